Context: an optimization exercise on an open-source flow, tuned for small area. The choices shown serve that exercise and are no tape-out recipe.
Only simulation tests tie the RTL to the original design; equivalence was not proved.
Runs are listed by start time; runs that overlapped did not see each other's results, and the first one shown may already differ from the original design.
The series may have gaps, and a smaller design here may also do less where the tests do not look.
Power is estimated from default activity; no workload was simulated.

`run.sh`:
```
#!/bin/bash
# synth_recipe.tcl (not shown) runs the flow's synth.tcl, then flattens the netlist and writes it again
# the make line also repeats each setting of config.mk as NAME=value (left out here)
make -C /OpenROAD-flow-scripts/flow DESIGN_CONFIG=/design/flow/config.mk WORK_HOME=/design/flow/orfs CLKGATE_MAP_FILE= SYNTH_SCRIPT=/design/flow/synth_recipe.tcl finish
```
`config.mk`:
```
export PLATFORM = sky130hd
export DESIGN_NAME = riscv_core
export DESIGN_NICKNAME = riscv_core
export VERILOG_FILES = /design/flow/design.v
export SDC_FILE = /design/flow/constraint.sdc
export NUM_CORES = 8
export LEC_CHECK = 0
export CAP_MARGIN = 20
export CORE_MARGIN = 2
export CORE_UTILIZATION = 32
export SLEW_MARGIN = 20
```
`constraint.sdc`:
```
create_clock -name core_clock -period 14.0 [get_ports {clock}]
set_input_delay 2.8000 -clock core_clock [delete_from_list [all_inputs] [get_ports {clock}]]
set_output_delay 2.8000 -clock core_clock [all_outputs]
set_load 0.01 [all_outputs]
```
`design.v`:
```
module signExtend(	input [24:0] instr,
					output [31:0] imm_i,
					output [31:0] imm_s,
					output [31:0] imm_b,
					output [31:0] imm_u,
					output [31:0] imm_j,
					output [31:0] imm_z
					);
assign imm_i = { {20{{instr[24]}}}, instr[24:13]};
assign imm_s = { {20{instr[24]}}, instr[24:18], instr[4:0]};
assign imm_b = { {20{instr[24]}}, instr[0], instr[23:18], instr[4:1], 1'b0};
assign imm_u = { instr[24:5], {12{1'b0}}};
assign imm_j = { {12{instr[24]}}, instr[12:5], instr[13], instr[23:18], instr[17:14], 1'b0};
assign imm_z = { {27{1'b0}}, instr[19:15] };  
endmodule
module SignExtendSelector(	output reg [31:0] out,
							input [31:0] imm_i,
							input [31:0] imm_s,
							input [31:0] imm_b,
							input [31:0] imm_u,
							input [31:0] imm_j,
							input [31:0] imm_z,
							input [6:0] opcode);
always @(*)
begin
	case (opcode)
		7'b0010011:	out = imm_i;
		7'b0000011:	out = imm_i;
		7'b1100111:	out = imm_i;
		7'b1110011:  out = imm_z;
		7'b0100011:		out = imm_s;
		7'b1100011:		out = imm_b;
		7'b1101111:		out = imm_j;
		7'b0010111,
		7'b0110111:	out = imm_u;
		default:		out = 32'b0;
	endcase
end
endmodule
module RegFile (input clock, reset,
				input [4:0] raA, raB, wa,
				input wen,
				input [31:0] wd,
				output [31:0] rdA, rdB);
integer i;
reg [31:0] data[31:0];
always @(posedge clock or negedge reset)
begin
	if (reset == 1'b0) begin
		for (i = 0; i < 32; i = i+1)
			data[i] <= 0;
            data[2] <= 256;
    end
	else begin
		if (wen == 1'b1 && wa != 5'b0)
			data[wa] <=  wd;
	end
end
assign rdA = (wen == 1'b1 && wa == raA && wa != 5'b0) ? wd : data[raA];
assign rdB = (wen == 1'b1 && wa == raB && wa != 5'b0) ? wd : data[raB];
endmodule
module CSRFile (input clock, 
                input reset,
                input [11:0] csrAddr,
                input [11:0] csrWAddr,
                input ren,
                input wen,
                input [31:0] wd,
                output reg [31:0] rd,
                input write_pc,
                input [31:0] PC,
                input [31:0] IDEX_PC,
                input timer_interrupt,
                input software_interrupt,
                input external_interrupt,
                input syscall,
                output reg int_taken,
                output reg trap_in_ID,
                output reg flushPipeline,
                output reg [31:0] trap_vector
);
parameter FLUSH_COUNT = 4'd13;
integer i;
reg [31:0] mstatus;  
reg [31:0] mstatush;  
reg [31:0] misa;     
reg [31:0] mie;      
reg [31:0] mtvec;    
reg [31:0] mscratch; 
reg [31:0] mepc;     
reg [31:0] mcause;   
reg [31:0] mtval;    
wire [31:0] mip;      
assign mip = {16'b0,4'b0,external_interrupt,3'b0,timer_interrupt,3'b0,software_interrupt,3'b0}; 
reg [2:0] enableInterrupts;
reg [3:0] pipeline_flush_count;
always @(posedge clock or negedge reset)
begin
    if(reset == 1'b0)
    begin
        mstatus <= 32'b0;
        mstatush <= 32'b0;
        misa <= 32'h40000100;
        mie <= 32'b0;
        mtvec <= 32'b0;
        mscratch <= 32'b0;
        mepc <= 32'b0;
        mcause <= 32'b0;
        mtval <= 32'b0;
        int_taken <= 1'b0;
        trap_vector <= 32'b0;
        enableInterrupts <= 3'b111;
        flushPipeline <= 1'b0;
        pipeline_flush_count <= FLUSH_COUNT;
        rd <= 32'b0;
        trap_in_ID <= 1'b0;
    end
    else
    begin
        begin  
            if(wen == 1'b1)
            begin
                case(csrWAddr)
                    12'h300: mstatus <= wd;
                    12'h304: mie <= wd;
                    12'h305: mtvec <= {wd[31:2],2'b0};
                    12'h301: mstatush <= wd;
                    12'h340: mscratch <= wd;
                    12'h341: mepc <= wd;
                    12'h342: mcause <= wd;
                    12'h343: mtval <= wd;
                endcase 
            end
            if(csrAddr==csrWAddr)
            begin
                rd <= wd;
            end
            else begin
                if(write_pc)begin
                    case(csrAddr)
                        12'h300: rd <= mstatus;
                        12'h301: rd <= misa;
                        12'h304: rd <= mie;
                        12'h305: rd <= mtvec;
                        12'h301: rd <= mstatush;
                        12'h340: rd <= mscratch;
                        12'h341: rd <= mepc;
                        12'h342: rd <= mcause;
                        12'h343: rd <= mtval;
                        12'h344: rd <= mip;
                        default: rd <= 32'b0;
                    endcase 
                end
            end
        end
        begin  
            if(enableInterrupts <= 3'b110)
            begin
                enableInterrupts <= enableInterrupts + 1;
                if(enableInterrupts == 3'b110)
                begin
                    mstatus[3] <= mstatus[7];
                end
            end
            if(flushPipeline == 1'b1)
            begin
                if(write_pc == 1'b1)
                    pipeline_flush_count <= pipeline_flush_count + 1;
                if(pipeline_flush_count == FLUSH_COUNT)
                begin
                    flushPipeline <= 1'b0;
                    mepc <= IDEX_PC;
                    int_taken <= 1;
                end
            end
            else if(write_pc == 1'b1)
            begin
                int_taken <= 1'b0;
                trap_in_ID <= 1'b0;
                if(syscall == 1'b1) begin
                    if(csrAddr==0)begin
                        mepc <= IDEX_PC;
                        trap_in_ID <= 1'b1;
                        trap_vector <= {mtvec[31:2],2'b0};
                        mcause <= {1'b1,31'd11};
                        mstatus[7] <= mstatus[3];
                        mstatus[3] <= 1'b0;
                    end
                    else if(csrAddr==1)begin
                        mepc <= IDEX_PC;
                        trap_in_ID <= 1'b1;
                        trap_vector <= {mtvec[31:2],2'b0};
                        mcause <= {1'b1,31'd3};
                        mstatus[7] <= mstatus[3];
                        mstatus[3] <= 1'b0;
                    end
                    else if(csrAddr=='h302)begin
                        trap_in_ID <= 1'b1;
                        trap_vector <= mepc;
                        enableInterrupts <= 0;
                    end
                end
                else if(mstatus[3] == 1'b1) begin
                    if(external_interrupt & mie[11]==1'b1 & mip[11] == 1'b1) begin
                        trap_vector <= {mtvec[31:2],2'b0};
                        mcause <= {1'b1,31'd11};
                        mstatus[7] <= mstatus[3];
                        mstatus[3] <= 1'b0;
                        flushPipeline <= 1'b1;
                        pipeline_flush_count <= 0;
                    end
                    else if(timer_interrupt & mie[7]==1'b1 & mip[7] == 1'b1) begin
                        trap_vector <= {mtvec[31:2],2'b0};
                        mcause <= {1'b1,31'd7};
                        mstatus[7] <= mstatus[3];
                        mstatus[3] <= 1'b0;
                        flushPipeline <= 1'b1;
                        pipeline_flush_count <= 0;
                    end
                    else if(software_interrupt & mie[3]==1'b1 & mip[3] == 1'b1) begin
                        trap_vector <= {mtvec[31:2],2'b0};
                        mcause <= {1'b1,31'd3};
                        mstatus[7] <= mstatus[3];
                        mstatus[3] <= 1'b0;
                        flushPipeline <= 1'b1;
                        pipeline_flush_count <= 0;
                    end
                end
            end
        end
    end
end
endmodule
module ALUCPU #(parameter N = 32) (output [N-1:0] out,
								output zero,
								output overflow,
								input signed [N-1:0] inA, inB,
								input [3:0] op);
wire 	[N-1:0] 	out_val;
/*verilator lint_off UNUSED*/
wire 	[N:0]		unsigned_sub;
/*verilator lint_on UNUSED*/
assign unsigned_sub = {({1'b0, inA} - {1'b0, inB})};
assign {overflow, out_val} = (op == 4'b0000) ? (inA + inB) : 
	(op == 4'b0001) 	? 	(inA - inB) :  
	(op == 4'b0010) 	? 	{1'b0, (inA ^ inB)} :
	(op == 4'b0011)  	? 	{1'b0, (inA | inB)} :
	(op == 4'b0100) 	? 	{1'b0, (inA & inB)} :
	(op == 4'b1110) 	? 	{1'b0, ((!inA) & inB)} :
	(op == 4'b0101) 	? 	{1'b0, (inA << inB[4:0])} :
	(op == 4'b0110) 	? 	{1'b0, (inA >> inB[4:0])} :
	(op == 4'b0111) 	? 	{1'b0, {inA >>> inB[4:0]}} :
	(op == 4'b1000) 	? 	{1'b0, ( (inA < inB) ? 32'b1 : 32'b0 )} :
	(op == 4'b1001)	? 	{1'b0, ( ($unsigned(inA) < $unsigned(inB)) ? 32'b1 : 32'b0)} :
	(op == 4'b1010)  	? 	{1'b0, unsigned_sub[32:1]} :  
	(op == 4'b1011)   	? 	{1'b0, inB[31:12], 12'b0}:
	(op == 4'b1100) 	? 	(inA + {inB[31:12], 12'b0}) : 33'b0;
assign zero = (out == 0);
assign out 	= {{(N-32){out_val[31]}}, out_val[31:0]};
endmodule
module control_alu(	output reg [3:0] ALUOp,
					output reg csr_immidiate,
					input [2:0] ALUcntrl,
					input [2:0] funct3,
					input [6:0] funct7);
always @(ALUcntrl or funct3 or funct7)
begin
	csr_immidiate = 0;
	case (ALUcntrl)
		3'b000: begin
			case (funct3)
				3'b000:	ALUOp = (funct7 == 7'h00) ? 4'b0000 : 4'b0001;
				3'b100:		ALUOp = 4'b0010;
				3'b110:			ALUOp = 4'b0011;
				3'b111:		ALUOp = 4'b0100;
				3'b001:		ALUOp = 4'b0101;
				3'b101:		ALUOp = (funct7 == 7'h00) ? 4'b0110 : 4'b0111;
				3'b010:		ALUOp = 4'b1000;
				3'b011:		ALUOp = 4'b1001;
				default:			ALUOp = 4'b0000;
			endcase
		end
		3'b001: begin
			ALUOp  = 4'b0000;
		end
		3'b010: begin
			case (funct3)
				3'b000, 3'b001, 3'b100, 3'b101:	ALUOp = 4'b0001;
				3'b110, 3'b111:							ALUOp = 4'b1010;
				default:											ALUOp = 4'b0001;
			endcase
		end
		3'b011: begin
			ALUOp = 4'b1011;
		end
		3'b100: begin
			ALUOp = 4'b1100;
		end
		3'b101: begin
			case (funct3)
				3'b000:	ALUOp = 4'b0000;
				3'b100:	ALUOp = 4'b0010;
				3'b110:	ALUOp = 4'b0011;
				3'b111:	ALUOp = 4'b0100;
				3'b001:	ALUOp = 4'b0101;
				3'b101:	ALUOp = (funct7 == 7'h00) ? 4'b0110 : 4'b0111;
				3'b010:	ALUOp = 4'b1000;
				3'b011:	ALUOp = 4'b1001;
				default:		ALUOp = 4'b0000;
			endcase
		end
		3'b110: begin
			ALUOp = 4'b0000;
		end
		3'b111:begin
			case (funct3)
				3'b001:
				begin
					csr_immidiate = 0;
					ALUOp = 4'b0000;
				end
				3'b010:
				begin
					csr_immidiate = 0;
					ALUOp = 4'b0011;
				end
				3'b011:
				begin
					csr_immidiate = 0;
					ALUOp = 4'b1110;
				end
				3'b101:
				begin
					csr_immidiate = 1;
					ALUOp = 4'b0000;
				end
				3'b110:
				begin
					csr_immidiate = 1;
					ALUOp = 4'b0011;
				end
				3'b111:
				begin
					csr_immidiate = 1;
					ALUOp = 4'b1110;
				end
				default:
				begin
					csr_immidiate = 0;
					ALUOp = 4'b0000;
				end
			endcase
		end
		default: begin
			ALUOp = 4'b0000;
		end
	endcase
end
endmodule
module control_branch(	output reg branch_taken,
						input [2:0] funct3,
						input Branch,
						input zero,
						input sign);
always @(*)
begin
	if (Branch) begin
		case (funct3)
			3'b000:	branch_taken = zero;
			3'b001:	branch_taken = ~zero;
			3'b100,
			3'b110:	branch_taken = sign;
			3'b101,
			3'b111:	branch_taken = ~sign;
			default:		branch_taken = 1'b0;
		endcase
	end
	else begin
		branch_taken = 1'b0;
	end
end
endmodule
module control_bypass_ex(
    output reg [31:0] bypassOutA,      
    output reg [31:0] bypassOutB,      
    input [4:0] idex_rs1,              
    input [4:0] idex_rs2,              
    input [4:0] idex_rd,               
    input [1:0] idex_reg_type,         
	input [1:0] exmem_reg_type,              
	input [1:0] memwb_reg_type,              
    input [31:0] idex_rdA,             
    input [31:0] idex_rdB,             
    input [31:0] wRegData,             
    input [31:0] EXMEM_ALUOut,         
    input [31:0] csr_data,             
    input [31:0] WB_csr_data,             
    input [31:0] idex_csr_addr,             
    input [31:0] exmem_csr_addr,             
    input [31:0] memwb_csr_addr,             
    input csr_immidiate,               
	input exmem_csr_write_allowed,
	input memwb_csr_write_allowed,
    input [4:0] exmem_rd,              
    input [4:0] memwb_rd,              
    input exmem_regwrite,              
    input memwb_regwrite               
);
reg [1:0] bypassA;  
reg [1:0] bypassB;  
always @(*) begin
	if (exmem_regwrite == 1'b1 && exmem_rd != 5'b0 && exmem_rd == idex_rs1) begin
		bypassA = 2'b10;  
	end
	else if (memwb_regwrite == 1'b1 && memwb_rd != 5'b0 && memwb_rd == idex_rs1) begin
		bypassA = 2'b01;  
	end
	else begin
		bypassA = 2'b00;  
	end
end
always @(*) begin
	case(idex_reg_type)
	2'b00:begin
		if (exmem_regwrite == 1'b1 && exmem_rd == idex_rs2) begin
			bypassB = 2'b10;  
		end
		else if (memwb_regwrite == 1'b1 && memwb_rd == idex_rs2) begin
			bypassB = 2'b01;  
		end
		else begin
			bypassB = 2'b00;  
		end
	end
	2'b01:begin
		if (exmem_regwrite == 1'b1 && exmem_rd != 5'b0 && exmem_csr_addr == idex_csr_addr) begin
			bypassB = 2'b10;  
		end
		else if (memwb_regwrite == 1'b1 && memwb_rd != 5'b0 && memwb_csr_addr == idex_csr_addr) begin
			bypassB = 2'b01;  
		end
		else begin
			bypassB = 2'b00;  
		end
	end
	default:begin
		bypassB = 2'b00;  
	end
	endcase
end
always @(*) begin
	if(csr_immidiate == 1'b1) begin
		bypassOutA = idex_rs1;
	end
	else begin
		case (bypassA)
			2'b00: bypassOutA = idex_rdA;			 
			2'b01: bypassOutA = (idex_reg_type == 2'b01) ?WB_csr_data:wRegData; 
			default: bypassOutA = EXMEM_ALUOut;		 
		endcase
	end
end
always @(*) begin
    case (bypassB)
        2'b00: bypassOutB = (idex_reg_type == 2'b01) ? csr_data : idex_rdB; 	 
        2'b01: bypassOutB = (idex_reg_type == 2'b01) ? WB_csr_data : wRegData; 	 
        default: bypassOutB = EXMEM_ALUOut;                                		 
    endcase
end
endmodule
module control_main(output reg RegDst,
					output reg Branch,
					output reg MemRead,
					output reg MemWrite,
					output reg MemToReg,
					output reg ALUSrc,
					output reg RegWrite,
					output reg Jump,
					output reg JumpJALR,
					output reg inA_is_PC,
					output reg [1:0] reg_type,
					output reg [2:0] ALUcntrl,
					input [6:0] opcode);
always @(*)
begin
	reg_type = 0;  
	case (opcode)
		7'b0110011: begin 
			RegDst		= 1'b1;
			MemRead		= 1'b0;
			MemWrite	= 1'b0;
			MemToReg	= 1'b0;
			ALUSrc		= 1'b0;
			RegWrite	= 1'b1;
			Branch		= 1'b0;
			Jump		= 0;
			JumpJALR	= 0;
			inA_is_PC	= 1'b0;
			ALUcntrl	= 3'b000;
		end
		7'b0010011: begin
			RegDst 		= 1'b1;
			MemRead 	= 1'b0;
			MemWrite 	= 1'b0;
			MemToReg 	= 1'b0;
			ALUSrc 		= 1'b1;
			RegWrite 	= 1'b1;
			Branch 		= 1'b0;
			Jump 		= 0;
			JumpJALR 	= 0;
			inA_is_PC 	= 1'b0;
			ALUcntrl 	= 3'b101;
		end
		7'b0000011: begin 
			RegDst		= 1'b1;
			MemRead		= 1'b1;
			MemWrite	= 1'b0;
			MemToReg	= 1'b1;
			ALUSrc		= 1'b1;
			RegWrite	= 1'b1;
			Branch		= 1'b0;
			Jump		= 0;
			JumpJALR	= 0;
			inA_is_PC	= 1'b0;
			ALUcntrl	= 3'b001;
		end
		7'b1110011: 	begin
			reg_type 	= 2'b01;  
			RegDst		= 1'b1;
			MemRead		= 1'b0;
			MemWrite	= 1'b0;
			MemToReg	= 1'b0;
			ALUSrc		= 1'b0;
			RegWrite	= 1'b1;
			Branch		= 1'b0;
			Jump		= 0;
			JumpJALR	= 0;
			inA_is_PC	= 1'b0;
			ALUcntrl	= 3'b111;
		end
		7'b1100111: begin
			RegDst		= 1'b1;
			MemRead		= 1'b0;
			MemWrite	= 1'b0;
			MemToReg	= 1'b0;
			ALUSrc		= 1'b0;
			RegWrite	= 1'b1;
			Branch		= 1'b0;
			Jump		= 0;
			JumpJALR	= 1;
			inA_is_PC	= 1'b1;
			ALUcntrl	= 3'b110;
		end
		7'b0100011: begin 
			RegDst		= 1'b0;
			MemRead		= 1'b0;
			MemWrite	= 1'b1;
			MemToReg	= 1'b0;
			ALUSrc		= 1'b1;
			RegWrite	= 1'b0;
			Branch		= 1'b0;
			Jump		= 0;
			JumpJALR	= 0;
			inA_is_PC	= 1'b0;
			ALUcntrl	= 3'b001;
		end
		7'b1100011: begin 
			RegDst		= 1'b0;
			MemRead		= 1'b0;
			MemWrite	= 1'b0;
			MemToReg	= 1'b0;
			ALUSrc		= 1'b0;
			RegWrite	= 1'b0;
			Branch		= 1'b1;
			Jump		= 0;
			JumpJALR	= 0;
			inA_is_PC	= 1'b0;
			ALUcntrl	= 3'b010;
		end
		7'b1101111: begin
			RegDst		= 1'b1;
			MemRead		= 1'b0;
			MemWrite	= 1'b0;
			MemToReg	= 1'b0;
			ALUSrc		= 1'b0;
			RegWrite	= 1'b1;
			Branch		= 1'b0;
			Jump		= 1;
			JumpJALR	= 0;
			inA_is_PC	= 1'b1;
			ALUcntrl	= 3'b110;
		end
		7'b0110111: begin
			RegDst		= 1'b1;
			MemRead		= 1'b0;
			MemWrite	= 1'b0;
			MemToReg	= 1'b0;
			ALUSrc		= 1'b1;
			RegWrite	= 1'b1;
			Branch		= 1'b0;
			Jump		= 1'b0;
			JumpJALR	= 0;
			inA_is_PC	= 1'b0;
			ALUcntrl	= 3'b011;
		end
		7'b0010111: begin
			RegDst		= 1'b1;
			MemRead		= 1'b0;
			MemWrite	= 1'b0;
			MemToReg	= 1'b0;
			ALUSrc		= 1'b1;
			RegWrite	= 1'b1;
			Branch		= 1'b0;
			Jump		= 1'b0;
			JumpJALR	= 0;
			inA_is_PC	= 1'b1;
			ALUcntrl	= 3'b100;
		end
		default: begin
			RegDst		= 1'b0;
			MemRead		= 1'b0;
			MemWrite	= 1'b0;
			MemToReg	= 1'b0;
			ALUSrc		= 1'b0;
			RegWrite	= 1'b0;
			Branch		= 0;
			Jump		= 0;
			JumpJALR	= 0;
			inA_is_PC	= 1'b0;
			ALUcntrl	= 3'b000;
		end
	endcase
end  
endmodule
module  control_stall_id(	
	output reg bubble_ifid,
	output reg bubble_idex,
	output reg bubble_exmem,
	output reg bubble_memwb,
	output reg write_ifid,
	output reg write_idex,
	output reg write_exmem,
	output reg write_memwb,
	output reg write_pc,
	output reg instr_en,
	output reg trap_waiting,
	input [4:0] ifid_rs,
	input [4:0] ifid_rt,
	input [4:0] idex_rd,
	input memRead,
	input idex_memWrite,
	input idex_memread,
	input memReady,
	input Jump,
	input IDEX_Branch,
	input EXMEM_Branch,
	input syscall,
	input int_trap,
	input trap_in_ID,
	input flushPipeline,
	input PCSrc);
reg memStalled;
reg suppressTrap;
reg [3:0] state;
always @(*)
begin
	state = 4'b0000;
	bubble_ifid		= 1'b0;
	bubble_idex		= 1'b0;
	bubble_exmem	= 1'b0;
	bubble_memwb	= 1'b0;
	write_pc		= 1'b1;
	write_ifid		= 1'b1;
	write_idex		= 1'b1;
	write_exmem		= 1'b1;
	write_memwb		= 1'b1;
	memStalled		= 1'b0;
	suppressTrap	= 1'b0;
	trap_waiting   	= syscall;
	instr_en 		= 1'b1;
	if(memReady == 1'b0) begin  
		state = 4'd1;
		memStalled		= 1'b1;
		if(memStalled == 1'b0) begin
			write_exmem		= 1'b0;
			write_idex		= 1'b0;
			write_ifid		= 1'b1;
			write_pc		= 1'b0;
		end
		else begin
			write_memwb		= 1'b0;
			write_exmem		= 1'b0;
			write_idex		= 1'b0;
			write_ifid		= 1'b0;
			write_pc		= 1'b0;
			trap_waiting	= 1'b0;
		end
	end
	else if((IDEX_Branch|EXMEM_Branch) && (syscall))begin
		state = 4'd2;
		suppressTrap=1;
		bubble_idex	= 1'b1;
		write_ifid	= 1'b0;
		trap_waiting= 1'b0;
	end
	else if(memRead==1'b1 && idex_memWrite == 1'b1)begin
		state = 4'd3;
		bubble_idex	= 1'b1;
		write_ifid	= 1'b0;
		write_pc	= 1'b0;
		instr_en	= 1'b0;
		trap_waiting= 1'b0;
	end
	else if ((idex_memread == 1'b1) && ((idex_rd==ifid_rs) || (idex_rd==ifid_rt))) begin  
		state = 4'd4;
		bubble_idex	= 1'b1;
		write_ifid	= 1'b0;
		write_pc	= 1'b0;
		instr_en 	= 1'b0;
		trap_waiting= 1'b0;
	end
	else if (Jump == 1'b1||trap_in_ID == 1'b1) begin  
		state = 4'd5;
		bubble_ifid	= 1'b1;
	end
	if(int_trap == 1'b1) begin  
		state = 4'd6;
		bubble_ifid		= 1'b1;
		bubble_idex		= 1'b1;
		bubble_exmem	= 1'b1;
		bubble_memwb	= 1'b1;
		write_pc	= 1'b1;
	end
	else if (PCSrc == 1'b1) begin  
		state = 4'd7;
		bubble_ifid		= 1'b1;
		bubble_idex		= 1'b1;
		bubble_exmem	= 1'b1;
		write_pc	= 1'b1;  
		instr_en = 1'b0;
	end
	if(flushPipeline == 1'b1) begin
		state = 4'd8;
		bubble_ifid		= 1'b1;
	end
end
endmodule
module mem_read_selector(	input [2:0] mem_select,
							input [31:0] DMemOut,
							input [1:0] byte_index,
							output reg [31:0] out);
wire [7:0] byte_sel;
wire [15:0] half;
assign byte_sel = (byte_index == 2'b00) ? DMemOut[7:0] :
				(byte_index == 2'b01) ? DMemOut[15:8] :
				(byte_index == 2'b10) ? DMemOut[23:16] : DMemOut[31:24];
assign half = (byte_index[1] == 1'b0) ? DMemOut[15:0] : DMemOut[31:16];
always @(*)
begin
	case (mem_select)
		3'b000:		out = {{24{byte_sel[7]}}, byte_sel};
		3'b001:		out = {{16{half[15]}}, half};
		3'b100:	out = {{24{1'b0}}, byte_sel};
		3'b101:	out = {{16{1'b0}}, half};
		default:		out = DMemOut;
	endcase
end
endmodule
module mem_write_selector(	input [2:0] mem_select,
							input [31:0] ALUin,
							input [1:0] offset,
							output reg [3:0] byte_select_vector,
							output reg [31:0] out);
always @(*)
begin
	case (mem_select)
		3'b000  : byte_select_vector = 4'b0001 << offset; 
		3'b001  : byte_select_vector = (offset[1] == 1'b1) ? 4'b1100 : 4'b0011;
		default: byte_select_vector = 4'b1111;
	endcase
end
always @(*)
begin
	if (mem_select == 3'b000)
		case (offset)
			2'b00: out = ALUin;
			2'b01: out = ALUin << 8;
			2'b10: out = ALUin << 16;
			2'b11: out = ALUin << 24;
		endcase
	else if (mem_select == 3'b001)
		case (offset)
			2'b00:		out = ALUin;
			2'b10:		out = ALUin << 16;
			default:	out = 32'b0;
		endcase
	else
		out = ALUin;
end
endmodule
module cpu(	input clock,
			input reset,
			output overflow,
			output 	[31:0] PC_out,
			input  	[31:0] instr_in,
			output 	[31:0] data_addr,
			output ren,
			output wen,
			output instr_en,
			output 	[31:0] data_out,
			input 	[31:0] data_in,
			output 	[3:0]  byte_select,
			input software_interrupt,
			input timer_interrupt,
			input external_interrupt,
			output write_pc_out,
			input memReady
			);
reg		[31:0]	IFID_instr;
reg 	[31:0]  PC_IF2;
reg		[31:0]	PC, PC_OLD, IFID_PC, IDEX_PC, EXMEM_PC, MEMWB_PC;
wire	[31:0]	PCplus4, JumpAddress;
reg 	[31:0] PC_new;
wire	[31:0]	instr;
reg		[31:0]	IF2_instr;
reg	[31:0]	IDEX_instr;
reg	[31:0]	EXMEM_instr;
reg	[31:0]	MEMWB_instr;
reg     [31:0]  delayed_instr;
wire			inA_is_PC, branch_taken;
wire	[31:0]	BranchInA;
reg		[31:0]	IDEX_signExtend;
wire	[31:0]	signExtend;
wire	[31:0]	rdA, rdB;
reg		[31:0]	IDEX_rdA, IDEX_rdB;
reg		[2:0]	IDEX_funct3;
reg		[6:0]	IDEX_funct7;
reg		[4:0]	IDEX_instr_rs2, IDEX_instr_rs1, IDEX_instr_rd;
reg				IDEX_RegDst, IDEX_ALUSrc, IDEX_inA_is_PC, IDEX_Jump, IDEX_JumpJALR;
reg 	[1:0] 	IDEX_reg_type;
reg		[2:0]	IDEX_ALUcntrl;
reg				IDEX_MemRead, IDEX_MemWrite;
reg				IDEX_MemToReg, IDEX_RegWrite;
reg 	[2:0]	EXMEM_funct3, MEMWB_funct3;
reg 	[4:0]	EXMEM_RegWriteAddr;
reg 	[31:0]	EXMEM_ALUOut;
reg 	[31:0]	EXMEM_BranchALUOut;
reg 	[1:0] 	EXMEM_reg_type;
reg				EXMEM_Zero, EXMEM_JumpJALR;
wire		[3:0]	byte_select_vector;
reg		[31:0]	EXMEM_MemWriteData;
wire	[31:0]	MemWriteData;
reg				EXMEM_MemRead, EXMEM_MemWrite, EXMEM_RegWrite, EXMEM_MemToReg;
reg		[31:0]	MEMWB_DMemOut;
reg		[4:0]	MEMWB_RegWriteAddr;
reg		[31:0]	MEMWB_ALUOut;
reg				MEMWB_MemToReg, MEMWB_RegWrite;
reg 	[1:0] 	MEMWB_reg_type;
reg 	[31:0] 	ALUInA, ALUInB;
wire 	[31:0] 	bypassOutA, bypassOutB;
wire	[31:0]	ALUOut, BranchALUOut, DMemOut, MemOut;
reg     [31:0]  wRegData;
reg     [31:0]  WB_csr_data;
wire			Zero, RegDst, MemRead, MemWrite, MemToReg, ALUSrc, PCSrc, RegWrite, Jump, JumpJALR;
wire 	[1:0] 	reg_type;  
wire			Branch;
reg				IDEX_Branch, EXMEM_Branch;
wire			bubble_ifid, bubble_idex, bubble_exmem;    
wire			bubble_memwb = 1'b0;  
wire			write_ifid, write_idex, write_exmem, write_memwb, write_pc;   
wire	[6:0]	opcode;
wire	[2:0]	funct3, ALUcntrl; 
wire 	[31:0] 	csr_data;
reg 	[31:0] 	EXMEM_csr_data;
reg 	[31:0] 	MEMWB_csr_data;
wire 	[11:0]	csr_addr;
reg 	[11:0]	IDEX_csr_addr;
reg 	[11:0]	EXMEM_csr_addr;
reg 	[11:0]	MEMWB_csr_addr;
reg 			csr_write_allowed;
reg 			IDEX_csr_write_allowed;
reg 			EXMEM_csr_write_allowed;
reg 			MEMWB_csr_write_allowed;
wire       		csr_immidiate;
reg      		IDEX_csr_immidiate;
reg      		EXMEM_csr_immidiate;
reg      		MEMWB_csr_immidiate;
wire	[6:0]	funct7;
wire	[4:0]	instr_rs1, instr_rs2, instr_rd, RegWriteAddr;
wire	[3:0]	ALUOp;
wire	[1:0]	bypassA, bypassB;
wire	[31:0]	imm_i, imm_s, imm_b, imm_u, imm_j, imm_z;
reg keepDelayInstr;
wire flushPipeline;
wire int_taken;
wire [31:0] trap_vector;
wire syscall, trap_waiting;
wire trap_in_ID;
assign PC_out = PC;
assign instr = instr_in;
assign write_pc_out = write_pc;
assign data_addr = (ren==1'b1)?ALUOut:EXMEM_ALUOut;
assign ren = IDEX_MemRead&(~branch_taken);
assign wen = EXMEM_MemWrite;
assign data_out = MemWriteData;
assign DMemOut = data_in;
assign byte_select = byte_select_vector;
always @(posedge clock or negedge reset)
begin 
	if (reset == 1'b0)
	begin
		PC <= 32'h00000000; 
	end
	else if (write_pc == 1'b1)
	begin
		PC <= PC_new;
	end
	else
	begin
	end
end
reg write_pc_delayed;
reg bubble_ifid_delayed;
always @(posedge clock or negedge reset)
begin
	if(reset == 1'b0)begin
		PC_IF2 <= 32'b0;
		write_pc_delayed <= 1'b0;
		bubble_ifid_delayed <= 1'b0;
		delayed_instr <= 32'b0;
		keepDelayInstr <= 1'b0;
	end
	else begin
		write_pc_delayed <= write_pc;
		if(write_ifid == 1'b1)begin
			if(bubble_ifid == 1'b1)begin
				PC_IF2 <= 32'hffffffff;
			end
			else begin
				PC_IF2 <= PC;
			end
			bubble_ifid_delayed <= bubble_ifid;
			delayed_instr <= 0;
			keepDelayInstr <= 0;
		end
		else begin
			if(bubble_ifid == 1'b1||bubble_ifid_delayed == 1'b1)begin
				PC_IF2 <= 32'hffffffff;
			end
			if(keepDelayInstr ==1'b0) begin
				keepDelayInstr <= 1;
				delayed_instr <= (PCSrc)?32'hffffffff: instr;
			end
		end
	end
end
always@(*)
begin
	if(delayed_instr == 0) begin
		IF2_instr = instr;
	end
	else begin
		if(bubble_ifid_delayed == 1'b1) begin
			IF2_instr = 32'b0;
		end
		else begin
			IF2_instr = delayed_instr;
		end
	end
end
reg [31:0] PCPrevious;
always @(*) begin
	if(int_taken||trap_in_ID)
	begin
		PC_new = trap_vector;
	end
	else if (PCSrc == 1'b0) begin
		if (Jump == 1'b0) begin
			PC_new = PC + ((flushPipeline == 1'b1) ? 32'd0 : 32'd4);
		end
		else begin
			PC_new = JumpAddress;
		end
	end
	else begin
		PC_new = EXMEM_BranchALUOut;
	end
end
assign JumpAddress = IFID_PC + signExtend;
always @(posedge clock or negedge reset)
begin 
	if((reset == 1'b0))
	begin
		IFID_PC			<= 32'b0;
		IFID_instr		<= 32'b0;
	end
	else begin
		if ((bubble_ifid_delayed||bubble_ifid == 1'b1)) begin
			IFID_instr		<= 32'b0;
			IFID_PC			<= 32'hffffffff;
		end 
		else if (write_ifid == 1'b1) begin
			IFID_PC			<= PC_IF2;
			IFID_instr		<= IF2_instr;
		end
	end
end
assign opcode		= IFID_instr[6:0];
assign funct3		= IFID_instr[14:12];
assign funct7		= IFID_instr[31:25];
assign instr_rs1	= IFID_instr[19:15];
assign csr_addr		= IFID_instr[31:20];
assign instr_rs2	= IFID_instr[24:20];
assign instr_rd		= IFID_instr[11:7];
assign syscall		= (IDEX_Jump==1'b0 & 
						IDEX_JumpJALR==1'b0&opcode == 7'b1110011 & funct3==0) ? 1'b1 : 1'b0;
always @(*) begin
	if(reg_type == 2'b01) begin
		if(funct3[1:0] == 2'b00) begin
			csr_write_allowed = 1'b0;
		end
		else if(funct3[1:0] == 2'b01) begin
			csr_write_allowed = 1'b1;
		end
		else begin
			if(instr_rs1 == 32'b0) begin
				csr_write_allowed = 1'b0;
			end
			else begin
				csr_write_allowed = 1'b1;
			end
		end
	end
	else begin
		csr_write_allowed = 1'b0;
	end
end
signExtend signExtendUnit (
	.instr(IFID_instr[31:7]),
	.imm_i(imm_i),
	.imm_s(imm_s),
	.imm_b(imm_b),
	.imm_u(imm_u),
	.imm_j(imm_j),
	.imm_z(imm_z)
);
RegFile cpu_regs (
	.clock(clock),
	.reset(reset),
	.raA(instr_rs1),
	.raB(instr_rs2),
	.wa(MEMWB_RegWriteAddr),
	.wen(MEMWB_RegWrite),
	.wd(wRegData),
	.rdA(rdA),
	.rdB(rdB)
);
SignExtendSelector SignExtendSelector (
	.out(signExtend),
	.imm_i(imm_i),
	.imm_s(imm_s),
	.imm_b(imm_b),
	.imm_u(imm_u),
	.imm_j(imm_j),
	.imm_z(imm_z),
	.opcode(opcode)
);
always @(posedge clock or negedge reset)
begin 
	if ((reset == 1'b0)) begin
		IDEX_inA_is_PC	<= 1'b0;
		IDEX_Jump		<= 1'b0;
		IDEX_JumpJALR	<= 1'b0;
		IDEX_signExtend	<= 32'b0;
		IDEX_instr_rd	<= 5'b0;
		IDEX_instr_rs1	<= 5'b0;
		IDEX_instr_rs2	<= 5'b0;
		IDEX_RegDst		<= 1'b0;
		IDEX_ALUcntrl	<= 3'b0;
		IDEX_ALUSrc		<= 1'b0;
		IDEX_Branch		<= 1'b0;
		IDEX_MemRead	<= 1'b0;
		IDEX_MemWrite	<= 1'b0;
		IDEX_MemToReg	<= 1'b0;
		IDEX_RegWrite	<= 1'b0;
		IDEX_funct3		<= 3'b0;
		IDEX_funct7		<= 7'b0;
		IDEX_PC			<= 32'b0;
		IDEX_rdA		<= 32'b0;
		IDEX_rdB		<= 32'b0;
		IDEX_reg_type	<= 3'b0;
		IDEX_instr		<= 32'b0;
		IDEX_csr_addr	<= 12'b0;
		IDEX_csr_write_allowed <= 1'b0;
	end
	else
	begin
		if ((bubble_idex == 1'b1)) begin
			IDEX_inA_is_PC	<= 1'b0;
			IDEX_Jump		<= 1'b0;
			IDEX_JumpJALR	<= 1'b0;
			IDEX_signExtend	<= 32'b0;
			IDEX_instr_rd	<= 5'b0;
			IDEX_instr_rs1	<= 5'b0;
			IDEX_instr_rs2	<= 5'b0;
			IDEX_RegDst		<= 1'b0;
			IDEX_ALUcntrl	<= 3'b0;
			IDEX_ALUSrc		<= 1'b0;
			IDEX_Branch		<= 1'b0;
			IDEX_MemRead	<= 1'b0;
			IDEX_MemWrite	<= 1'b0;
			IDEX_MemToReg	<= 1'b0;
			IDEX_RegWrite	<= 1'b0;
			IDEX_funct3		<= 3'b0;
			IDEX_funct7		<= 7'b0;
			IDEX_rdA		<= 32'b0;
			IDEX_rdB		<= 32'b0;
			IDEX_reg_type	<= 3'b0;
			IDEX_instr		<= 32'b0;
			IDEX_csr_addr	<= 12'b0;
			IDEX_csr_write_allowed <= 1'b0;
			IDEX_PC			<= 32'hffffffff;
		end
		else if (write_idex == 1'b1) begin
			IDEX_inA_is_PC	<= inA_is_PC;
			IDEX_Jump		<= Jump;
			IDEX_JumpJALR	<= JumpJALR;
			IDEX_signExtend	<= signExtend;
			IDEX_instr_rd	<= instr_rd;
			IDEX_instr_rs1	<= instr_rs1;
			IDEX_instr_rs2	<= instr_rs2;
			IDEX_RegDst		<= RegDst;
			IDEX_ALUcntrl	<= ALUcntrl;
			IDEX_ALUSrc		<= ALUSrc;
			IDEX_Branch		<= Branch;
			IDEX_MemRead	<= MemRead;
			IDEX_MemWrite	<= MemWrite;
			IDEX_MemToReg	<= MemToReg;
			IDEX_RegWrite	<= RegWrite;
			IDEX_funct3		<= funct3;
			IDEX_funct7		<= funct7;
			IDEX_PC			<= IFID_PC;
			IDEX_rdA		<= rdA;
			IDEX_rdB		<= rdB;
			IDEX_reg_type	<= reg_type;
			IDEX_instr		<= IFID_instr;
			IDEX_csr_addr	<= csr_addr;
			IDEX_csr_write_allowed <= csr_write_allowed;
		end
	end
end
reg [31:0] newmepc;
localparam MEPC_IDLE = 32'h0;
localparam MEPC_WAITINGJUMP = 32'h1;
reg mepc_state;
always@(posedge clock or negedge reset)begin
	if(reset==1'b0)begin
		newmepc <= 32'h0;
		mepc_state <= MEPC_IDLE;
	end
	else
	begin
		case(mepc_state)
			MEPC_IDLE:begin
				if(flushPipeline)
				begin
					if(branch_taken||Jump||EXMEM_JumpJALR)
					begin
						newmepc <= PC_new;
					end
					else if(write_pc==1'b0&&IFID_PC!=32'hffffffff)
					begin
						newmepc <= IFID_PC;
					end
					else if(PC_IF2!=32'hffffffff)
					begin
						newmepc <= PC_IF2;
					end
					else
					begin
						newmepc <= PC;
					end
					mepc_state <= MEPC_WAITINGJUMP;
				end
			end
			MEPC_WAITINGJUMP:begin
				if(branch_taken||Jump||EXMEM_JumpJALR)
				begin
					newmepc <= PC_new;
				end
				if(flushPipeline==1'b0)
				begin
					mepc_state <= MEPC_IDLE;
				end
			end
		endcase
	end
end
CSRFile csrFile(
	.clock(clock),
	.reset(reset),
	.wen(MEMWB_csr_write_allowed),
	.ren(reg_type==2'b01),
	.csrAddr(csr_addr),
	.csrWAddr(MEMWB_csr_addr),
	.wd(WB_csr_data),
	.rd(csr_data),
	.write_pc(write_pc),
	.PC(PC),
	.IDEX_PC(newmepc),
	.software_interrupt(software_interrupt),
	.timer_interrupt(timer_interrupt),
	.external_interrupt(external_interrupt),
	.syscall(trap_waiting),
	.int_taken(int_taken),
	.trap_in_ID(trap_in_ID),
	.flushPipeline(flushPipeline),
	.trap_vector(trap_vector)
);
control_main control_main (
	.RegDst(RegDst),
	.reg_type(reg_type),
	.Branch(Branch),
	.MemRead(MemRead),
	.MemWrite(MemWrite),
	.MemToReg(MemToReg),
	.ALUSrc(ALUSrc),
	.RegWrite(RegWrite),
	.Jump(Jump),
	.JumpJALR(JumpJALR),
	.inA_is_PC(inA_is_PC),
	.ALUcntrl(ALUcntrl),
	.opcode(opcode)
);
control_stall_id control_stall_id (
	.bubble_ifid	(bubble_ifid),
	.bubble_idex	(bubble_idex),
	.bubble_exmem	(bubble_exmem),
	.write_ifid		(write_ifid),
	.write_idex		(write_idex),
	.write_exmem	(write_exmem),
	.write_memwb	(write_memwb),
	.write_pc		(write_pc),
	.instr_en		(instr_en),
	.trap_waiting	(trap_waiting),
	.ifid_rs		(instr_rs1),
	.ifid_rt		(instr_rs2),
	.idex_rd		(IDEX_instr_rd),
	.memRead		(MemRead),
	.idex_memWrite	(IDEX_MemWrite),
	.idex_memread	(IDEX_MemRead),
	.Jump			(Jump),
	.IDEX_Branch	(IDEX_Branch),
	.EXMEM_Branch	(EXMEM_Branch),
	.syscall		(syscall),
	.trap_in_ID		(trap_in_ID),
	.int_trap		(int_taken),
	.flushPipeline	(flushPipeline),
	.memReady		(memReady),
	.PCSrc			(PCSrc));
always @(*) begin
    if (IDEX_inA_is_PC == 1'b1) begin
        ALUInA = IDEX_PC;
    end else begin
        ALUInA = bypassOutA;
    end
end
always @(*) begin
    if (IDEX_Jump == 1'b1 || IDEX_JumpJALR == 1'b1) begin
        ALUInB = 32'd4;
    end else if (IDEX_ALUSrc == 1'b0) begin
        ALUInB = bypassOutB;
    end else begin
        ALUInB = IDEX_signExtend;
    end
end
assign BranchInA = (IDEX_JumpJALR == 1'b1) ? bypassOutA : IDEX_PC;
assign BranchALUOut = BranchInA + IDEX_signExtend;
ALUCPU cpu_alu(.out(ALUOut),
			.zero(Zero),	
			.overflow(overflow),
			.inA(ALUInA),
			.inB(ALUInB),
			.op(ALUOp));
assign RegWriteAddr = (IDEX_RegDst==1'b0) ? IDEX_instr_rs2 : IDEX_instr_rd;
always @(posedge clock or negedge reset)
begin
	if ((reset == 1'b0)) begin
		EXMEM_ALUOut		<= 32'b0;
		EXMEM_JumpJALR 		<= 1'b0;
		EXMEM_BranchALUOut	<= 32'b0;
		EXMEM_RegWriteAddr	<= 5'b0;
		EXMEM_MemWriteData	<= 32'b0;
		EXMEM_Zero			<= 1'b0;
		EXMEM_Branch		<= 1'b0;
		EXMEM_MemRead		<= 1'b0;
		EXMEM_MemWrite		<= 1'b0;
		EXMEM_MemToReg		<= 1'b0;
		EXMEM_RegWrite		<= 1'b0;
		EXMEM_funct3		<= 3'b0;
		EXMEM_csr_data		<= 32'b0;
		EXMEM_reg_type		<= 2'b00;
		EXMEM_csr_addr		<= 12'b0;
		EXMEM_csr_write_allowed <= 1'b0;
		EXMEM_PC			<= 32'hffffffff;
		EXMEM_instr			<= 32'b0;
	end 
	else
	begin
		if ((bubble_exmem == 1'b1)) begin
			EXMEM_ALUOut		<= 32'b0;
			EXMEM_JumpJALR 		<= 1'b0;
			EXMEM_BranchALUOut	<= 32'b0;
			EXMEM_RegWriteAddr	<= 5'b0;
			EXMEM_MemWriteData	<= 32'b0;
			EXMEM_Zero			<= 1'b0;
			EXMEM_Branch		<= 1'b0;
			EXMEM_MemRead		<= 1'b0;
			EXMEM_MemWrite		<= 1'b0;
			EXMEM_MemToReg		<= 1'b0;
			EXMEM_RegWrite		<= 1'b0;
			EXMEM_funct3		<= 3'b0;
			EXMEM_csr_data		<= 32'b0;
			EXMEM_reg_type		<= 2'b00;
			EXMEM_csr_addr		<= 12'b0;
			EXMEM_csr_write_allowed <= 1'b0;
			EXMEM_PC			<= 32'hffffffff;
			EXMEM_instr			<= 32'b0;
		end 
		else if (write_exmem == 1'b1) begin
			EXMEM_ALUOut		<= ALUOut;
			EXMEM_JumpJALR		<= IDEX_JumpJALR;
			EXMEM_BranchALUOut	<= BranchALUOut;
			EXMEM_RegWriteAddr	<= RegWriteAddr;
			EXMEM_MemWriteData	<= bypassOutB;
			EXMEM_Zero			<= Zero;
			EXMEM_Branch		<= IDEX_Branch;
			EXMEM_MemRead		<= IDEX_MemRead;
			EXMEM_MemWrite		<= IDEX_MemWrite;
			EXMEM_MemToReg		<= IDEX_MemToReg;
			EXMEM_RegWrite		<= IDEX_RegWrite;
			EXMEM_funct3		<= IDEX_funct3;
			EXMEM_csr_data		<= csr_data;
			EXMEM_reg_type		<= IDEX_reg_type;
			EXMEM_csr_addr		<= IDEX_csr_addr;
			EXMEM_csr_write_allowed <= IDEX_csr_write_allowed;
			EXMEM_PC			<= IDEX_PC;
			EXMEM_instr			<= IDEX_instr;
		end
	end
end
control_alu control_alu(
	.ALUOp(ALUOp), 
	.ALUcntrl(IDEX_ALUcntrl), 
	.csr_immidiate(csr_immidiate),
	.funct3(IDEX_funct3), 
	.funct7(IDEX_funct7)
);
control_bypass_ex control_bypass_ex(
	.bypassOutA(bypassOutA),
	.bypassOutB(bypassOutB),
	.idex_rs1(IDEX_instr_rs1), 
	.idex_rs2(IDEX_instr_rs2),
	.idex_rd(IDEX_instr_rd),
	.idex_reg_type(IDEX_reg_type),
	.exmem_reg_type(EXMEM_reg_type),
	.memwb_reg_type(MEMWB_reg_type),
	.idex_rdA(IDEX_rdA),
	.idex_rdB(IDEX_rdB),
	.wRegData(wRegData),
	.EXMEM_ALUOut(EXMEM_ALUOut),
	.idex_csr_addr(IDEX_csr_addr),
	.exmem_csr_addr(EXMEM_csr_addr),
	.memwb_csr_addr(MEMWB_csr_addr),
	.csr_data(csr_data),
	.WB_csr_data(WB_csr_data),
	.csr_immidiate(csr_immidiate),
	.exmem_csr_write_allowed(EXMEM_csr_write_allowed),
	.memwb_csr_write_allowed(MEMWB_csr_write_allowed),
	.exmem_rd(EXMEM_RegWriteAddr), 
	.memwb_rd(MEMWB_RegWriteAddr),
	.exmem_regwrite(EXMEM_RegWrite), 
	.memwb_regwrite(MEMWB_RegWrite)
);
mem_write_selector mem_write_selector(
	.mem_select(EXMEM_funct3),
	.ALUin(EXMEM_MemWriteData),
	.offset(EXMEM_ALUOut[1:0]),
	.byte_select_vector(byte_select_vector),
	.out(MemWriteData)
);
always @(posedge clock or negedge reset)
begin 
	if (reset == 1'b0) begin
		MEMWB_DMemOut		<= 32'b0;
		MEMWB_ALUOut		<= 32'b0;
		MEMWB_RegWriteAddr	<= 5'b0;
		MEMWB_MemToReg		<= 1'b0;
		MEMWB_RegWrite		<= 1'b0;
		MEMWB_funct3		<= 3'b0;
		MEMWB_csr_data		<= 32'b0;
		MEMWB_reg_type		<= 2'b00;
		MEMWB_csr_addr		<= 12'b0;
		MEMWB_csr_write_allowed <= 1'b0;
		MEMWB_PC			<= 32'b0;
		MEMWB_instr			<= 32'b0;
	end 
	else 
	begin
		if(bubble_memwb == 1'b1) begin
			MEMWB_DMemOut		<= 32'b0;
			MEMWB_ALUOut		<= 32'b0;
			MEMWB_RegWriteAddr	<= 5'b0;
			MEMWB_MemToReg		<= 1'b0;
			MEMWB_RegWrite		<= 1'b0;
			MEMWB_funct3		<= 3'b0;
			MEMWB_csr_data		<= 32'b0;
			MEMWB_reg_type		<= 2'b00;
			MEMWB_csr_addr		<= 12'b0;
			MEMWB_csr_write_allowed <= 1'b0;
			MEMWB_PC			<= 32'hffffffff;
			MEMWB_instr			<= 32'b0;
		end 
		else if (write_memwb == 1'b1) begin
			MEMWB_DMemOut		<= DMemOut;
			MEMWB_ALUOut		<= EXMEM_ALUOut;
			MEMWB_RegWriteAddr	<= EXMEM_RegWriteAddr;
			MEMWB_MemToReg		<= EXMEM_MemToReg;
			MEMWB_RegWrite		<= EXMEM_RegWrite;
			MEMWB_funct3		<= EXMEM_funct3;
			MEMWB_csr_data		<= EXMEM_csr_data;
			MEMWB_reg_type		<= EXMEM_reg_type;
			MEMWB_csr_addr		<= EXMEM_csr_addr;
			MEMWB_csr_write_allowed <= EXMEM_csr_write_allowed;
			MEMWB_PC			<= EXMEM_PC;
			MEMWB_instr			<= EXMEM_instr;
		end
	end
end
control_branch control_branch (
	.branch_taken(branch_taken),
	.funct3(EXMEM_funct3),
	.Branch(EXMEM_Branch),
	.zero(EXMEM_Zero),
	.sign(EXMEM_ALUOut[31])
);
assign PCSrc = (EXMEM_JumpJALR) ? 1'b1 : branch_taken;
mem_read_selector mem_read_selector(
	.mem_select(MEMWB_funct3),
	.DMemOut(MEMWB_DMemOut),
	.byte_index(MEMWB_ALUOut[1:0]),
	.out(MemOut)
);
always @(*) begin
	if (MEMWB_reg_type == 0) begin
		if (MEMWB_MemToReg == 1'b0) begin
			wRegData = MEMWB_ALUOut;
		end else begin
			wRegData = MemOut;
		end
	end else begin
		wRegData = MEMWB_csr_data;
	end
end
always @(*)
begin 
	if (write_memwb == 1'b1) begin
		if (MEMWB_MemToReg == 1'b0) begin
			WB_csr_data = MEMWB_ALUOut;
		end else begin
			WB_csr_data = MemOut;
		end
	end
	else
	begin
		WB_csr_data = 0;
	end
end
endmodule
module riscv_core (
	input         clock,
	input         reset,
	output [31:0] PC_out,
	input  [31:0] instr_in,
	output        instr_en,
	output [31:0] data_addr,
	output        ren,
	output        wen,
	output [31:0] data_out,
	input  [31:0] data_in,
	output [3:0]  byte_select,
	input         memReady,
	input         software_interrupt,
	input         timer_interrupt,
	input         external_interrupt
);
	wire overflow_unused;
	wire write_pc_unused;
	cpu cpu1 (
		.clock(clock),
		.reset(reset),
		.overflow(overflow_unused),
		.PC_out(PC_out),
		.instr_in(instr_in),
		.data_addr(data_addr),
		.ren(ren),
		.wen(wen),
		.instr_en(instr_en),
		.data_out(data_out),
		.data_in(data_in),
		.byte_select(byte_select),
		.software_interrupt(software_interrupt),
		.timer_interrupt(timer_interrupt),
		.external_interrupt(external_interrupt),
		.write_pc_out(write_pc_unused),
		.memReady(memReady)
	);
endmodule
```
==> results.cfg, run 1 <==
[logic_synthesis]
synth_compound_gate_area_share_pct = 26.3
ys.warnings.count = 15
yosys.area_share.simple_pct = 15.7
ys_ff_latch = 1957
synth_top_family_by_area = compound AO/OA/AOI/OAI gates
netlist-cell-type-count = 107
synth-xor-area-share_pct = 1.70
synth_fa_ha_area_share_pct = 1.97
syn_area_per_cell_um2 = 8.76
synth_area_leaders = dfrtp_1, o21ai_0, nand2_1
synth_enable_flop_cells = 0
synth_flop_cell = dfrtp_1
netlist_instances = 12500
yosysTopAreaCell = dfrtp_1
ys_seq_area_share_pct = 44.9
synthMuxAreaShare_pct = 4.93
yosysTopAreaCellShare_pct = 44.7
syn-cell-area_mm2 = 0.109
postSynth.asyncResetShare_pct = 100

[global_routing]
grt_max_degree = 171
overflow = 0
grt.total_usage_pct = 33.9
antenna_found_initial = 64
grt_pass1_vias = 102000
grt_pass1_wl_um = 836000

[clocking]
clk_pin_slew_ps = 60
cts-root-buf = clkbuf_16
clock-sinks = 1957
cts_buffer_depth = 4
htreeDepth = 4
post_cts_buffers = 0
cts_made_buffers = 220
cts_tree = built
clock_latency_ps = 980

[power]
power.density_mw_per_mm2 = 202
vdd_drop_max_v = 0.000147
leakagePower_uw = 0.0515

[sta]
hold-worst-slack_ps = 403
final.min_clock_period_ps = 13690
slew_headroom_pct = 13.2
final_hold_viol_count = 0
worstMarginPinSlew_ps = 1300
maxSlewViolCount = 0
fin_setup_tns_ps = 0
final.setup_skew_ps = 101
fmax_mhz = 73.0
period_share_pct = 97.8
setup_slack_ps = 307
rsz0062_at_grt = no
setup_viol = 0

[placement]
dp_slack_ps = 457
dp_cells = 16500
dpl_cell_area_mm2 = 0.117
gp_congestion = 1.06
io_buffers = 172
detailed_place_hpwl_um = 413000

[route]
num_vias = 110000
vias_per_cell = 6.53
drtIter0Drc = 18800
routed_wl_um = 607000
wire_per_inst_um = 35.9
drtAntennaViolNets = 0
first_pass_iters = 11
route.detailed.drc = 0

[critical_path]
crit_path_start_kind = input port
worstSetupPathType = input port to primary output
path_max_fanout = 37
max_stage_delay_ps = 770
cp_slowest_cell = a2111oi_1
cp-end-kind = primary output
cp.required_ps = 11200
arrival_ps = 10890

[final_layout]
final_common_cell = dfrtp_1
fillers = 34800
drive_gt1_share_pct = 10.5
regMostFlops = cpu1.cpu_regs.data
nNetsFinal = 12400
fin_cells = 16900
largest_reg_flops = 1024
stdcell_area_mm2 = 0.124
area_growth_pct = 14.0
final_cell_mix = dfrtp_1, nand2_1, o21ai_0

[worst_hold_path]
hold_class = flip-flop to flip-flop

[floorplanning]
start_util_pct = 32.1
rows = 214
die_h_um = 588
coreArea_mm2 = 0.340
die_area_mm2 = 0.346
die_width_um = 588
ioPinCount = 173

[run]
maxCapViolCount = 0

[status]
status = no timing/DRC/antenna violations
-- synthesized netlist by cell type, types with 27 or more instances --
| cell | n |
|---|---|
| a221oi_1 | 225 |
| o2111ai_1 | 27 |
| mux2i_1 | 304 |
| o21bai_1 | 28 |
| or3_1 | 40 |
| nor2b_1 | 61 |
| nand3_1 | 253 |
| and2_1 | 32 |
| o21ai_1 | 33 |
| inv_1 | 165 |
| buf_2 | 43 |
| a32oi_1 | 30 |
| o21a_1 | 44 |
| ha_1 | 164 |
| o221ai_1 | 67 |
| o211ai_1 | 123 |
| o22ai_1 | 55 |
| nand2b_1 | 68 |
| a211oi_1 | 143 |
| a31oi_1 | 61 |
| a22o_1 | 249 |
| nor4_1 | 37 |
| nor2_1 | 1258 |
| and3_1 | 54 |
| nand4_1 | 237 |
| clkbuf_1 | 976 |
| a22oi_1 | 544 |
| o21ai_0 | 1467 |
| xor2_1 | 74 |
| xnor2_1 | 138 |
| mux2_2 | 195 |
| a21o_1 | 56 |
| a21oi_1 | 841 |
| dfrtp_1 | 1950 |
| o31ai_1 | 37 |
| nand2_1 | 1584 |
| nor3_1 | 181 |
| buf_1 | 75 |
| a222oi_1 | 107 |
| o22a_1 | 29 |
-- critical path, delay by kind of cell --
kind            cells  cell delay (ps)
compound gates     13             4200
fa+ha+maj           2              580
buf+inv             6             1510
mux                 3              740
simple gates        5              930
-- cell families after synthesis --
kind of cell / Yosys count
and+or+nand+nor: 3924
DFF: 1957
xor gates and xnor gates: 212
adders and majority gates: 169
AOI/OAI and AO/OA: 4405
muxes: 505
buffers and inverters: 1285
-- through the flow --
stage	util [%]	power [µW]
after floorplan	-	12900
after global placement	34.4	18300
after detailed placement	34.4	18300
after CTS	36.6	24400
after global routing	36.6	25600
final	36.6	25100
-- metal layers --
metal  track usage (%)  part of all wire [%]  vias up
met3              12.3                    13     2621
li1                  -                     -    45000
met5             0.629                 0.073        -
met2              47.8                    41     8947
met4              25.2                   9.3       32
met1              42.0                    37    53900
-- power by group --
part | internal [µW] | leakage [µW] | switching [µW]
registers | 6430 | 0.0251 | 1330
logic | 3280 | 0.0227 | 7890
clock network | 3540 | 0.00371 | 2630
total | 13300 | 0.0515 | 11900
-- path summary, 6_finish.rpt --
check                      cells after the start                  startpoint  slack (ps)                   endpoint
min                                            0   cpu1.cpu_regs.data[0][12]         400  cpu1.cpu_regs.data[0][12]
min in group asynchronous                      1                       reset        1790  cpu1.cpu_regs.data[2][23]
max reg2reg                                   26  cpu1.MEMWB_RegWriteAddr[1]        4220            cpu1.EXMEM_Zero
max in group asynchronous                      4                       reset        9180        cpu1.MEMWB_MemToReg
min reg2reg                                    0   cpu1.cpu_regs.data[0][12]         400  cpu1.cpu_regs.data[0][12]
max                                           29                    memReady         310              data_addr[30]
-- final cells by class --
type                    count  area (µm²)  area share, %
repair buffers            592        5050           4.06
diodes                     44         110         0.0885
flip-flops and latches   1957       49000           39.4
inverters                 178         672          0.540
well taps                4536        5680           4.56
clock inverters            99        1270           1.02
multi-input cells        9215       56300           45.3
clock buffers             301        6260           5.04
-- what timing repair did --
action                                  in CTS  in global routing
endpoints found under the setup margin       0                  1
hold endpoints to repair                     0                  0
hold buffers                                 0                  0
resized for setup                            0                  1
==> run 2, diff against run 1 <==
==> design.v (replaced) <==
module riscv_core (
	input         clock,
	input         reset,
	output [31:0] PC_out,
	input  [31:0] instr_in,
	output        instr_en,
	output [31:0] data_addr,
	output        ren,
	output        wen,
	output [31:0] data_out,
	input  [31:0] data_in,
	output [3:0]  byte_select,
	input         memReady,
	input         software_interrupt,
	input         timer_interrupt,
	input         external_interrupt
);
localparam OP_R     = 7'b0110011;
localparam OP_I     = 7'b0010011;
localparam OP_L     = 7'b0000011;
localparam OP_ENV   = 7'b1110011;
localparam OP_JALR  = 7'b1100111;
localparam OP_S     = 7'b0100011;
localparam OP_B     = 7'b1100011;
localparam OP_J     = 7'b1101111;
localparam OP_LUI   = 7'b0110111;
localparam OP_AUIPC = 7'b0010111;
reg  [31:0] PC, PC_IF2, delayed_instr, IFID_PC, IFID_instr;
reg         bubble_ifid_delayed, keepDelayInstr;
reg  [31:0] IDEX_instr, IDEX_PC;
reg  [31:0] EXMEM_ALUOut, EXMEM_X;
reg  [4:0]  EXMEM_rd;
reg  [2:0]  EXMEM_funct3;
reg  [11:0] EXMEM_csr_addr;
reg         EXMEM_cond, EXMEM_Branch, EXMEM_JumpJALR, EXMEM_MemWrite, EXMEM_MemToReg,
            EXMEM_RegWrite, EXMEM_csr, EXMEM_csr_wa;
reg  [31:0] MEMWB_R, MEMWB_Y;
reg  [4:0]  MEMWB_rd;
reg  [11:0] MEMWB_csr_addr;
reg         MEMWB_RegWrite, MEMWB_csr, MEMWB_csr_wa;
reg  [31:0] newmepc;
reg         mepc_state;
reg  [31:0] mstatus, mie, mscratch, mepc, mcause, mtval, trap_vector, csr_rd;
reg  [31:2] mtvec;
reg         int_taken, trap_in_ID, flushPipeline;
reg  [2:0]  enableInterrupts;
reg  [3:0]  pipeline_flush_count;
wire [6:0]  opcode   = IFID_instr[6:0];
wire [2:0]  funct3   = IFID_instr[14:12];
wire [4:0]  instr_rs1 = IFID_instr[19:15];
wire [4:0]  instr_rs2 = IFID_instr[24:20];
wire [11:0] csr_addr = IFID_instr[31:20];
wire        Jump     = (opcode == OP_J);
wire        MemRead  = (opcode == OP_L);
wire [31:0] imm_j    = {{12{IFID_instr[31]}}, IFID_instr[19:12], IFID_instr[20], IFID_instr[30:21], 1'b0};
wire [31:0] JumpAddress = IFID_PC + imm_j;
wire [6:0]  e_op   = IDEX_instr[6:0];
wire [2:0]  e_f3   = IDEX_instr[14:12];
wire [6:0]  e_f7   = IDEX_instr[31:25];
wire [4:0]  e_rs1  = IDEX_instr[19:15];
wire [4:0]  e_rs2  = IDEX_instr[24:20];
wire [4:0]  e_rd   = IDEX_instr[11:7];
wire [11:0] e_csr  = IDEX_instr[31:20];
wire e_R = (e_op == OP_R), e_I = (e_op == OP_I), e_L = (e_op == OP_L), e_ENV = (e_op == OP_ENV),
     e_JALR = (e_op == OP_JALR), e_S = (e_op == OP_S), e_B = (e_op == OP_B), e_J = (e_op == OP_J),
     e_LUI = (e_op == OP_LUI), e_AUIPC = (e_op == OP_AUIPC);
wire e_Rdec = ~(e_I | e_L | e_ENV | e_JALR | e_S | e_B | e_J | e_LUI | e_AUIPC);
wire e_RegWrite = e_R | e_I | e_L | e_ENV | e_JALR | e_J | e_LUI | e_AUIPC;
wire e_ALUSrc   = e_I | e_L | e_S | e_LUI | e_AUIPC;
wire e_inA_is_PC = e_JALR | e_J | e_AUIPC;
wire e_csr_wa   = e_ENV & ((e_f3[1:0] == 2'b01) | (e_f3[1] & (e_rs1 != 5'd0)));
reg  [31:0] e_imm;
always @(*) begin
	case (e_op)
		OP_I, OP_L, OP_JALR: e_imm = {{20{IDEX_instr[31]}}, IDEX_instr[31:20]};
		OP_ENV:              e_imm = {27'b0, IDEX_instr[19:15]};
		OP_S:                e_imm = {{20{IDEX_instr[31]}}, IDEX_instr[31:25], IDEX_instr[11:7]};
		OP_B:                e_imm = {{20{IDEX_instr[31]}}, IDEX_instr[7], IDEX_instr[30:25], IDEX_instr[11:8], 1'b0};
		OP_J:                e_imm = {{12{IDEX_instr[31]}}, IDEX_instr[19:12], IDEX_instr[20], IDEX_instr[30:21], 1'b0};
		OP_LUI, OP_AUIPC:    e_imm = {IDEX_instr[31:12], 12'b0};
		default:             e_imm = 32'b0;
	endcase
end
wire IDEX_Jump = e_J, IDEX_JumpJALR = e_JALR, IDEX_Branch = e_B;
wire IDEX_MemRead = e_L, IDEX_MemWrite = e_S;
wire syscall = ~IDEX_Jump & ~IDEX_JumpJALR & (opcode == OP_ENV) & (funct3 == 3'b000);
wire branch_taken;
wire PCSrc = EXMEM_JumpJALR | branch_taken;
reg bubble_ifid, bubble_idex, bubble_exmem, write_ifid, write_idex, write_exmem, write_memwb,
    write_pc, instr_en_r, trap_waiting;
always @(*) begin
	bubble_ifid  = 1'b0;
	bubble_idex  = 1'b0;
	bubble_exmem = 1'b0;
	write_pc     = 1'b1;
	write_ifid   = 1'b1;
	write_idex   = 1'b1;
	write_exmem  = 1'b1;
	write_memwb  = 1'b1;
	trap_waiting = syscall;
	instr_en_r   = 1'b1;
	if (memReady == 1'b0) begin
		write_memwb  = 1'b0;
		write_exmem  = 1'b0;
		write_idex   = 1'b0;
		write_ifid   = 1'b0;
		write_pc     = 1'b0;
		trap_waiting = 1'b0;
	end
	else if ((IDEX_Branch | EXMEM_Branch) && syscall) begin
		bubble_idex  = 1'b1;
		write_ifid   = 1'b0;
		trap_waiting = 1'b0;
	end
	else if ((MemRead && IDEX_MemWrite) ||
	         (IDEX_MemRead && ((e_rd == instr_rs1) || (e_rd == instr_rs2)))) begin
		bubble_idex  = 1'b1;
		write_ifid   = 1'b0;
		write_pc     = 1'b0;
		instr_en_r   = 1'b0;
		trap_waiting = 1'b0;
	end
	else if (Jump || trap_in_ID) begin
		bubble_ifid  = 1'b1;
	end
	if (int_taken) begin
		bubble_ifid  = 1'b1;
		bubble_idex  = 1'b1;
		bubble_exmem = 1'b1;
		write_pc     = 1'b1;
	end
	else if (PCSrc) begin
		bubble_ifid  = 1'b1;
		bubble_idex  = 1'b1;
		bubble_exmem = 1'b1;
		write_pc     = 1'b1;
		instr_en_r   = 1'b0;
	end
	if (flushPipeline)
		bubble_ifid  = 1'b1;
end
assign instr_en = instr_en_r;
reg [31:0] PC_new;
always @(*) begin
	if (int_taken || trap_in_ID)
		PC_new = trap_vector;
	else if (PCSrc)
		PC_new = EXMEM_X;
	else if (Jump)
		PC_new = JumpAddress;
	else
		PC_new = PC + (flushPipeline ? 32'd0 : 32'd4);
end
always @(posedge clock or negedge reset) begin
	if (!reset)
		PC <= 32'b0;
	else if (write_pc)
		PC <= PC_new;
end
assign PC_out = PC;
always @(posedge clock or negedge reset) begin
	if (!reset) begin
		PC_IF2 <= 32'b0;
		bubble_ifid_delayed <= 1'b0;
		delayed_instr <= 32'b0;
		keepDelayInstr <= 1'b0;
	end
	else begin
		if (write_ifid) begin
			PC_IF2 <= bubble_ifid ? 32'hffffffff : PC;
			bubble_ifid_delayed <= bubble_ifid;
			delayed_instr <= 32'b0;
			keepDelayInstr <= 1'b0;
		end
		else begin
			if (bubble_ifid || bubble_ifid_delayed)
				PC_IF2 <= 32'hffffffff;
			if (!keepDelayInstr) begin
				keepDelayInstr <= 1'b1;
				delayed_instr <= PCSrc ? 32'hffffffff : instr_in;
			end
		end
	end
end
wire [31:0] IF2_instr = (delayed_instr == 32'b0) ? instr_in :
                        (bubble_ifid_delayed ? 32'b0 : delayed_instr);
always @(posedge clock or negedge reset) begin
	if (!reset) begin
		IFID_PC    <= 32'b0;
		IFID_instr <= 32'b0;
	end
	else if (bubble_ifid_delayed || bubble_ifid) begin
		IFID_PC    <= 32'hffffffff;
		IFID_instr <= 32'b0;
	end
	else if (write_ifid) begin
		IFID_PC    <= PC_IF2;
		IFID_instr <= IF2_instr;
	end
end
always @(posedge clock or negedge reset) begin
	if (!reset)
		IDEX_instr <= 32'b0;
	else if (bubble_idex)
		IDEX_instr <= 32'b0;
	else if (write_idex)
		IDEX_instr <= IFID_instr;
end
always @(posedge clock)
	if (write_idex)
		IDEX_PC <= IFID_PC;
reg  [31:0] rf [1:31];
reg  [31:1] rf_valid;
wire [31:0] wRegData;
wire        rf_we = MEMWB_RegWrite && (MEMWB_rd != 5'd0);
integer k;
always @(posedge clock) begin
	for (k = 1; k < 32; k = k + 1)
		if (rf_we && MEMWB_rd == k)
			rf[k] <= wRegData;
end
always @(posedge clock or negedge reset) begin
	if (!reset)
		rf_valid <= 31'b0;
	else begin
		for (k = 1; k < 32; k = k + 1)
			if (rf_we && MEMWB_rd == k)
				rf_valid[k] <= 1'b1;
	end
end
wire [31:0] ohA = 32'b1 << e_rs1, ohB = 32'b1 << e_rs2;
reg  [31:0] mA, mB;
reg         vA, vB;
always @(*) begin
	mA = 32'b0; mB = 32'b0; vA = 1'b0; vB = 1'b0;
	for (k = 1; k < 32; k = k + 1) begin
		mA = mA | ({32{ohA[k]}} & rf[k]);
		mB = mB | ({32{ohB[k]}} & rf[k]);
		vA = vA | (ohA[k] & rf_valid[k]);
		vB = vB | (ohB[k] & rf_valid[k]);
	end
end
wire [31:0] regA = (mA & {32{vA}}) | {23'b0, ohA[2] & ~rf_valid[2], 8'b0};
wire [31:0] regB = (mB & {32{vB}}) | {23'b0, ohB[2] & ~rf_valid[2], 8'b0};
wire [31:0] WB_csr_data = write_memwb ? MEMWB_R : 32'b0;
assign wRegData = MEMWB_csr ? MEMWB_Y : MEMWB_R;
localparam A_ADD = 4'd0, A_SUB = 4'd1, A_XOR = 4'd2, A_OR = 4'd3, A_AND = 4'd4, A_SLL = 4'd5,
           A_SRL = 4'd6, A_SRA = 4'd7, A_SLT = 4'd8, A_SLTU = 4'd9, A_SUBU = 4'd10,
           A_LUI = 4'd11, A_AUIPC = 4'd12, A_CLEAR = 4'd14;
reg [3:0] ALUOp;
reg       csr_imm;
always @(*) begin
	csr_imm = 1'b0;
	ALUOp = A_ADD;
	if (e_Rdec || e_I) begin
		case (e_f3)
			3'b000: ALUOp = (!e_I && e_f7 != 7'b0) ? A_SUB : A_ADD;
			3'b100: ALUOp = A_XOR;
			3'b110: ALUOp = A_OR;
			3'b111: ALUOp = A_AND;
			3'b001: ALUOp = A_SLL;
			3'b101: ALUOp = (e_f7 == 7'b0) ? A_SRL : A_SRA;
			3'b010: ALUOp = A_SLT;
			3'b011: ALUOp = A_SLTU;
		endcase
	end
	else if (e_B)
		ALUOp = e_f3[2:1] == 2'b11 ? A_SUBU : A_SUB;
	else if (e_LUI)
		ALUOp = A_LUI;
	else if (e_AUIPC)
		ALUOp = A_AUIPC;
	else if (e_ENV) begin
		csr_imm = e_f3[2] & (e_f3[1:0] != 2'b00);
		case (e_f3[1:0])
			2'b10: ALUOp = A_OR;
			2'b11: ALUOp = A_CLEAR;
			default: ALUOp = A_ADD;
		endcase
	end
end
wire fwdA_ex = EXMEM_RegWrite && (EXMEM_rd != 5'd0) && (EXMEM_rd == e_rs1);
wire fwdA_wb = MEMWB_RegWrite && (MEMWB_rd != 5'd0) && (MEMWB_rd == e_rs1);
wire fwdB_ex = EXMEM_RegWrite && (e_ENV ? ((EXMEM_rd != 5'd0) && (EXMEM_csr_addr == e_csr)) : (EXMEM_rd == e_rs2));
wire fwdB_wb = MEMWB_RegWrite && (e_ENV ? ((MEMWB_rd != 5'd0) && (MEMWB_csr_addr == e_csr)) : (MEMWB_rd == e_rs2));
wire [31:0] wb_fwd = e_ENV ? WB_csr_data : wRegData;
wire [31:0] bypassOutA = csr_imm ? {27'b0, e_rs1} :
                         fwdA_ex ? EXMEM_ALUOut : fwdA_wb ? wb_fwd : regA;
wire [31:0] bypassOutB = fwdB_ex ? EXMEM_ALUOut : fwdB_wb ? wb_fwd : (e_ENV ? csr_rd : regB);
wire [31:0] ALUInA = e_inA_is_PC ? IDEX_PC : bypassOutA;
wire [31:0] ALUInB = (e_J | e_JALR) ? 32'd4 : (e_ALUSrc ? e_imm : bypassOutB);
wire [31:0] BranchALUOut = (e_JALR ? bypassOutA : IDEX_PC) + e_imm;
wire        is_sub = (ALUOp == A_SUB) | (ALUOp == A_SUBU) | (ALUOp == A_SLT) | (ALUOp == A_SLTU);
wire [32:0] sum33  = {1'b0, ALUInA} + {1'b0, ALUInB ^ {32{is_sub}}} + {32'b0, is_sub};
wire [31:0] sum    = sum33[31:0];
wire        ltu    = ~sum33[32];
wire        lts    = (ALUInA[31] ^ ALUInB[31]) ? ALUInA[31] : sum[31];
wire        sh_left = (ALUOp == A_SLL);
wire [31:0] sh_in;
wire [31:0] sh_r;
wire [31:0] sh_out;
genvar gi;
generate for (gi = 0; gi < 32; gi = gi + 1) begin : REV
	assign sh_in[gi]  = sh_left ? ALUInA[31-gi] : ALUInA[gi];
	assign sh_out[gi] = sh_left ? sh_r[31-gi] : sh_r[gi];
end endgenerate
wire signed [32:0] sh_ext = {(ALUOp == A_SRA) & ALUInA[31], sh_in};
wire [32:0] sh_full = sh_ext >>> ALUInB[4:0];
assign sh_r = sh_full[31:0];
reg  [31:0] ALUOut;
always @(*) begin
	case (ALUOp)
		A_SUBU:  ALUOut = {ltu, sum[31:1]};
		A_XOR:   ALUOut = ALUInA ^ ALUInB;
		A_OR:    ALUOut = ALUInA | ALUInB;
		A_AND:   ALUOut = ALUInA & ALUInB;
		A_CLEAR: ALUOut = {31'b0, (ALUInA == 32'b0) & ALUInB[0]};
		A_SLL, A_SRL, A_SRA: ALUOut = sh_out;
		A_SLT:   ALUOut = {31'b0, lts};
		A_SLTU:  ALUOut = {31'b0, ltu};
		A_LUI:   ALUOut = ALUInB;
		default: ALUOut = sum;    
	endcase
end
reg cond;
always @(*) begin
	case (e_f3)
		3'b000: cond = (sum == 32'b0);
		3'b001: cond = (sum != 32'b0);
		3'b100: cond = sum[31];
		3'b101: cond = ~sum[31];
		3'b110: cond = ltu;
		3'b111: cond = ~ltu;
		default: cond = 1'b0;
	endcase
end
always @(posedge clock or negedge reset) begin
	if (!reset) begin
		EXMEM_ALUOut   <= 32'b0;
		EXMEM_JumpJALR <= 1'b0;
		EXMEM_Branch   <= 1'b0;
		EXMEM_MemWrite <= 1'b0;
		EXMEM_MemToReg <= 1'b0;
		EXMEM_RegWrite <= 1'b0;
		EXMEM_csr_addr <= 12'b0;
		EXMEM_csr_wa   <= 1'b0;
	end
	else if (bubble_exmem) begin
		EXMEM_ALUOut   <= 32'b0;
		EXMEM_JumpJALR <= 1'b0;
		EXMEM_Branch   <= 1'b0;
		EXMEM_MemWrite <= 1'b0;
		EXMEM_MemToReg <= 1'b0;
		EXMEM_RegWrite <= 1'b0;
		EXMEM_csr_addr <= 12'b0;
		EXMEM_csr_wa   <= 1'b0;
	end
	else if (write_exmem) begin
		EXMEM_ALUOut   <= ALUOut;
		EXMEM_JumpJALR <= e_JALR;
		EXMEM_Branch   <= e_B;
		EXMEM_MemWrite <= e_S;
		EXMEM_MemToReg <= e_L;
		EXMEM_RegWrite <= e_RegWrite;
		EXMEM_csr_addr <= e_csr;
		EXMEM_csr_wa   <= e_csr_wa;
	end
end
always @(posedge clock) begin
	if (write_exmem) begin
		EXMEM_X      <= (e_B | e_JALR) ? BranchALUOut : (e_ENV ? csr_rd : bypassOutB);
		EXMEM_rd     <= e_rd;
		EXMEM_funct3 <= e_f3;
		EXMEM_cond   <= cond;
		EXMEM_csr    <= e_ENV;
	end
end
assign ren = IDEX_MemRead & ~branch_taken;
assign wen = EXMEM_MemWrite;
assign data_addr = ren ? ALUOut : EXMEM_ALUOut;
wire [1:0] offset = EXMEM_ALUOut[1:0];
assign byte_select = (EXMEM_funct3 == 3'b000) ? (4'b0001 << offset) :
                     (EXMEM_funct3 == 3'b001) ? (offset[1] ? 4'b1100 : 4'b0011) : 4'b1111;
assign data_out = (EXMEM_funct3 == 3'b000) ? {4{EXMEM_X[7:0]}} :
                  (EXMEM_funct3 == 3'b001) ? (offset[0] ? 32'b0 : {2{EXMEM_X[15:0]}}) : EXMEM_X;
assign branch_taken = EXMEM_Branch & EXMEM_cond;
wire [7:0]  byte_sel = data_in[8*offset +: 8];
wire [15:0] half     = offset[1] ? data_in[31:16] : data_in[15:0];
reg  [31:0] MemOut;
always @(*) begin
	case (EXMEM_funct3)
		3'b000:  MemOut = {{24{byte_sel[7]}}, byte_sel};
		3'b001:  MemOut = {{16{half[15]}}, half};
		3'b100:  MemOut = {24'b0, byte_sel};
		3'b101:  MemOut = {16'b0, half};
		default: MemOut = data_in;
	endcase
end
always @(posedge clock or negedge reset) begin
	if (!reset) begin
		MEMWB_R        <= 32'b0;
		MEMWB_RegWrite <= 1'b0;
		MEMWB_csr_addr <= 12'b0;
		MEMWB_csr_wa   <= 1'b0;
	end
	else if (write_memwb) begin
		MEMWB_R        <= EXMEM_MemToReg ? MemOut : EXMEM_ALUOut;
		MEMWB_RegWrite <= EXMEM_RegWrite;
		MEMWB_csr_addr <= EXMEM_csr_addr;
		MEMWB_csr_wa   <= EXMEM_csr_wa;
	end
end
always @(posedge clock) begin
	if (write_memwb) begin
		MEMWB_Y   <= EXMEM_X;
		MEMWB_rd  <= EXMEM_rd;
		MEMWB_csr <= EXMEM_csr;
	end
end
always @(posedge clock or negedge reset) begin
	if (!reset) begin
		newmepc    <= 32'b0;
		mepc_state <= 1'b0;
	end
	else if (!mepc_state) begin
		if (flushPipeline) begin
			if (branch_taken || Jump || EXMEM_JumpJALR)
				newmepc <= PC_new;
			else if (!write_pc && IFID_PC != 32'hffffffff)
				newmepc <= IFID_PC;
			else if (PC_IF2 != 32'hffffffff)
				newmepc <= PC_IF2;
			else
				newmepc <= PC;
			mepc_state <= 1'b1;
		end
	end
	else begin
		if (branch_taken || Jump || EXMEM_JumpJALR)
			newmepc <= PC_new;
		if (!flushPipeline)
			mepc_state <= 1'b0;
	end
end
wire [31:0] mip = {20'b0, external_interrupt, 3'b0, timer_interrupt, 3'b0, software_interrupt, 3'b0};
wire        csr_we = MEMWB_csr_wa;
wire [31:0] csr_wd = WB_csr_data;
wire [31:0] mtvec_full = {mtvec, 2'b00};
always @(posedge clock or negedge reset) begin
	if (!reset)
		csr_rd <= 32'b0;
	else if (csr_addr == MEMWB_csr_addr)
		csr_rd <= csr_wd;
	else if (write_pc) begin
		case (csr_addr)
			12'h300: csr_rd <= mstatus;
			12'h301: csr_rd <= 32'h40000100;
			12'h304: csr_rd <= mie;
			12'h305: csr_rd <= mtvec_full;
			12'h340: csr_rd <= mscratch;
			12'h341: csr_rd <= mepc;
			12'h342: csr_rd <= mcause;
			12'h343: csr_rd <= mtval;
			12'h344: csr_rd <= mip;
			default: csr_rd <= 32'b0;
		endcase
	end
end
always @(posedge clock or negedge reset) begin
	if (!reset) begin
		mstatus <= 32'b0;
		mie <= 32'b0;
		mtvec <= 30'b0;
		mscratch <= 32'b0;
		mepc <= 32'b0;
		mcause <= 32'b0;
		mtval <= 32'b0;
		int_taken <= 1'b0;
		enableInterrupts <= 3'b111;
		flushPipeline <= 1'b0;
		pipeline_flush_count <= 4'd13;
		trap_in_ID <= 1'b0;
	end
	else begin
		if (csr_we) begin
			case (MEMWB_csr_addr)
				12'h300: mstatus <= csr_wd;
				12'h304: mie <= csr_wd;
				12'h305: mtvec <= csr_wd[31:2];
				12'h340: mscratch <= csr_wd;
				12'h341: mepc <= csr_wd;
				12'h342: mcause <= csr_wd;
				12'h343: mtval <= csr_wd;
				default: ;
			endcase
		end
		if (enableInterrupts <= 3'b110) begin
			enableInterrupts <= enableInterrupts + 3'd1;
			if (enableInterrupts == 3'b110)
				mstatus[3] <= mstatus[7];
		end
		if (flushPipeline) begin
			if (write_pc)
				pipeline_flush_count <= pipeline_flush_count + 4'd1;
			if (pipeline_flush_count == 4'd13) begin
				flushPipeline <= 1'b0;
				mepc <= newmepc;
				int_taken <= 1'b1;
			end
		end
		else if (write_pc) begin
			int_taken <= 1'b0;
			trap_in_ID <= 1'b0;
			if (trap_waiting) begin
				if (csr_addr == 12'h000) begin
					mepc <= newmepc;
					trap_in_ID <= 1'b1;
					mcause <= {1'b1, 31'd11};
					mstatus[7] <= mstatus[3];
					mstatus[3] <= 1'b0;
				end
				else if (csr_addr == 12'h001) begin
					mepc <= newmepc;
					trap_in_ID <= 1'b1;
					mcause <= {1'b1, 31'd3};
					mstatus[7] <= mstatus[3];
					mstatus[3] <= 1'b0;
				end
				else if (csr_addr == 12'h302) begin
					trap_in_ID <= 1'b1;
					enableInterrupts <= 3'b000;
				end
			end
			else if (mstatus[3]) begin
				if (external_interrupt & mie[11]) begin
					mcause <= {1'b1, 31'd11};
					mstatus[7] <= mstatus[3];
					mstatus[3] <= 1'b0;
					flushPipeline <= 1'b1;
					pipeline_flush_count <= 4'd0;
				end
				else if (timer_interrupt & mie[7]) begin
					mcause <= {1'b1, 31'd7};
					mstatus[7] <= mstatus[3];
					mstatus[3] <= 1'b0;
					flushPipeline <= 1'b1;
					pipeline_flush_count <= 4'd0;
				end
				else if (software_interrupt & mie[3]) begin
					mcause <= {1'b1, 31'd3};
					mstatus[7] <= mstatus[3];
					mstatus[3] <= 1'b0;
					flushPipeline <= 1'b1;
					pipeline_flush_count <= 4'd0;
				end
			end
		end
	end
end
always @(posedge clock) begin
	if (!flushPipeline && write_pc) begin
		if (trap_waiting && (csr_addr == 12'h000 || csr_addr == 12'h001))
			trap_vector <= mtvec_full;
		else if (trap_waiting && csr_addr == 12'h302)
			trap_vector <= mepc;
		else if (!trap_waiting && mstatus[3] &&
		         ((external_interrupt & mie[11]) | (timer_interrupt & mie[7]) | (software_interrupt & mie[3])))
			trap_vector <= mtvec_full;
	end
end
endmodule
--- a/config.mk
+++ b/config.mk
@@ -7,5 +7,8 @@
 export LEC_CHECK = 0
 export CAP_MARGIN = 20
 export CORE_MARGIN = 2
-export CORE_UTILIZATION = 32
+export CORE_UTILIZATION = 60
+export CTS_CLUSTER_DIAMETER = 100
+export CTS_CLUSTER_SIZE = 20
+export PLACE_DENSITY = 0.7
 export SLEW_MARGIN = 20
==> results.cfg, run 2 <==
[status]
status = no timing/DRC/antenna violations

[final_layout]
multiInputGateArea_mm2 = 0.0408
final_cell_mix = edfxtp_1, nand2_1, a22oi_1
drive_gt1_share_pct = 8.92
largest_reg_flops = 992
fin_cells = 11000
nNetsFinal = 9078
regArea_mm2 = 0.0496
final_common_cell = edfxtp_1
regMostFlops = rf
fillers = 12200
area_growth_pct = 7.65

[placement]
detailed_place_hpwl_um = 290000
io_buffers = 172
dp_cells = 10800
gp_congestion = 1.08

[global_routing]
grt_pass1_wl_um = 612000
overflow = 0
grt.total_usage_pct = 55.0
grt_max_degree = 176
grt_pass1_vias = 80200
antenna_found_initial = 55

[power]
vdd_drop_max_v = 0.000178
power.density_mw_per_mm2 = 220
leakagePower_uw = 0.0385

[route]
routed_wl_um = 448000
num_vias = 88500
wire_per_inst_um = 40.8
route.detailed.drc = 0
first_pass_iters = 17
drtAntennaViolNets = 0
vias_per_cell = 8.05
drtIter0Drc = 23000

[critical_path]
worstSetupPathType = flip-flop to primary output
cp.required_ps = 11200
max_stage_delay_ps = 1090
path_buf_inv = 5
cp_num_cells = 32
crit_path_start_kind = flip-flop
r2r-end = EXMEM_cond
critPathLaunch = IDEX_instr[22]
cp_top_family = compound AO/OA/AOI/OAI gates
cp_slowest_cell = nor4_1
r2r_setup_slack_ps = 3190
path_max_fanout = 26
timing.rr.start = IDEX_instr[22]
cp-end-kind = primary output
rr_worst_depth = 32
crit_end = data_addr[27]
arrival_ps = 10460

[logic_synthesis]
netlist-cell-type-count = 106
yosysTopAreaCellShare_pct = 36.6
ys_ff_latch = 1754
syn-cell-area_mm2 = 0.0931
synth_area_leaders = edfxtp_1, dfrtp_1, a22oi_1
postSynth.asyncResetShare_pct = 35.2
yosysTopAreaCell = edfxtp_1
netlist_instances = 9018
synth_commonest_cells = edfxtp_1, nand2_1, a22oi_1
ys_seq_area_share_pct = 53.2
synthMuxAreaShare_pct = 3.60
synth_compound_gate_area_share_pct = 19.9
synth_most_common_cell = edfxtp_1
synth_fa_ha_area_share_pct = 2.24
synth_enable_flop_cells = 1136
ys.warnings.count = 2
synth_top_family_by_area = compound AO/OA/AOI/OAI gates
synth_flop_cell = edfxtp_1
synth-xor-area-share_pct = 1.92
yosys.area_share.simple_pct = 15.3
syn_area_per_cell_um2 = 10.3

[sta]
final.min_clock_period_ps = 13260
worstMarginPinSlew_ps = 1330
period_share_pct = 94.7
fin_setup_tns_ps = 0
final.setup_skew_ps = 62.4
setup_viol = 0
maxSlewViolCount = 0
slew_headroom_pct = 11.2
final_hold_viol_count = 0
rsz0062_at_grt = no
fmax_mhz = 75.4

[clocking]
ctsResizeCount = 0
cts_made_buffers = 99
clock_latency_ps = 810
htreeDepth = 3
cts_hold_buffers = 0
post_cts_buffers = 0
cts-root-buf = clkbuf_16
clock-sinks = 1754
cts_tree = built
clk_pin_slew_ps = 100
cts_buffer_depth = 3

[floorplanning]
die_h_um = 398
ioPinCount = 173
die_width_um = 398
coreArea_mm2 = 0.154
start_util_pct = 60.5
die_area_mm2 = 0.158
rows = 144

[run]
maxCapViolCount = 0

[worst_hold_path]
hold_class = flip-flop to flip-flop
[run 2: metal layers]
metal	up-vias	GRT usage, %	wire length (µm)
met5	-	2.33	823
met4	47	40.5	47300
met3	2881	31.8	89500
met2	10000	69.7	165000
met1	41700	68.4	146000
li1	33900	-	-
[run 2: final cells by class]
cell class	instances	area share [%]
Antenna cell	50	0.125
Clock buffer	151	2.69
Clock inverter	8	0.155
Inverter	131	0.492
Multi-Input combinational cell	6407	40.7
Sequential cell	1754	49.5
Tap cell	2044	2.55
Timing Repair Buffer	450	3.88
[run 2: worst min path at each step]
stage                          from        end  slack [ps]  depth (start not counted)
after floorplan           EXMEM_csr  MEMWB_csr         400                          0
after global routing      EXMEM_csr  MEMWB_csr         440                          0
final                     EXMEM_csr  MEMWB_csr         430                          0
after global placement    EXMEM_csr  MEMWB_csr         400                          0
after CTS                 EXMEM_csr  MEMWB_csr         430                          0
after detailed placement  EXMEM_csr  MEMWB_csr         430                          0
[run 2: per-stage QoR]
stage	area (µm²)	setup WS (ps)	power, µW	util, %	hold WS (ps)
6_report	100000	740	22000	65.1	426
5_1_grt	100000	792	22400	65.0	442
4_1_cts	100000	1370	21100	65.0	427
3_5_place_dp	97200	1980	18100	63.1	428
3_3_place_gp	97200	2000	18000	63.1	403
2_1_floorplan	93100	3320	13200	-	400
[run 2: logic make-up after synthesis]
family,after synthesis
adders and majority gates,165
buffers and inverters,857
DFF,1754
and+or+nand+nor,3025
xor gates and xnor gates,204
muxes,316
AOI/OAI and AO/OA,2697
[run 2: where the power goes]
part	internal [µW]	switching (µW)
Sequential	6390	1140
Clock	1350	1810
Combinational	3400	7950
==> run 3, diff against run 2 <==
--- a/design.v
+++ b/design.v
@@ -53,7 +53,9 @@
 wire        Jump     = (opcode == OP_J);
 wire        MemRead  = (opcode == OP_L);
 wire [31:0] imm_j    = {{12{IFID_instr[31]}}, IFID_instr[19:12], IFID_instr[20], IFID_instr[30:21], 1'b0};
-wire [31:0] JumpAddress = IFID_PC + imm_j;
+wire [31:0] JumpAddress;
+rca #(31) jump_adder(.a(IFID_PC[31:1]), .b(imm_j[31:1]), .ci(1'b0), .s(JumpAddress[31:1]), .co());
+assign JumpAddress[0] = IFID_PC[0];
 wire [6:0]  e_op   = IDEX_instr[6:0];
 wire [2:0]  e_f3   = IDEX_instr[14:12];
 wire [6:0]  e_f7   = IDEX_instr[31:25];
@@ -229,19 +231,6 @@
 	end
 end
 wire [31:0] ohA = 32'b1 << e_rs1, ohB = 32'b1 << e_rs2;
-reg  [31:0] mA, mB;
-reg         vA, vB;
-always @(*) begin
-	mA = 32'b0; mB = 32'b0; vA = 1'b0; vB = 1'b0;
-	for (k = 1; k < 32; k = k + 1) begin
-		mA = mA | ({32{ohA[k]}} & rf[k]);
-		mB = mB | ({32{ohB[k]}} & rf[k]);
-		vA = vA | (ohA[k] & rf_valid[k]);
-		vB = vB | (ohB[k] & rf_valid[k]);
-	end
-end
-wire [31:0] regA = (mA & {32{vA}}) | {23'b0, ohA[2] & ~rf_valid[2], 8'b0};
-wire [31:0] regB = (mB & {32{vB}}) | {23'b0, ohB[2] & ~rf_valid[2], 8'b0};
 wire [31:0] WB_csr_data = write_memwb ? MEMWB_R : 32'b0;
 assign wRegData = MEMWB_csr ? MEMWB_Y : MEMWB_R;
 localparam A_ADD = 4'd0, A_SUB = 4'd1, A_XOR = 4'd2, A_OR = 4'd3, A_AND = 4'd4, A_SLL = 4'd5,
@@ -283,10 +272,37 @@
 wire fwdA_wb = MEMWB_RegWrite && (MEMWB_rd != 5'd0) && (MEMWB_rd == e_rs1);
 wire fwdB_ex = EXMEM_RegWrite && (e_ENV ? ((EXMEM_rd != 5'd0) && (EXMEM_csr_addr == e_csr)) : (EXMEM_rd == e_rs2));
 wire fwdB_wb = MEMWB_RegWrite && (e_ENV ? ((MEMWB_rd != 5'd0) && (MEMWB_csr_addr == e_csr)) : (MEMWB_rd == e_rs2));
-wire [31:0] wb_fwd = e_ENV ? WB_csr_data : wRegData;
-wire [31:0] bypassOutA = csr_imm ? {27'b0, e_rs1} :
-                         fwdA_ex ? EXMEM_ALUOut : fwdA_wb ? wb_fwd : regA;
-wire [31:0] bypassOutB = fwdB_ex ? EXMEM_ALUOut : fwdB_wb ? wb_fwd : (e_ENV ? csr_rd : regB);
+wire wbR = e_ENV | ~MEMWB_csr;                   
+wire wbY = ~e_ENV & MEMWB_csr;                   
+wire a_rf = ~csr_imm & ~fwdA_ex & ~fwdA_wb;
+wire b_nf = ~fwdB_ex & ~fwdB_wb;
+wire b_rf = b_nf & ~e_ENV;
+wire [34:0] selA, selB;
+assign selA[30:0] = {31{a_rf}} & ohA[31:1] & rf_valid;
+assign selA[31] = ~csr_imm & fwdA_ex;
+assign selA[32] = ~csr_imm & ~fwdA_ex & fwdA_wb & wbR;
+assign selA[33] = ~csr_imm & ~fwdA_ex & fwdA_wb & wbY;
+assign selA[34] = 1'b0;
+assign selB[30:0] = {31{b_rf}} & ohB[31:1] & rf_valid;
+assign selB[31] = fwdB_ex;
+assign selB[32] = ~fwdB_ex & fwdB_wb & wbR;
+assign selB[33] = ~fwdB_ex & fwdB_wb & wbY;
+assign selB[34] = b_nf & e_ENV;
+wire [32*35-1:0] srcA, srcB;
+genvar gk;
+generate for (gk = 1; gk < 32; gk = gk + 1) begin : SRC
+	assign srcA[(gk-1)*32 +: 32] = rf[gk];
+	assign srcB[(gk-1)*32 +: 32] = rf[gk];
+end endgenerate
+assign srcA[31*32 +: 32] = EXMEM_ALUOut;  assign srcB[31*32 +: 32] = EXMEM_ALUOut;
+assign srcA[32*32 +: 32] = MEMWB_R;       assign srcB[32*32 +: 32] = MEMWB_R;
+assign srcA[33*32 +: 32] = MEMWB_Y;       assign srcB[33*32 +: 32] = MEMWB_Y;
+assign srcA[34*32 +: 32] = 32'b0;         assign srcB[34*32 +: 32] = csr_rd;
+wire [31:0] muxA, muxB;
+aomux #(35) opA(.sel(selA), .d(srcA), .y(muxA));
+aomux #(35) opB(.sel(selB), .d(srcB), .y(muxB));
+wire [31:0] bypassOutA = muxA | {23'b0, a_rf & ohA[2] & ~rf_valid[2], 3'b0, {5{csr_imm}} & e_rs1};
+wire [31:0] bypassOutB = muxB | {23'b0, b_rf & ohB[2] & ~rf_valid[2], 8'b0};
 wire [31:0] ALUInA = e_inA_is_PC ? IDEX_PC : bypassOutA;
 wire [31:0] ALUInB = (e_J | e_JALR) ? 32'd4 : (e_ALUSrc ? e_imm : bypassOutB);
 wire [31:0] BranchALUOut = (e_JALR ? bypassOutA : IDEX_PC) + e_imm;
@@ -569,3 +585,21 @@
 	end
 end
 endmodule
+module aomux #(parameter N = 2) (input [N-1:0] sel, input [32*N-1:0] d, output reg [31:0] y);
+integer i;
+always @(*) begin
+	y = 32'b0;
+	for (i = 0; i < N; i = i + 1)
+		y = y | ({32{sel[i]}} & d[32*i +: 32]);
+end
+endmodule
+module rca #(parameter N = 32) (input [N-1:0] a, input [N-1:0] b, input ci, output [N-1:0] s, output co);
+wire [N:0] c;
+assign c[0] = ci;
+genvar i;
+generate for (i = 0; i < N; i = i + 1) begin : B
+	assign s[i]   = a[i] ^ b[i] ^ c[i];
+	assign c[i+1] = (a[i] & b[i]) | (a[i] & c[i]) | (b[i] & c[i]);
+end endgenerate
+assign co = c[N];
+endmodule
--- a/config.mk
+++ b/config.mk
@@ -12,3 +12,4 @@
 export CTS_CLUSTER_SIZE = 20
 export PLACE_DENSITY = 0.7
 export SLEW_MARGIN = 20
+export SYNTH_HIERARCHICAL = 1
==> results.cfg, run 3 <==
[status]
status = complete, but fails checks
violations = negative setup slack

[clocking]
cts_buffer_depth = 3
clock-sinks = 1754
cts-root-buf = clkbuf_16
cts_hold_buffers = 0
htreeDepth = 3
cts_tree = built
cts_made_buffers = 100
clk_pin_slew_ps = 100
clock_latency_ps = 840

[power]
clock_power_share_pct = 13.1
total_power_uw = 24800
switching_power_uw = 12500
swShare_pct = 50.6
vdd_drop_max_v = 0.000280
leakagePower_uw = 0.0363
seq_power_share_pct = 32.4
power.density_mw_per_mm2 = 251
pwr-share-comb_pct = 54.5
p_int_uw = 12200

[final_layout]
area_growth_pct = 8.21
nNetsFinal = 8518
stdcell_area_mm2 = 0.0988
final_cell_mix = edfxtp_1, nand2_1, nor2_1
largest_reg_flops = 992
final_common_cell = edfxtp_1
regMostFlops = rf
drive_gt1_share_pct = 10.9

[route]
routed_wl_um = 448000
drtAntennaViolNets = 0
num_vias = 84700
drtIter0Drc = 19500
wire_per_inst_um = 43.0
route.detailed.drc = 0
vias_per_cell = 8.12
first_pass_iters = 15

[critical_path]
timing.rr.start = IFID_PC[1]
crit_path_start_kind = flip-flop
r2r_setup_slack_ps = 310
arrival_ps = 11350
critPathLaunch = MEMWB_rd[2]
cp.required_ps = 11200
r2r-end = newmepc[31]
path_max_fanout = 14
worstSetupPathType = flip-flop to primary output
rr_worst_depth = 41
crit_end = data_addr[29]
max_stage_delay_ps = 990
cp-end-kind = primary output
cp_slowest_cell = and3_2

[global_routing]
antenna_found_initial = 54
grt_pass1_wl_um = 608000
grt_max_degree = 177
grt.total_usage_pct = 56.1
overflow = 0
grt_pass1_vias = 77200

[sta]
fmax_mhz = 70.7
hold-worst-slack_ps = 433
final.setup_skew_ps = 90.4
final_hold_viol_count = 0
slew_headroom_pct = 15.3
setup_slack_ps = -149
setup_viol = 1
period_share_pct = 101
worstMarginPinSlew_ps = 1270
maxSlewViolCount = 0
final.min_clock_period_ps = 14150

[floorplanning]
rows = 143
start_util_pct = 60.3
coreArea_mm2 = 0.152
die_h_um = 394
die_area_mm2 = 0.155
die_width_um = 394
ioPinCount = 173

[placement]
io_buffers = 172
gp_congestion = 1.10
dpl_cell_area_mm2 = 0.0956
detailed_place_hpwl_um = 298000
dp_slack_ps = -41.4

[run]
maxCapViolCount = 0

[worst_hold_path]
hold_class = flip-flop to flip-flop

[logic_synthesis]
syn-cell-area_mm2 = 0.0913
syn_area_per_cell_um2 = 11.0
netlist_instances = 8276
ys.warnings.count = 9
==> run 3: routing by layer <==
metal | global-route usage, % | vias to the layer above | share of wire (%)
met3 | 29.8 | 2568 | 19
met1 | 68.6 | 40600 | 32
met4 | 45.6 | 57 | 11
li1 | - | 32100 | -
met5 | 2.09 | - | 0.17
met2 | 72.4 | 9352 | 38
==> run 3: worst max-delay path: cells and delay by family (launching register included) <==
kind            cells  cell delay [ps]
simple gates       11             5410
compound gates     11             2310
buf+inv             3             1150
flops               1              560
mux                 1              490
fa+ha+maj           1              400
xor+xnor            1              200
==> run 3: how the worst min path moves through the flow <==
stage / startpoint / to / slack (ps) / depth (start not counted)
finish: EXMEM_csr / MEMWB_csr / 430 / 0
global placement: EXMEM_csr / MEMWB_csr / 400 / 0
floorplan: flushPipeline / mepc_state / 350 / 0
CTS: EXMEM_csr / MEMWB_csr / 430 / 0
global route: EXMEM_csr / MEMWB_csr / 440 / 0
detailed placement: EXMEM_csr / MEMWB_csr / 410 / 0
==> run 3: final cells by class <==
cell class / count / area, µm²
Multi-Input combinational cell: 5782 / 38800
Sequential cell: 1754 / 49600
Tap cell: 2030 / 2540
Inverter: 134 / 503
Clock inverter: 12 / 268
Clock buffer: 163 / 2740
Antenna cell: 41 / 103
Timing Repair Buffer: 511 / 4350
Fill cell: 12000 / 52700
==> run 3: power groups by stage <==
| stage | sequential [µW] | clock [µW] | combinational [µW] |
|---|---|---|---|
| after floorplan | 7150 | 0 | 7710 |
| after global routing | 7980 | 3360 | 13800 |
| after global placement | 7940 | 0 | 12400 |
| after detailed placement | 7950 | 0 | 12500 |
| after CTS | 7840 | 3180 | 12600 |
| final | 8030 | 3230 | 13500 |
==> run 3: timing repair <==
action | CTS | global route
buffers inserted | 0 | 1
resized for setup | 0 | 12
setup endpoints to repair | 0 | 8
==> run 3: metrics by stage <==
step	util, %	TNS (ps)	instances
CTS	65.1	0	10400
global route	65.2	-23.8	10400
floorplan	-	0	8313
global placement	63.1	0	10200
finish	65.2	-149	10400
detailed placement	63.1	-41.4	10200

==> what the ideal ports hide <==
No port has a modelled driver above. Below, the same layouts with a new extraction and two added sets of constraints. Step 1 sets driving cells, clkbuf_16 on the clock port and buf_2 on the other inputs (assumed; they add their load-dependent delay and slew). Step 2 times the ports against the registers' clock, not the clock port: input delays grow and output delays shrink by t, the midpoint of the rising clock arrivals with the driver on. Slacks: ideal ports / drivers / drivers and shift; pairs: ideal ports / drivers.
run | t (ns) | setup WS [ns] | worst hold slack (ns) | worst slew at a driven data input, ns
run 1 | 1.034 | 0.307 / 0.266 / 0.266 | 0.403 / 0.403 / 0.403 | 0.12
run 2 | 0.873 | 0.740 / 0.642 / 1.516 | 0.426 / 0.426 / 0.426 | 0.06
run 3 | 0.893 | -0.149 / -0.243 / 0.314 | 0.433 / 0.433 / 0.433 | 0.06
For run 1, which loses most, drivers alone change the setup slack by -0.041 ns; drivers and shift together by -0.041 ns.
